What follows belongs to an exercise in optimizing a design on an open flow for small area, a short achievable clock period and few clock cycles per item; a production flow would make more cautious choices. RTL that was checked went through simulation tests only; none was proved equivalent to the original. Runs are listed by start time; runs that overlapped did not see each other's results, and the first one shown may already differ from the original design. Not every run is shown, and edits may drop behaviour that the tests do not exercise. For runs 2 to 4 and 7 to 10, only the layout was checked, not whether the RTL still works. Power is estimated from default activity; no workload was simulated.

### run.sh
#!/bin/bash
# synth_recipe.tcl (not shown) runs the flow's synth.tcl, then flattens the netlist and writes it again
# the make line also repeats each setting of config.mk as NAME=value (left out here)
make -C /OpenROAD-flow-scripts/flow DESIGN_CONFIG=/design/flow/config.mk WORK_HOME=/design/flow/orfs CLKGATE_MAP_FILE= SYNTH_SCRIPT=/design/flow/synth_recipe.tcl finish
### config.mk
export PLATFORM = sky130hd
export DESIGN_NAME = functional_unit
export DESIGN_NICKNAME = functional_unit
export VERILOG_FILES = /design/flow/design.v
export SDC_FILE = /design/flow/constraint.sdc
export NUM_CORES = 4
export LEC_CHECK = 0
export CAP_MARGIN = 20
export CORE_MARGIN = 2
export CORE_UTILIZATION = 40
export SLEW_MARGIN = 20
### constraint.sdc
create_clock -name core_clock -period 16.0 [get_ports {clk}]
set_input_delay 3.2000 -clock core_clock [delete_from_list [all_inputs] [get_ports {clk}]]
set_output_delay 3.2000 -clock core_clock [all_outputs]
set_load 0.01 [all_outputs]
### design.v
module functional_unit(
    input[9:0] y_input,
    input clk,
    input start,
    input rst_n,
    output reg [1:0] state,
    output reg [7:0] x_guess,
    output reg done
    );
    reg [1:0] next_state;  
    reg [7:0] lower, upper, mid;
    reg [7:0] next_lower, next_upper;
    reg [7:0] x_guess_next;
    reg [9:0] diff, update_diff, last_comp;
    reg [9:0] func;
    parameter [1:0] IDLE=0;
    parameter [1:0] CALC=1;
    parameter [1:0] FINISH=2;
    always@(posedge clk) begin
        if (~rst_n) begin
            lower<=8'd0;
            upper<=8'd255;
            state<=IDLE;
            x_guess<=8'd0;
        end else begin
            upper<=next_upper;
            lower<=next_lower;
            state<=next_state;
            x_guess<=x_guess_next;
        end
    end
    always @(*) begin
        done=1'b0;
        next_state=state;
        next_upper=upper;
        next_lower=lower;
        x_guess_next=x_guess;
        mid=8'd0;
        func=10'd0;
        diff=10'd0;
        update_diff=10'd0;
        last_comp=10'd0;
        case (state) 
            IDLE: begin
                if (start) begin
                    next_state=CALC;
                end
            end
            CALC: begin
                if (lower<upper) begin
                    next_state=CALC;
                    mid=(lower+upper)/2;
                    func=(24*mid+3000)/10;
                    update_diff=(func-y_input)>=0?(func-y_input):(y_input-func);
                    diff=((24*x_guess+3000)/10-y_input)>=0?((24*x_guess+3000)/10-y_input):(y_input-(24*x_guess+3000)/10);
                    if (update_diff<diff) begin
                        x_guess_next=mid;
                    end else begin 
                        x_guess_next=x_guess;
                    end
                    if (func<y_input) begin
                        next_lower=mid+1;
                    end else begin
                        next_upper=mid-1;
                    end
                end
                else if (lower==upper) begin
                    next_state=FINISH;
                    x_guess_next=lower;
                end
                else begin
                    next_state=FINISH;
                    func=(24*x_guess+3000)/10;
                    if (func>y_input) begin
                        last_comp=(24*(x_guess-1)+3000)/10;
                        update_diff=y_input-last_comp;
                        diff=func-y_input;
                        if (update_diff<diff) begin
                            x_guess_next=x_guess-1;
                        end else begin
                            x_guess_next=x_guess;
                        end
                    end
                    else if (func<y_input) begin
                        last_comp=(24*(x_guess+1)+3000)/10;
                        update_diff=last_comp-y_input;
                        diff=y_input-func;
                        if (update_diff<diff) begin
                            x_guess_next=x_guess+1;
                        end else begin
                            x_guess_next=x_guess;
                        end
                    end
                    else begin
                        x_guess_next=x_guess;
                    end
                end
            end
            FINISH: begin
                done=1'b1;
                next_state=IDLE;
                x_guess_next=8'd0;
                next_lower=8'd0;
                next_upper=8'd255;
            end
        endcase
    end
endmodule
==> impl_results.md, run 1 <==
* Mapped cell area at 15700 um2
* Core Box Area at 38600 um2
* Fmax at 0.0662 GHz
* Unique masters post-synth at 125
* Slew Viols, Final at 0
* Global routing usage on met2 at 36.9%
* TritonRoute pass-1 iters at 6
* Initial antenna violation count at 0
* H-tree lvl count at 1
* Setup violators final at 0
* Main synth FF type: dfxtp_1
* Grt ovf at 0
* Post-synthesis area per instance at 6.98 um2
* M3 GR Usage at 2.03%
* IO Pins at 24
* Most frequent cells in the layout: nand2_1, nor2_1, a21oi_1, ha_1, o21ai_0
* Die span in y at 202 um
* Detailed Route WL at 49900 um
* Fin crit period at 15.11 ns
* Post-synth EDFFs at 0
* CTS max path bufs at 2
* GR Util All Layers at 23.4%
* CP Class: flop to flop
* Worst Tran Pin Value at 1.11 ns
* Run status: complete, no violations
* Synth Instances at 2246
* Number of vias per cell at 6.28
* I/O Buffers at 23
* Crit. End Element: flop
* Largest net degree at the start of global routing at 29
* GPL Wtd Cong at 0.918
* Max-cap violations at 0
* Root Buffer: clkbuf_16
* Critical path's largest stage delay at 0.52 ns
* Post-DP HPWL at 39900 um
* Chip width at 202 um
* Slowest-stage cell, CP: or4b_1
* Grt peak-use layer: met2
* Final Hold Violating Endpoints at 0
* Hold_buf cts at 0
* DP Cell Count at 2727
* Synthesized net count at 2430
* Rel. slew slack at 25.2%
* FFs w/ async S/R, synth at 0%
* Share of layout cells above drive strength 1 at 9.27%
* Area Growth Syn to Fin at 7.27%
* Final period util at 94.4%
* Hold/Removal Path Class: flop to flop
* Vias in the first global route at 15400
* Worst path arrival time at 15.29 ns
* Clk_skew at 0.00560 ns
* Vias at 17200
* Worst-path maximum fanout at 14
* WL/cell at 18.2 um
* Antenna diodes at 0
* Antenna Nets Post-Route at 0
* Seq cells post-synth at 26
* Global Route met1 Usage at 33.9%
* Fin nets at 2409
* Clock-pin slew of the registers on the worst-case setup and hold paths at 0.07 ns
* Clock Latency Late Sink at 0.26 ns
* FP Rows at 72
* Iter 0 DRT Violations at 1397
* Flop2flop setup slack at 0.89 ns
* Fin cells at 2741
* Num CTS Buffers at 3
* Commonest non-fill, non-tap cell in the layout: nand2_1
* DRC violations left at 0
* Starting Density at 40.6%
* CP Launch Type: flop
* CTS tree: built
* Part of the Yosys area used for sequential elements at 3.32%
* Die ar. at 40800 um2
* Crit-path most repeated cell: ha_1
* Synth warn at 1
* First-pass GRT wire length at 81200 um
* Worst Path Required at 16.18 ns
* Clk sinks at 26
path summary, 6_finish.rpt:
path,start,to,cells past startpoint
min,upper[6],upper[6],2
min reg2reg,upper[6],upper[6],2
max reg2reg,x_guess[1],x_guess[5],63
max,x_guess[1],x_guess[5],63
cells in the mapped netlist (24+ instances only):
master	n	share of area (%)
or3_1	27	1.1
and2_1	27	1.1
o211ai_1	39	1.9
a211oi_1	37	1.8
nor3_1	77	2.5
nand2b_1	38	1.5
mux2i_1	24	1.5
nand2_1	179	4.3
and3_1	27	1.1
nor4_1	24	0.96
clkbuf_1	67	1.6
a21oi_1	163	5.2
inv_1	101	2.4
o21ai_0	142	4.5
a31oi_1	40	1.6
nor2_1	173	4.1
ha_1	162	13
xnor2_1	143	8.0
nand3_1	76	2.4
xor2_1	61	3.4
dfxtp_1	26	3.3
nor2b_1	42	1.7
a21o_1	52	2.5
state kept, by name, summed over array words and instances, names as in the netlist:
| signal | flops |
|---|---|
| lower | 8 |
| state | 2 |
| upper | 8 |
| x_guess | 8 |
worst max-delay path: cells and delay by family (launching register included):
kind	cells	cell delay, ns
muxes	1	0.33
AOI/OAI and AO/OA	29	6.45
buffers and inverters	5	1.09
and+or+nand+nor	20	4.44
adders and majority gates	7	2.16
DFF	1	0.38
xor gates and xnor gates	1	0.16
routing by layer:
layer	part of all wire, %	routed length [um]
met5	0	0
met4	2.4	1220
met3	5.2	2600
met2	44	22100
met1	48	24000
timing repair:
action	4_1_cts	5_1_grt
setup endpoints to repair	0	24
buffers inserted	0	9
resized for setup	0	58
endpoints found under the hold margin	0	0
logic make-up (layout without fill, tap and decap cells):
| family | count (synthesis) | after routing | share of synthesized area [%] |
|---|---|---|---|
| XOR/XNOR | 210 | 210 | 12.1 |
| buffers and inverters | 201 | 178 | 5.31 |
| adder cells (fa/ha/maj) | 178 | 178 | 14.5 |
| AND/OR/NAND/NOR | 791 | 791 | 25.8 |
| multiplexers | 41 | 41 | 2.82 |
| AO/OA/AOI/OAI | 799 | 799 | 36.1 |
| flip-flops | 26 | 26 | 3.32 |
per-stage QoR:
step                utilization, %  TNS, ns  area (um2)  worst slack [ns]  hold WS [ns]
finish                        43.5        0       16800             0.894         0.535
global route                  43.5  -0.0326       16800           -0.0157         0.572
CTS                           42.6        0       16500             0.156         0.543
detailed placement            42.4        0       16400             0.201         0.530
global placement              42.4        0       16400             0.298         0.514
floorplan                        -        0       15700              2.11         0.486
area by class of cell:
class	count	area [um2]
well taps	518	648
clock buffers	3	75.1
multi-input cells	2019	14600
repair buffers	68	568
inverters	107	412
flip-flops and latches	26	524
fillers	3943	21800
Testbench counts, summed over its fixed seeds: cycles 32,357, items 3,200.
Power of run 1 is left out: the tool's default activity adds up to more than one toggle a clock period on the data nets, which glitch-free logic cannot reach.
==> run 2: changes to the inputs <==
==> design.v (replaced) <==
module functional_unit(
    input [9:0] y_input,
    input clk,
    input start,
    input rst_n,
    output [1:0] state,
    output reg [7:0] x_guess,
    output done
    );
    reg busy;
    wire [12:0] v = 13'd5 * y_input - 13'd1489;
    wire [6:0] k = v / 13'd24;
    wire lo = y_input < 10'd303;
    wire hi = y_input >= 10'd910;
    wire [7:0] x_next = lo ? 8'd0 : hi ? 8'd255 : {k, 1'b0};
    always @(posedge clk) begin
        busy <= rst_n & start;
        x_guess <= x_next;
    end
    assign done = busy;
    assign state = {busy, 1'b0};
endmodule
==> run 2 against run 1 <==
Still clean. Sequential share of layout area grew 4.8 points. Flip-flop and latch count decreased by 17. Fmax grew 91%. Global-route usage fell by 4.4 points. Worst hold slack improved by 3.0 ns. Via count down 88%. Clock-buffer cell count increased by 1. Setup slack better by 7.2 ns. Utilization increased by 4.3 points. Die area shrank 86%. Critical path depth shrank 48. Critical endpoint is now x_guess[1]. Largest cell class unchanged.
==> impl_results.md, run 2 <==
* Num CTS Buffers at 3
* Grt ovf at 0
* Synth top area share at 14.5%
* H-tree lvl count at 1
* FP Rows at 25
* Synthesized net count at 304
* Post-CTS setup buffers at 0
* Sw Pwr at 166 uW
* Root Buffer: clkbuf_8
* CTS tree: built
* GR Util All Layers at 18.9%
* RSZ-0062 raised after global routing: no
* Max reg flops at 8
* Hold_buf cts at 0
* Unique masters post-synth at 66
* WL/cell at 14.3 um
* Design area at 2270 um2
* Synth warn at 1
* Post-synth EDFFs at 0
* Final period util at 49.5%
* Slowest-stage cell, CP: nor4_1
* Chip width at 74.5 um
* Crit. End Element: flop
* Worst hold start: start
* CP Class: input port to flop
* Largest net degree at the start of global routing at 18
* Most frequent cells in the layout: a21oi_1, nor2_1, ha_1, clkdlybuf4s50_1, nand2_1
* Initial antenna violation count at 0
* Seq cells post-synth at 9
* Number of vias per cell at 5.99
* Slew Viols, Final at 0
* Die ar. at 5550 um2
* Die span in y at 74.5 um
* Critical path destination: x_guess[1]
* Synth top area cells: ha_1, dfxtp_1, a21oi_1
* Commonest cells in the netlist: a21oi_1, nor2_1, ha_1
* Final hold slack at 3.55 ns
* Hold/Removal Path Class: input port to flop
* Main synth FF type: dfxtp_1
* First-pass GRT wire length at 8550 um
* TritonRoute pass-1 iters at 4
* Critical path's largest stage delay at 0.62 ns
* CP Launch Type: input port
* Clock-pin slew of the registers on the worst-case setup and hold paths at 0.04 ns
* Internal power at 165 uW
* Seq pwr share at 10.3%
* Sw frac at 50.1%
* Core Box Area at 4750 um2
* Clock power share at 7.7%
* Worst VDD drop at 0.0501 mV
* Worst Path Required at 16.15 ns
* Post-route setup slack at 8.08 ns
* Worst setup path startpoint: y_input[2]
* CTS max path bufs at 2
* GPL Wtd Cong at 0.899
* Post-synthesis area per instance at 7.53 um2
* Fin nets at 320
* FFs w/ async S/R, synth at 0%
* Starting Density at 41.8%
* DP Cell Count at 342
* Fin cells at 346
* Final Hold Violating Endpoints at 0
* Static Leakage at 0.000937 uW
* Vias at 2074
* Worst path arrival time at 8.07 ns
* Rel. slew slack at 33.6%
* Setup TNS at 0 ns
* Fin crit period at 7.92 ns
* Max-cap violations at 0
* Worst hold stages at 2
* Run status: complete, no violations
* Area Growth Syn to Fin at 14.3%
* Synth Instances at 264
* Post-DP Area at 2230 um2
* Iter 0 DRT Violations at 175
* Worst-path maximum fanout at 14
* Post-cts resize count at 0
* Largest registers: x_guess: 8 flops, busy: 1 flops
* Clk sinks at 9
* Antenna Nets Post-Route at 0
* Comb power frac at 82.0%
* IO Pins at 24
* Fmax at 0.126 GHz
* Area leader, netlist: ha_1
* Setup violators final at 0
* Detailed Route WL at 4940 um
* DP Worst Slack at 7.87 ns
* Part of the Yosys area used for sequential elements at 9.06%
* Power per cell area at 146 nW/um2
* Share of layout cells above drive strength 1 at 7.53%
* Most flops, register: x_guess
* Post-DP HPWL at 3920 um
* Vias in the first global route at 1859
* I/O Buffers at 22
* CP cell instances: clkdlybuf4s50_1 -> ha_1 -> fa_1 -> ha_1 -> a21oi_2 -> o22ai_1 -> and3_4 -> nor4_1 -> nor2_1 -> a211oi_1 -> o32ai_2 -> nor2_1 -> nor3_1 -> or4b_1 -> a41oi_1
* Worst Tran Pin Value at 0.993 ns
* DRC violations left at 0
* Antenna diodes at 0
* Mapped cell area at 1990 um2
run 2: cell types whose count changed after synthesis, sizes merged, moves of 67 or more:
cell	delta
a21oi	-140
ha	-139
o21ai	-145
nand2	-162
nor2	-152
inv	-93
xnor2	-138
nand3	-67
run 2: area by class of cell:
| type | instances | area (um2) |
|---|---|---|
| fill | 493 | 2480 |
| multi-input combinational | 231 | 1690 |
| timing repair buffer | 23 | 228 |
| sequential | 9 | 180 |
| tap | 67 | 83.8 |
| clock buffer | 4 | 45.0 |
| inverter | 12 | 45.0 |
run 2: cells by family after synthesis:
family | Yosys count | share of synthesized area (%)
other cells | 1 | 0.189
simple gates | 87 | 21.5
buf+inv | 24 | 5.85
flops | 9 | 9.06
compound gates | 99 | 36.3
fa+ha+maj | 28 | 19.0
mux | 3 | 1.64
xor+xnor | 13 | 6.42
run 2: metrics by stage:
step | utilization (%) | total power [uW]
after floorplan | - | 242
after global placement | 46.9 | 303
after detailed placement | 46.9 | 301
after CTS | 47.8 | 329
after global routing | 47.8 | 363
final | 47.8 | 331
run 2: worst max-delay path, delay by kind of cell:
kind | cells | cell delay, ns
AOI/OAI and AO/OA | 5 | 1.07
and+or+nand+nor | 6 | 2.22
buffers and inverters | 1 | 0.48
adders and majority gates | 3 | 1.07
run 2: layer usage:
layer | vias to the layer above | part of all wire [%] | global-route usage [%]
li1 | 1033 | - | -
met1 | 961 | 47 | 27.6
met2 | 78 | 48 | 31.1
met3 | 2 | 4.9 | 1.63
met4 | 0 | 0.081 | 2.78
met5 | - | 0 | 0
run 2: worst min path at each step:
stage | to | slack, ns
after floorplan | busy | 3.32
after detailed placement | busy | 3.78
after global placement | busy | 3.77
after CTS | busy | 3.55
final | busy | 3.55
after global routing | busy | 3.56
run 2: power groups by stage:
stage               registers [uW]  clock network, uW  logic (uW)
finish                        34.0               25.5         272
global route                  35.0               27.8         300
CTS                           34.1               26.2         269
detailed placement            34.7                  0         267
global placement              34.4                  0         269
floorplan                     39.7                  0         202
==> run 3: changes to the inputs <==
==> design.v (replaced) <==
module functional_unit(
    input [9:0] y_input,
    input clk,
    input start,
    input rst_n,
    output [1:0] state,
    output [7:0] x_guess,
    output done
    );
    genvar i;
    wire [9:0] y = y_input;
    wire [7:0] r1, r0;
    wire [6:0] a;
    assign r1[7] = 1'b0;
    assign r0[7] = 1'b0;
    generate for (i = 6; i >= 0; i = i - 1) begin : dv
        wire nb = y[i+3];
        assign a[i]  = r1[i+1] | (r0[i+1] & nb);
        assign r1[i] = (~r1[i+1] & r0[i+1] & ~nb) | (r1[i+1] & nb);
        assign r0[i] = (~r1[i+1] & ~r0[i+1] & nb) | (r1[i+1] & ~nb);
    end endgenerate
    wire [4:0] b = {r1[0], r0[0], y[2:0]};
    reg [2:0] t1;
    always @(*) begin
        case (b)
            5'd0: t1 = 3'd1;
            5'd1, 5'd2, 5'd3, 5'd4: t1 = 3'd2;
            5'd5, 5'd6, 5'd7, 5'd8, 5'd9: t1 = 3'd3;
            5'd10, 5'd11, 5'd12, 5'd13, 5'd14: t1 = 3'd4;
            5'd15, 5'd16, 5'd17, 5'd18, 5'd19: t1 = 3'd5;
            default: t1 = 3'd6;
        endcase
    end
    reg busy;
    reg [5:0] a_q;      
    reg [2:0] t1_q;
    reg hi_q;
    always @(posedge clk) begin
        busy <= rst_n & start;
        a_q <= a[5:0];
        t1_q <= t1;
        hi_q <= y >= 10'd910;
    end
    wire [8:0] p = {1'b0, a_q, 2'b00};
    wire [8:0] w = {3'b000, a_q};
    wire [8:0] u = {6'd0, t1_q};
    wire [9:0] c1, c2;
    wire [8:0] m, s;
    assign c1[0] = 1'b0;
    assign c2[0] = 1'b0;
    generate for (i = 0; i < 9; i = i + 1) begin : add
        assign m[i] = w[i] ^ u[i] ^ c1[i];
        assign c1[i+1] = (w[i] & u[i]) | (w[i] & c1[i]) | (u[i] & c1[i]);
        assign s[i] = p[i] ^ m[i] ^ c2[i];
        assign c2[i+1] = (p[i] & m[i]) | (p[i] & c2[i]) | (m[i] & c2[i]);
    end endgenerate
    wire ok = s[7] | s[6];
    assign x_guess = hi_q ? 8'd255 : ok ? {s[7], s[5:0], 1'b0} : 8'd0;
    assign done = busy;
    assign state = {busy, 1'b0};
endmodule
==> flow/run.sh (new file) <==
#!/bin/bash
# Own flow: the standard synthesis, its combinational logic re-mapped with a stronger
# ABC script (registers untouched), then the standard layout steps with small port buffers.
set -euo pipefail
W=$(pwd)
R=$W/orfs/results/${FLOW_PLATFORM}/functional_unit/base
YOSYS=${YOSYS_EXE:-$(command -v yosys || echo /OpenROAD-flow-scripts/tools/install/yosys/bin/yosys)}
LIB=$FLOW_HOME/platforms/${FLOW_PLATFORM}/lib/sky130_fd_sc_hd__tt_025C_1v80.lib
PORTBUF=${PORTBUF:-sky130_fd_sc_hd__buf_1}

bash standard.sh synth > standard_synth.log 2>&1
cp "$LIB" platform.lib
python3 flow/minilib.py platform.lib comb.lib > minilib.log 2>&1
cp "$R/1_2_yosys.v" std_synth.v
"$YOSYS" -s flow/post.ys > post_synth.log 2>&1
cp post_synth.v "$R/1_2_yosys.v"
rm -f "$R/1_synth.odb" "$R/1_synth.sdc"
bash standard.sh "BUFFER_PORTS_ARGS=-buffer_cell $PORTBUF" finish > standard_finish.log 2>&1
==> flow/heavy.abc (new file) <==
strash
balance; rewrite; refactor; balance; rewrite; rewrite -z; balance; refactor -z; rewrite -z; balance
balance -l; resub -K 6 -l; rewrite -l; resub -K 6 -N 2 -l; refactor -l; resub -K 8 -l; balance -l; resub -K 8 -N 2 -l; rewrite -l; resub -K 10 -l; rewrite -z -l; resub -K 10 -N 2 -l; balance -l; resub -K 12 -l; refactor -z -l; resub -K 12 -N 2 -l; rewrite -z -l; balance -l
dch -f
amap
topo
==> flow/minilib.py (new file) <==
# Writes a Liberty file holding only the platform's combinational logic cells
# (no flip-flops, latches, clock gates, tie/fill/tap/decap cells, don't-use cells),
# so that Yosys can read them as logic and ABC can map to them.
import re, sys
src = open(sys.argv[1]).read()
i = src.find('cell (')
out = [src[:i]]
pos = i
skip_prefix = ('df', 'sdf', 'dl', 'sed', 'edf', 'ebuf', 'einv', 'conb', 'tap', 'fill',
               'decap', 'diode', 'dfr')
while True:
    j = src.find('cell (', pos)
    if j < 0:
        break
    k = src.find('{', j)
    d = 1
    m = k + 1
    while d:
        c = src[m]
        if c == '{':
            d += 1
        elif c == '}':
            d -= 1
        m += 1
    blk = src[j:m]
    name = re.match(r'cell \("?(\w+)"?\)', blk).group(1)
    base = name.split('__')[1]
    if ('statetable' not in blk and ' ff (' not in blk and ' ff(' not in blk
            and 'latch' not in blk and 'lpflow' not in name and 'probe' not in name
            and 'clkdly' not in name and not base.startswith(skip_prefix)):
        out.append(blk + "\n")
    pos = m
out.append("}\n")
open(sys.argv[2], 'w').write("".join(out))
==> flow/post.ys (new file) <==
# Re-map the combinational logic of the standard synthesis netlist with a stronger
# ABC script. Flip-flops and tie cells stay as they are (same instances, same names).
read_liberty -ignore_redef comb.lib
read_liberty -lib -ignore_redef platform.lib
read_verilog std_synth.v
hierarchy -top functional_unit
flatten
opt -purge
techmap
opt -purge
abc -script flow/heavy.abc -liberty comb.lib
opt_clean -purge
tee -o post_synth.stat stat -liberty platform.lib
write_verilog -noattr -noexpr post_synth.v
==> standard.sh (new file) <==
#!/bin/bash
# synth_recipe.tcl (not shown) runs the flow's synth.tcl, then flattens the netlist and writes it again
# the make line also repeats each setting of config.mk as NAME=value (left out here)
make -C /OpenROAD-flow-scripts/flow DESIGN_CONFIG=/design/flow/config.mk WORK_HOME=/design/flow/orfs CLKGATE_MAP_FILE= SYNTH_SCRIPT=/design/flow/synth_recipe.tcl "${@:-finish}"
--- a/config.mk
+++ b/config.mk
@@ -6,6 +6,6 @@
 export NUM_CORES = 4
 export LEC_CHECK = 0
 export CAP_MARGIN = 20
-export CORE_MARGIN = 2
-export CORE_UTILIZATION = 40
+export CORE_AREA = 3 3 65 65
+export DIE_AREA = 0 0 68 68
 export SLEW_MARGIN = 20
removed: run.sh
==> run 3 against run 2 <==
Via count shrank 56%. Critical endpoint is now x_guess[2]. Cell count shrank 40%. Flip-flop and latch count grew 2. Wire length shrank 65%.
==> impl_results.md, run 3 <==
* Worst Path Required at 12.80 ns
* Setup violators final at 0
* First-pass GRT wire length at 2840 um
* Most flops, register: a_q
* Grt ovf at 0
* Worst VDD drop at 0.0240 mV
* CP Launch Type: flop
* Antenna diodes at 0
* GR Util All Layers at 7.89%
* Starting Density at 23.4%
* GPL Wtd Cong at 0.765
* Die ar. at 4620 um2
* Post-cts resize count at 0
* Mapped cell area at 823 um2
* Fin nets at 176
* Fmax at 0.158 GHz
* Clk sinks at 11
* Synthesized net count at 149
* Detailed Route WL at 1730 um
* CTS max path bufs at 2
* Post-CTS setup buffers at 0
* Share of layout cells above drive strength 1 at 2.47%
* Initial antenna violation count at 0
* Hold_buf cts at 0
* CP Class: flop to output port
* Utilization after layout at 28.7%
* I/O Buffers at 22
* CP top delay family: compound AO/OA/AOI/OAI gates
* Largest registers: a_q: 6 flops, t1_q: 3 flops
* Final Hold Violating Endpoints at 0
* Max reg flops at 6
* Iter 0 DRT Violations at 23
* WL/cell at 8.30 um
* Fin cells at 208
* Hold/Removal Path Class: input port to flop
* Number of buffers and inverters on the critical path at 4
* IO Pins at 24
* RSZ-0062 raised after global routing: no
* Root Buffer: clkbuf_8
* Crit-path most repeated cell: nand2_1
* # fillers at 408
* Post-synthesis area per instance at 6.05 um2
* Setup TNS at 0 ns
* Static Leakage at 0.000358 uW
* Number of vias per cell at 4.36
* Synth Instances at 136
* Run status: complete, no violations
* CP cell instances: nor2_1 -> a21oi_1 -> a22oi_1 -> nand2_1 -> o21ai_0 -> clkinv_1 -> nand2_1 -> clkinv_1 -> o22ai_1 -> clkinv_1 -> a22oi_1 -> nand2_1 -> o21ai_0 -> nand2_1 -> nand2_1 -> nand2_1 -> nand2_1 -> o21ai_0 -> nor2_1 -> o21ai_0 -> buf_1
* Power per cell area at 104 nW/um2
* Final hold slack at 3.16 ns
* H-tree lvl count at 1
* Area Growth Syn to Fin at 22.6%
* Worst path arrival time at 3.13 ns
* Slowest-stage cell, CP: dfxtp_1
* DRC violations left at 0
* Clock-pin slew of the registers on the worst-case setup and hold paths at 0.05 ns
* Critical path's largest stage delay at 0.33 ns
* Post-DP HPWL at 1510 um
* CTS tree: built
* Num CTS Buffers at 3
* Core Box Area at 3520 um2
* Fin crit period at 6.33 ns
* DP Cell Count at 204
* Vias at 906
* Chip width at 68 um
* Vias in the first global route at 758
* Synth warn at 1
* Worst-path maximum fanout at 6
* Slew Viols, Final at 0
* Commonest non-fill, non-tap cell in the layout: clkinv_1
* Antenna Nets Post-Route at 0
* Die span in y at 68 um
* Most frequent cells in the layout: clkinv_1, o21ai_0, buf_1, nor2_1, nand2_1
* FP Rows at 21
* Largest net degree at the start of global routing at 9
* Final period util at 39.6%
* TritonRoute pass-1 iters at 4
* Crit. End Element: output port
* Max-cap violations at 0
[run 3: layer usage]
| metal | up-vias | GRT usage, % | share of wire (%) |
|---|---|---|---|
| met5 | - | 0 | 0 |
| met4 | 0 | 4.47 | 1.9 |
| met3 | 4 | 0.493 | 2.8 |
| met2 | 17 | 13.6 | 47 |
| met1 | 362 | 9.63 | 48 |
| li1 | 523 | - | - |
[run 3: final cells by class]
class / instances / area (um2) / share of cell area [%]
timing repair buffer: 22 / 82.6 / 8.18
sequential: 11 / 220 / 21.8
multi-input combinational: 98 / 502 / 49.7
inverter: 27 / 101 / 10.0
tap: 46 / 57.6 / 5.70
clock inverter: 1 / 5.00 / 0.496
clock buffer: 3 / 41.3 / 4.09
[run 3: final timing paths]
path  slack [ns]  startpoint         end  depth (start not counted)
max         9.67      a_q[1]  x_guess[2]                         21
min         3.16       start        busy                          2
[run 3: stage by stage]
stage / worst slack, ns / area [um2] / total power, uW
finish: 9.67 / 1010 / 105
CTS: 9.62 / 1010 / 107
floorplan: 10.24 / 823 / 67.7
global route: 9.21 / 1010 / 117
detailed placement: 9.90 / 963 / 79.7
global placement: 9.94 / 963 / 79.2
[run 3: power breakdown]
part,leakage (uW),switching [uW],total [uW],internal [uW]
clock network,0.0000255,9.45,26.5,17.0
registers,0.0000923,2.59,33.6,31.0
logic,0.000240,28.8,45.2,16.4
==> run 4: changes to the inputs <==
--- a/flow/run.sh
+++ b/flow/run.sh
@@ -6,7 +6,7 @@
 R=$W/orfs/results/${FLOW_PLATFORM}/functional_unit/base
 YOSYS=${YOSYS_EXE:-$(command -v yosys || echo /OpenROAD-flow-scripts/tools/install/yosys/bin/yosys)}
 LIB=$FLOW_HOME/platforms/${FLOW_PLATFORM}/lib/sky130_fd_sc_hd__tt_025C_1v80.lib
-PORTBUF=${PORTBUF:-sky130_fd_sc_hd__buf_1}
+PORTBUF=${PORTBUF:-sky130_fd_sc_hd__buf_2}
 
 bash standard.sh synth > standard_synth.log 2>&1
 cp "$LIB" platform.lib
==> run 4 against run 3 <==
Still clean. Fmax is 0.22% lower. Flip-flop and latch count stayed put. Sequential power hardly changed. Non-clock buffer count stayed put. Utilization is 0.75 points higher. Sequential share of layout area is 0.55 points lower. Largest cell class unchanged. Largest power group unchanged.
==> impl_results.md, run 4 <==
* Detailed Route WL at 1750 um
* WL/cell at 8.41 um
* Slew Viols, Final at 0
* Share of layout cells above drive strength 1 at 15.4%
* Number of buffers and inverters on the critical path at 4
* Mapped cell area at 823 um2
* # fillers at 414
* Most flops, register: a_q
* CP Class: flop to output port
* Worst setup path startpoint: a_q[1]
* DR top layer: met4
* Die span in y at 68 um
* CP top delay family: compound AO/OA/AOI/OAI gates
* Hold/Removal Path Class: input port to flop
* Run status: complete, no violations
* Commonest non-fill, non-tap cell in the layout: clkinv_1
* Static Leakage at 0.000421 uW
* Antenna Nets Post-Route at 0
* Iter 0 DRT Violations at 26
* Fmax at 0.158 GHz
* DRC violations left at 0
* Slowest-stage cell, CP: dfxtp_1
* Most frequent cells in the layout: clkinv_1, o21ai_0, buf_2, nor2_1, nand2_1
* Synthesized net count at 149
* Starting Density at 23.4%
* Crit. End Element: output port
* Design area at 1040 um2
* Fin cells at 208
* Worst hold stages at 2
* Clock-pin slew of the registers on the worst-case setup and hold paths at 0.04 ns
* Met2 wire len at 830 um
* Post-Route M1 WL at 853 um
* Final period util at 39.7%
* I/O Buffers at 22
* Met3 Wirelength at 48 um
* Vias in the first global route at 717
* Grt ovf at 0
* IO Pins at 24
* GR Util All Layers at 7.38%
* Core Box Area at 3520 um2
* DP Cell Count at 204
* H-tree lvl count at 1
* Chip width at 68 um
* Post-DP Area at 991 um2
* Largest net degree at the start of global routing at 9
* Root Buffer: clkbuf_8
* Antenna diodes at 0
* GPL Wtd Cong at 0.770
* WP depth at 21
* Fin nets at 176
* CTS tree: built
* Critical path's largest stage delay at 0.33 ns
* Num CTS Buffers at 3
* Setup violators final at 0
* Clk sinks at 11
* Worst-path maximum fanout at 6
* CP Launch Type: flop
* Worst VDD drop at 0.0230 mV
* Crit-path most repeated cell: nand2_1
* Worst path arrival time at 3.15 ns
* Synth Instances at 136
* CP cell instances: nor2_1 -> a21oi_1 -> a22oi_1 -> nand2_1 -> o21ai_0 -> clkinv_1 -> nand2_1 -> clkinv_1 -> o22ai_1 -> clkinv_1 -> a22oi_1 -> nand2_1 -> o21ai_0 -> nand2_1 -> nand2_1 -> nand2_1 -> nand2_1 -> o21ai_0 -> nor2_1 -> o21ai_0 -> buf_2
* Final Hold Violating Endpoints at 0
* Post-cts resize count at 0
* Setup TNS at 0 ns
* Synth warn at 1
* FP Rows at 21
* Largest registers: a_q: 6 flops, t1_q: 3 flops
* RSZ-0062 raised after global routing: no
* Max-cap violations at 0
* TritonRoute pass-1 iters at 2
* Post-CTS setup buffers at 0
* Post-synthesis area per instance at 6.05 um2
* Post-DP HPWL at 1500 um
* Worst Path Required at 12.80 ns
* Fin crit period at 6.35 ns
* Initial antenna violation count at 0
* Worst hold start: start
* Power per cell area at 103 nW/um2
* Area Growth Syn to Fin at 25.8%
* Hold_buf cts at 0
* Number of vias per cell at 4.38
* CTS max path bufs at 2
* First-pass GRT wire length at 2710 um
* Max reg flops at 6
* Vias at 911
* Die ar. at 4620 um2
[run 4: changes by cell type in the layout (fill, tap and decap cells not counted)]
cell / before / now
buf_1: 22 / 0
buf_2: 0 / 22
clkbuf_1: 0 / 1
clkinv_2: 1 / 0
[run 4: worst paths after layout]
| path | end | slack, ns |
|---|---|---|
| max | x_guess[2] | 9.65 |
| min | busy | 3.17 |
[run 4: power breakdown]
part / switching (uW) / internal (uW) / leakage (uW) / total (uW)
sequential: 2.68 / 31.0 / 0.0000923 / 33.7
clock: 8.72 / 17.3 / 0.0000228 / 26.1
combinational: 28.6 / 18.7 / 0.000306 / 47.3
total: 40.0 / 67.1 / 0.000421 / 107
[run 4: stage by stage]
step	power (uW)	setup WS (ns)	utilization, %	hold slack, ns
CTS	109	9.63	29.4	3.16
detailed placement	81.8	9.89	28.1	3.41
global placement	81.3	9.96	28.1	3.40
finish	107	9.65	29.4	3.17
floorplan	67.7	10.24	-	3.31
global route	118	9.26	29.4	3.17
[run 4: final cells by class]
cell class	instances	area (um2)	area share (%)
timing repair buffer	22	110	10.6
clock buffer	4	45.0	4.35
inverter	27	101	9.78
tap	46	57.6	5.56
sequential	11	220	21.3
multi-input combinational	98	502	48.4
[run 4: routing by layer]
| layer | GRT usage, % | vias to the layer above |
|---|---|---|
| met5 | 0 | - |
| met4 | 4.47 | 0 |
| met3 | 0 | 2 |
| met2 | 13.1 | 13 |
| met1 | 8.84 | 371 |
| li1 | - | 525 |
==> run 5: changes to the inputs <==
--- a/design.v
+++ b/design.v
@@ -31,15 +31,17 @@
             default: t1 = 3'd6;
         endcase
     end
+    wire lo = y < 10'd298;
+    wire hi = y >= 10'd910;
     reg busy;
     reg [5:0] a_q;      
     reg [2:0] t1_q;
     reg hi_q;
     always @(posedge clk) begin
         busy <= rst_n & start;
-        a_q <= a[5:0];
-        t1_q <= t1;
-        hi_q <= y >= 10'd910;
+        a_q <= hi ? 6'd37 : lo ? 6'd0 : a[5:0];
+        t1_q <= hi ? 3'd6 : lo ? 3'd0 : t1;
+        hi_q <= hi;
     end
     wire [8:0] p = {1'b0, a_q, 2'b00};
     wire [8:0] w = {3'b000, a_q};
@@ -54,8 +56,7 @@
         assign s[i] = p[i] ^ m[i] ^ c2[i];
         assign c2[i+1] = (p[i] & m[i]) | (p[i] & c2[i]) | (m[i] & c2[i]);
     end endgenerate
-    wire ok = s[7] | s[6];
-    assign x_guess = hi_q ? 8'd255 : ok ? {s[7], s[5:0], 1'b0} : 8'd0;
+    assign x_guess = {s[7], s[5:0], hi_q};
     assign done = busy;
     assign state = {busy, 1'b0};
 endmodule
--- a/flow/run.sh
+++ b/flow/run.sh
@@ -6,7 +6,7 @@
 R=$W/orfs/results/${FLOW_PLATFORM}/functional_unit/base
 YOSYS=${YOSYS_EXE:-$(command -v yosys || echo /OpenROAD-flow-scripts/tools/install/yosys/bin/yosys)}
 LIB=$FLOW_HOME/platforms/${FLOW_PLATFORM}/lib/sky130_fd_sc_hd__tt_025C_1v80.lib
-PORTBUF=${PORTBUF:-sky130_fd_sc_hd__buf_2}
+PORTBUF=${PORTBUF:-sky130_fd_sc_hd__buf_1}
 
 bash standard.sh synth > standard_synth.log 2>&1
 cp "$LIB" platform.lib
--- a/config.mk
+++ b/config.mk
@@ -5,6 +5,7 @@
 export SDC_FILE = /design/flow/constraint.sdc
 export NUM_CORES = 4
 export LEC_CHECK = 0
+export ABC_AREA = 1
 export CAP_MARGIN = 20
 export CORE_AREA = 3 3 65 65
 export DIE_AREA = 0 0 68 68
==> run 5 against run 4 <==
Sequential power barely moved. Clock-buffer cell count did not move. First-iteration DRC count rose by 69%. Worst hold slack got worse by 0.0065 ns. Setup slack improved by 0.44 ns. Sequential share of layout area rose by 3.3 points. Wire length fell by 15%. Cell area fell by 13%. Critical path type unchanged.
==> impl_results.md, run 5 <==
* Fmax at 0.169 GHz
* Fin crit period at 5.90 ns
* Synthesized net count at 128
* Worst hold start: rst_n
* Chip width at 68 um
* Design area at 898 um2
* WP depth at 17
* Vias at 786
* Antenna Nets Post-Route at 0
* Crit. End Element: output port
* CP cell instances: nor2_1 -> a21oi_1 -> nand2_1 -> o21ai_0 -> nand2_1 -> o21ai_0 -> nor2_1 -> a21oi_1 -> nor2_1 -> a21oi_1 -> nand2_1 -> o21ai_0 -> a21oi_1 -> o21ai_0 -> clkinv_1 -> o32ai_1 -> buf_1
* Synth warn at 1
* Vias in the first global route at 694
* Largest net degree at the start of global routing at 7
* Internal power at 62.7 uW
* Static Leakage at 0.000341 uW
* Max reg flops at 6
* Global routing usage on met2 at 11.4%
* Hold/Removal Path Class: input port to flop
* Worst VDD drop at 0.0210 mV
* Comb power frac at 38.9%
* Starting Density at 20.3%
* Critical path's largest stage delay at 0.40 ns
* GPL Wtd Cong at 0.725
* Max-cap violations at 0
* Share of layout cells above drive strength 1 at 2.13%
* Die ar. at 4620 um2
* Power per cell area at 109 nW/um2
* Detailed Route WL at 1490 um
* Number of buffers and inverters on the critical path at 2
* Grt ovf at 0
* FP Rows at 21
* Post-CTS setup buffers at 0
* Initial antenna violation count at 0
* Post-DP Area at 853 um2
* Global Route met1 Usage at 8.25%
* Post-cts resize count at 0
* Mapped cell area at 713 um2
* Number of vias per cell at 4.20
* CTS max path bufs at 2
* RSZ-0062 raised after global routing: no
* Seq pwr share at 34.3%
* Num CTS Buffers at 3
* Core Box Area at 3520 um2
* First-pass GRT wire length at 2550 um
* CP Launch Type: flop
* Worst path arrival time at 2.70 ns
* Iter 0 DRT Violations at 44
* DRC violations left at 0
* Final hold slack at 3.16 ns
* Run status: complete, no violations
* TritonRoute pass-1 iters at 4
* Grt peak-use layer: met2
* Final period util at 36.9%
* Area Growth Syn to Fin at 26.0%
* Root Buffer: clkbuf_8
* CP Class: flop to output port
* H-tree lvl count at 1
* Post-synthesis area per instance at 6.20 um2
* I/O Buffers at 22
* Most frequent cells in the layout: buf_1, nor2_1, o21ai_0, nand2_1, clkinv_1
* Worst Path Required at 12.80 ns
* Sw frac at 36.0%
* Slew Viols, Final at 0
* # fillers at 420
* Slowest-stage cell, CP: dfxtp_1
* Final Hold Violating Endpoints at 0
* Clk sinks at 11
* GR Util All Layers at 7.14%
* Antenna diodes at 0
* Worst hold stages at 2
* Hold EP: busy
* Fin nets at 155
* Largest registers: a_q: 6 flops, t1_q: 3 flops
* Most flops, register: a_q
* WL/cell at 7.96 um
* CP top delay family: compound AO/OA/AOI/OAI gates
* M3 GR Usage at 0.657%
* Die span in y at 68 um
* Setup violators final at 0
* Sw Pwr at 35.3 uW
* Synth Instances at 115
* Clock-pin slew of the registers on the worst-case setup and hold paths at 0.04 ns
* Commonest non-fill, non-tap cell in the layout: buf_1
* IO Pins at 24
* Hold_buf cts at 0
* CTS tree: built
* Clock power share at 26.8%
* Worst-path maximum fanout at 6
* Post-DP HPWL at 1260 um
* Setup TNS at 0 ns
==> run 5: cell types whose count changed in the layout (fill, tap and decap cells not counted), moves of 2 or more <==
cell,change
clkinv_1,-14
nand2_1,+2
buf_2,-22
a21oi_1,+2
a22oi_1,-4
buf_1,+22
o22ai_1,-2
o21a_1,+2
o21ai_0,-5
nor3_1,-2
==> run 5: worst max path at each step <==
stage                from    endpoint  slack (ns)
2_1_floorplan  y_input[8]     t1_q[0]       10.63
3_3_place_gp   y_input[8]     t1_q[0]       10.29
3_5_place_dp   y_input[8]     t1_q[0]       10.20
4_1_cts            a_q[1]  x_guess[7]       10.05
5_1_grt            a_q[1]  x_guess[7]        9.63
6_report           a_q[1]  x_guess[7]       10.10
==> run 5: metal layers <==
layer,vias up,wire length [um]
met5,-,0
met4,0,28
met3,3,92
met2,14,680
met1,319,687
li1,450,-
==> run 5: through the flow <==
step	worst slack, ns	instances	utilization (%)	power [uW]
2_1_floorplan	10.63	115	-	62.1
3_3_place_gp	10.29	183	24.2	72.0
3_5_place_dp	10.20	183	24.2	72.5
4_1_cts	10.05	187	25.5	99.5
5_1_grt	9.63	187	25.5	108
6_report	10.10	187	25.5	98.0
==> run 5: power groups by stage <==
stage | clock (uW) | combinational [uW] | sequential [uW]
final | 26.2 | 38.1 | 33.6
after global routing | 28.9 | 45.0 | 34.2
after CTS | 27.3 | 38.6 | 33.6
after floorplan | 0 | 28.3 | 33.7
after global placement | 0 | 38.0 | 34.0
after detailed placement | 0 | 38.4 | 34.1
==> run 5: area by class of cell <==
class / instances / area (um2) / area share [%]
multi-input combinational: 91 / 444 / 49.4
sequential: 11 / 220 / 24.5
timing repair buffer: 22 / 82.6 / 9.19
tap: 46 / 57.6 / 6.41
inverter: 13 / 48.8 / 5.43
clock buffer: 4 / 45.0 / 5.01
Testbench counts for the RTL of run 5, summed over its fixed seeds: cycles 6,400, items 3,200.
==> run 6: changes to the inputs <==
--- a/config.mk
+++ b/config.mk
@@ -8,5 +8,7 @@
 export ABC_AREA = 1
 export CAP_MARGIN = 20
 export CORE_AREA = 3 3 65 65
+export CTS_BUF_LIST = sky130_fd_sc_hd__clkbuf_2
+export CTS_CLUSTER_SIZE = 30
 export DIE_AREA = 0 0 68 68
 export SLEW_MARGIN = 20
==> run 6 against run 5 <==
First-iteration DRC count fell by 32%. Total power fell by 12%. Critical path depth did not move. Utilization fell by 0.71 points. Clock power fell by 45%. Worst hold slack got worse by 0.011 ns. Via count fell by 1.8%. Sequential power barely moved. Synthesized area did not move. Synthesized cell count did not move. Combinational power barely moved. Die area did not move. Critical endpoint unchanged. Largest cell class unchanged.
==> impl_results.md, run 6 <==
* Synthesized net count at 128
* Commonest non-fill, non-tap cell in the layout: buf_1
* Mapped cell area at 713 um2
* Setup TNS at 0 ns
* Post-route setup slack at 10.07 ns
* Share of layout cells above drive strength 1 at 2.84%
* Vias in the first global route at 695
* Worst hold stages at 2
* CP top delay family: compound AO/OA/AOI/OAI gates
* First-pass GRT wire length at 2500 um
* Antenna Nets Post-Route at 0
* Worst VDD drop at 0.0183 mV
* Most flops, register: a_q
* Largest registers: a_q: 6 flops, t1_q: 3 flops
* Detailed Route WL at 1440 um
* Static Leakage at 0.000335 uW
* Clock-pin slew of the registers on the worst-case setup and hold paths at 0.09 ns
* Number of vias per cell at 4.13
* Root Buffer: clkbuf_2
* Power per cell area at 98.5 nW/um2
* Max reg flops at 6
* Num CTS Buffers at 3
* H-tree lvl count at 1
* Largest net degree at the start of global routing at 7
* GR Util All Layers at 6.77%
* CTS tree: built
* GPL Wtd Cong at 0.725
* Seq. cell area at 220 um2
* CP cell instances: nor2_1 -> a21oi_1 -> nand2_1 -> o21ai_0 -> nand2_1 -> o21ai_0 -> nor2_1 -> a21oi_1 -> nor2_1 -> a21oi_1 -> nand2_1 -> o21ai_0 -> a21oi_1 -> o21ai_0 -> clkinv_1 -> o32ai_1 -> buf_1
* Footprint of the multi-input gates at 444 um2
* Core Box Area at 3520 um2
* Setup violators final at 0
* Clk sinks at 11
* Fmax at 0.169 GHz
* Vias at 772
* CP Class: flop to output port
* Fin cells at 187
* Post-synthesis area per instance at 6.20 um2
* Initial antenna violation count at 0
* Crit. End Element: output port
* Iter 0 DRT Violations at 30
* Slowest-stage cell, CP: dfxtp_1
* Antenna diodes at 0
* DP Cell Count at 183
* Number of buffers and inverters on the critical path at 2
* Max-cap violations at 0
* Hold_buf cts at 0
* Synth Instances at 115
* Post-CTS setup buffers at 0
* IO Pins at 24
* Die span in y at 68 um
* Post-DP HPWL at 1260 um
* DP Worst Slack at 10.20 ns
* Synth warn at 1
* TritonRoute pass-1 iters at 4
* # fillers at 420
* DRC violations left at 0
* Run status: complete, no violations
* Worst path arrival time at 2.73 ns
* WP depth at 17
* Chip width at 68 um
* CTS max path bufs at 2
* Fin crit period at 5.93 ns
* Worst-path maximum fanout at 6
* Final period util at 37.0%
* Area Growth Syn to Fin at 22.5%
* FP Rows at 21
* WL/cell at 7.69 um
* Post-cts resize count at 0
* Starting Density at 20.3%
* Grt ovf at 0
* I/O Buffers at 22
* Final Hold Violating Endpoints at 0
* Worst Path Required at 12.80 ns
* RSZ-0062 raised after global routing: no
* Most frequent cells in the layout: buf_1, nor2_1, o21ai_0, nand2_1, clkinv_1
* Fin nets at 155
* Die ar. at 4620 um2
* Slew Viols, Final at 0
* Critical path's largest stage delay at 0.42 ns
* CP Launch Type: flop
* Hold/Removal Path Class: input port to flop
==> run 6: worst paths after layout <==
check / from / slack, ns / to
max: a_q[1] / 10.07 / x_guess[7]
min: rst_n / 3.15 / busy
==> run 6: layout make-up <==
type	count	area share (%)
tap	46	6.59
timing repair buffer	22	9.46
multi-input combinational	91	50.9
sequential	11	25.2
inverter	13	5.59
clock buffer	4	2.29
==> run 6: power by group <==
| group | total (uW) | internal [uW] | switching [uW] | leakage (uW) |
|---|---|---|---|---|
| Sequential | 33.5 | 30.8 | 2.62 | 0.0000921 |
| Combinational | 38.1 | 14.4 | 23.8 | 0.000226 |
| Clock | 14.4 | 6.64 | 7.80 | 0.0000166 |
==> run 6: routing by layer <==
metal | vias up | routed length (um) | part of all wire, % | track usage, %
met3 | 0 | 89 | 6.2 | 0.657
met1 | 308 | 676 | 47 | 8.25
met2 | 13 | 672 | 47 | 11.2
li1 | 451 | - | - | -
met4 | 0 | 0 | 0 | 4.47
met5 | - | 0 | 0 | 0
==> run 6: stage by stage <==
stage | power [uW] | utilization [%] | area [um2] | hold WS [ns]
after floorplan | 62.1 | - | 713 | 3.31
after global placement | 72.0 | 24.2 | 853 | 3.39
after detailed placement | 72.5 | 24.2 | 853 | 3.40
after CTS | 87.4 | 24.8 | 873 | 3.13
after global routing | 95.8 | 24.8 | 873 | 3.12
final | 86.0 | 24.8 | 873 | 3.15
==> run 7: changes to the inputs <==
==> design.v (replaced) <==
module functional_unit(
    input [9:0] y_input,
    input clk,
    input start,
    input rst_n,
    output [1:0] state,
    output [7:0] x_guess,
    output done
    );
    genvar i;
    wire [9:0] y = y_input;
    wire [6:0] r1, r0;
    wire [5:0] q;
    assign r1[6] = 1'b0;
    assign r0[6] = 1'b0;
    generate for (i = 5; i >= 0; i = i - 1) begin : dv
        wire nb = y[i+4];
        assign q[i]  = r1[i+1] | (r0[i+1] & nb);
        assign r1[i] = (~r1[i+1] & r0[i+1] & ~nb) | (r1[i+1] & nb);
        assign r0[i] = (~r1[i+1] & ~r0[i+1] & nb) | (r1[i+1] & ~nb);
    end endgenerate
    localparam [255:0] TC = 256'hbbbbaaaaa999998888877776666655555444443333322221;
    wire [3:0] c = TC[{r1[0], r0[0], y[3:0]}*4 +: 4];
    wire lo = y < 10'd298;
    wire hi = y >= 10'd910;
    wire [4:0] ah_n = hi ? 5'd19 : lo ? 5'd0 : q[4:0];
    wire [3:0] c_n = hi ? 4'd1 : lo ? 4'd0 : c;
    reg busy;
    reg [4:0] ah_q;
    reg [3:0] c_q;
    reg hi_q;
    always @(posedge clk) begin
        busy <= rst_n & start;
        ah_q <= ah_n;
        c_q <= c_n;
        hi_q <= hi;
    end
    wire [7:0] s = 10 * ah_q + c_q;
    assign x_guess = {s[7], s[5:0], hi_q};
    assign done = busy;
    assign state = {busy, 1'b0};
endmodule
==> flow/area.abc (new file) <==
strash
balance; rewrite; refactor; balance; rewrite; rewrite -z; balance; refactor -z; rewrite -z; balance
&get -n
&deepsyn -T 30 -S 1

&put
dch -f; amap
topo
--- a/flow/post.ys
+++ b/flow/post.ys
@@ -8,7 +8,7 @@
 opt -purge
 techmap
 opt -purge
-abc -script flow/heavy.abc -liberty comb.lib
+abc -script flow/area.abc -liberty comb.lib
 opt_clean -purge
 tee -o post_synth.stat stat -liberty platform.lib
 write_verilog -noattr -noexpr post_synth.v
removed: flow/heavy.abc
==> run 7 against run 6 <==
Clock power about the same. Global-route usage up 0.45 points. Critical endpoint unchanged. Flip-flop and latch count unchanged. Die area unchanged. Sequential share of layout area down 0.072 points. Highest routed layer unchanged. Largest cell class unchanged. Clock-buffer cell count unchanged. First-iteration DRC count down 27%. Synthesized area up 0.35%. Combinational power down 19%. Worst hold slack about the same. Setup slack better by 0.27 ns.
==> impl_results.md, run 7 <==
* Post-CTS setup buffers at 0
* Crit. End Element: output port
* Global routing usage on met2 at 12.4%
* Chip width at 68 um
* RSZ-0062 raised after global routing: no
* Hold_buf cts at 0
* WL/cell at 8.64 um
* Worst Path Required at 12.80 ns
* DP Cell Count at 180
* Fmax at 0.177 GHz
* Largest registers: ah_q: 5 flops, c_q: 4 flops
* Fin nets at 152
* Post-synthesis area per instance at 6.39 um2
* Static Leakage at 0.000331 uW
* Most flops, register: ah_q
* Global Route met1 Usage at 8.86%
* CP Launch Type: flop
* Power per cell area at 89.6 nW/um2
* Post-cts resize count at 0
* Vias at 789
* Hold/Removal Path Class: input port to flop
* Num CTS Buffers at 3
* First-pass GRT wire length at 2680 um
* Largest net degree at the start of global routing at 8
* Area Growth Syn to Fin at 22.4%
* Antenna Nets Post-Route at 0
* Utilization after layout at 24.9%
* Worst hold stages at 2
* Setup TNS at 0 ns
* M3 GR Usage at 0.164%
* Commonest non-fill, non-tap cell in the layout: nor2_1
* GR Util All Layers at 7.21%
* Detailed Route WL at 1590 um
* Core Box Area at 3520 um2
* Clk sinks at 11
* Run status: complete, no violations
* IO Pins at 24
* Synth warn at 1
* Final period util at 35.4%
* Fin cells at 184
* Final Hold Violating Endpoints at 0
* Starting Density at 20.3%
* Post-DP Area at 856 um2
* DRC violations left at 0
* Worst path arrival time at 2.46 ns
* Grt peak-use layer: met2
* Die ar. at 4620 um2
* CTS max path bufs at 2
* Number of vias per cell at 4.29
* H-tree lvl count at 1
* Root Buffer: clkbuf_2
* Synthesized net count at 125
* Iter 0 DRT Violations at 22
* Initial antenna violation count at 0
* Die span in y at 68 um
* GPL Wtd Cong at 0.837
* FP Rows at 21
* Max reg flops at 5
* Worst-path maximum fanout at 7
* Max-cap violations at 0
* TritonRoute pass-1 iters at 4
* Post-DP HPWL at 1380 um
* I/O Buffers at 22
* Worst VDD drop at 0.0135 mV
* Setup violators final at 0
* Slew Viols, Final at 0
* Clock-pin slew of the registers on the worst-case setup and hold paths at 0.10 ns
* Mapped cell area at 716 um2
* Grt ovf at 0
* Fin crit period at 5.66 ns
* Most frequent cells in the layout: nor2_1, buf_1, nand2_1, clkinv_1
* Synth Instances at 112
* Share of layout cells above drive strength 1 at 2.90%
* Design area at 876 um2
* Vias in the first global route at 705
* Antenna diodes at 0
* CP Class: flop to output port
* CTS tree: built
run 7: cell types whose count changed in the layout (fill, tap and decap cells not counted), moves of 2 or more:
cell	change
o21ai_0	-8
a21oi_1	-5
o21a_1	-3
nor2_1	+2
run 7: final cells by class:
| class | instances | area [um2] |
|---|---|---|
| fill | 425 | 2650 |
| multi-input combinational | 88 | 447 |
| sequential | 11 | 220 |
| timing repair buffer | 22 | 82.6 |
| tap | 46 | 57.6 |
| inverter | 13 | 48.8 |
| clock buffer | 4 | 20.0 |
run 7: worst max-delay path: stages (launching register included):
cell and delay [ns]:
dfxtp_1 0.37, and2_0 0.17, nor2_1 0.13, nand2_1 0.08, o211ai_1 0.12, o21ai_0 0.16
nor2_1 0.16, nor2_1 0.08, nor2_1 0.11, nand2_1 0.07, a22oi_1 0.20, nor2b_1 0.10
a221oi_1 0.29, buf_1 0.19
run 7: metal layers:
layer / vias up / share of wire [%]
li1: 444 / -
met1: 331 / 45
met2: 14 / 50
met3: 0 / 5.0
met4: 0 / 0
met5: - / 0
run 7: path summary, 6_finish.rpt:
path / startpoint / end / slack, ns
worst min-delay path: rst_n / busy / 3.15
worst max-delay path: ah_q[1] / x_guess[7] / 10.34
run 7: metrics by stage:
stage | hold WS (ns) | setup slack, ns | power (uW)
6_report | 3.15 | 10.34 | 78.5
2_1_floorplan | 3.32 | 10.82 | 55.7
3_3_place_gp | 3.39 | 10.55 | 65.0
5_1_grt | 3.13 | 10.03 | 86.9
4_1_cts | 3.13 | 10.31 | 79.8
3_5_place_dp | 3.40 | 10.56 | 65.0
run 7: where the power goes:
group | switching [uW] | internal (uW)
clock network | 7.73 | 6.64
logic | 19.3 | 11.7
registers | 2.35 | 30.7
total | 29.4 | 49.1
==> run 8: changes to the inputs <==
==> design.v (replaced) <==
module functional_unit(
    input [9:0] y_input,
    input clk,
    input start,
    input rst_n,
    output [1:0] state,
    output [7:0] x_guess,
    output done
    );
    genvar i;
    wire [9:0] y = y_input;
    wire [5:0] r1, r0;
    wire [4:0] q;
    assign r1[5] = 1'b0;
    assign r0[5] = 1'b0;
    generate for (i = 4; i >= 0; i = i - 1) begin : dv
        wire nb = y[i+5];
        assign q[i]  = r1[i+1] | (r0[i+1] & nb);
        assign r1[i] = (~r1[i+1] & r0[i+1] & ~nb) | (r1[i+1] & nb);
        assign r0[i] = (~r1[i+1] & ~r0[i+1] & nb) | (r1[i+1] & ~nb);
    end endgenerate
    localparam [639:0] TC = 640'had6b5a5294a4e739ce5294a518c630842107bdef7b9ce739ad6b5ac6318b5ad6b5294a525294a5084210739ce6318c6294a5290842106318c6210841;
    wire [4:0] c = TC[{r1[0], r0[0], y[4:0]}*5 +: 5];
    wire lo = y < 10'd298;
    wire hi = y >= 10'd910;
    wire [3:0] ah_n = hi ? 4'd9 : lo ? 4'd0 : q[3:0];
    wire [4:0] c_n = hi ? 5'd11 : lo ? 5'd0 : c;
    reg busy;
    reg [3:0] ah_q;
    reg [4:0] c_q;
    reg hi_q;
    always @(posedge clk) begin
        busy <= rst_n & start;
        ah_q <= ah_n;
        c_q <= c_n;
        hi_q <= hi;
    end
    wire [7:0] s = 20 * ah_q + c_q;
    assign x_guess = {s[7], s[5:0], hi_q};
    assign done = busy;
    assign state = {busy, 1'b0};
endmodule
==> flow/post.ys (replaced) <==
# Re-map the combinational logic of the standard synthesis netlist with a stronger
# ABC script, separately for the logic before the registers (from the inputs) and the
# logic after them (to the outputs). Flip-flops and tie cells stay as they are
# (same instances, same names).
read_liberty -ignore_redef comb.lib
read_liberty -lib -ignore_redef platform.lib
read_verilog std_synth.v
hierarchy -top functional_unit
flatten
opt -purge
techmap
opt -purge
select -set s2 o:x_guess %ci*:-sky130_fd_sc_hd__dfxtp_1
abc -script flow/area.abc -liberty comb.lib @s2 %n
select -set s2 o:x_guess %ci*:-sky130_fd_sc_hd__dfxtp_1
abc -script flow/area.abc -liberty comb.lib @s2
opt_clean -purge
tee -o post_synth.stat stat -liberty platform.lib
write_verilog -noattr -noexpr post_synth.v
==> run 8 against run 7 <==
Still clean on timing, DRC and antenna. Die area did not move. Clock power barely moved. Sequential share of layout area fell by 1.1 points. Synthesized area rose by 5.6%. Cell count rose by 7.6%. Synthesized cell count rose by 13%. Clock-buffer cell count did not move. Non-clock buffer count did not move. Critical path type is now input port to flop.
==> impl_results.md, run 8 <==
* DP Worst Slack at 10.26 ns
* Detailed Route WL at 1720 um
* Slowest-stage cell, CP: o21ai_0
* Die ar. at 4620 um2
* CP Launch Type: input port
* Starting Density at 21.5%
* Worst Path Required at 16.14 ns
* Internal power at 47.7 uW
* Mapped cell area at 756 um2
* Share of layout cells above drive strength 1 at 2.63%
* Largest net degree at the start of global routing at 11
* CP cell instances: buf_1 -> clkinv_1 -> o21ai_0 -> nor2_1 -> a21oi_1 -> clkinv_1 -> o21ai_0 -> o21ai_0 -> clkinv_1 -> o21ai_0 -> nor2b_1 -> a21oi_1 -> o21ai_0 -> nor2_1 -> a21oi_1 -> nor2_1 -> nor2_1 -> nor3_1 -> nor2_1 -> nor2_1
* Post-cts resize count at 0
* IO Pins at 24
* Post-route setup slack at 10.52 ns
* Seq pwr share at 43.2%
* Antenna diodes at 0
* Hold_buf cts at 0
* Synth Instances at 126
* Post-DP HPWL at 1480 um
* Fin nets at 166
* Final period util at 34.3%
* GR Util All Layers at 8.40%
* Post-synthesis area per instance at 6.00 um2
* RSZ-0062 raised after global routing: no
* Synth warn at 1
* Worst path arrival time at 5.63 ns
* Antenna Nets Post-Route at 0
* Sw frac at 36.8%
* Fin crit period at 5.48 ns
* Clk sinks at 11
* CTS tree: built
* Number of buffers and inverters on the critical path at 4
* Sw Pwr at 27.7 uW
* Commonest non-fill, non-tap cell in the layout: nor2_1
* GPL Wtd Cong at 0.851
* Post-CTS setup buffers at 0
* Largest registers: c_q: 5 flops, ah_q: 4 flops
* I/O Buffers at 22
* WL/cell at 8.69 um
* Crit. End Element: flop
* Grt ovf at 0
* H-tree lvl count at 1
* Comb power frac at 37.4%
* Run status: complete, no violations
* Fin cells at 198
* Setup violators final at 0
* Synthesized net count at 139
* Clock-pin slew of the registers on the worst-case setup and hold paths at 0.10 ns
* CP Class: input port to flop
* First-pass GRT wire length at 3020 um
* Chip width at 68 um
* Root Buffer: clkbuf_2
* TritonRoute pass-1 iters at 4
* CP top delay family: compound AO/OA/AOI/OAI gates
* Worst hold stages at 2
* Fmax at 0.182 GHz
* Core Box Area at 3520 um2
* Power per cell area at 82.3 nW/um2
* Most flops, register: c_q
* Worst VDD drop at 0.0165 mV
* Iter 0 DRT Violations at 38
* Crit-path most repeated cell: nor2_1
* DRC violations left at 0
* Slew Viols, Final at 0
* Static Leakage at 0.000342 uW
* Hold EP: busy
* Number of vias per cell at 4.28
* Final Hold Violating Endpoints at 0
* FP Rows at 21
* Hold/Removal Path Class: input port to flop
* Clock power share at 19.4%
* Critical path's largest stage delay at 0.29 ns
* Most frequent cells in the layout: nor2_1, buf_1, clkinv_1, nand2_1, o21ai_0
* Max reg flops at 5
* CTS max path bufs at 2
* Worst hold start: rst_n
* Max-cap violations at 0
* DP Cell Count at 194
* Worst-path maximum fanout at 4
* Area Growth Syn to Fin at 21.2%
* Die span in y at 68 um
* Initial antenna violation count at 0
* Setup TNS at 0 ns
* Vias in the first global route at 761
* Num CTS Buffers at 3
* Vias at 848
run 8: how the worst max path moves through the flow:
| stage | start | end | slack [ns] | depth (start not counted) |
|---|---|---|---|---|
| final | y_input[7] | c_q[2] | 10.52 | 20 |
| after global routing | y_input[9] | c_q[2] | 10.13 | 20 |
| after CTS | y_input[7] | c_q[2] | 10.53 | 20 |
| after detailed placement | y_input[7] | c_q[2] | 10.26 | 20 |
| after global placement | y_input[7] | c_q[2] | 10.32 | 20 |
| after floorplan | y_input[9] | c_q[2] | 10.70 | 19 |
run 8: layer usage:
layer  global-route usage (%)  share of wire, %  up-vias  wire length (um)
met5                        0                 0        -                 0
met4                     4.47               1.5        0                25
met3                    0.985               5.6        2                96
met2                     14.2                43       20               747
met1                     10.3                49      350               851
li1                         -                 -      476                 -
run 8: through the flow:
stage / area, um2 / hold slack (ns) / utilization [%] / total power, uW
final: 916 / 3.15 / 26.0 / 75.4
after global routing: 916 / 3.12 / 26.0 / 83.7
after CTS: 916 / 3.13 / 26.0 / 76.3
after detailed placement: 896 / 3.40 / 25.4 / 61.5
after global placement: 896 / 3.41 / 25.4 / 61.4
after floorplan: 756 / 3.32 / - / 53.1
run 8: area by class of cell:
class / instances / area, um2
fill: 419 / 2610
multi-input combinational: 96 / 464
sequential: 11 / 220
timing repair buffer: 22 / 82.6
inverter: 19 / 71.3
tap: 46 / 57.6
clock buffer: 4 / 20.0
run 8: power by group through the flow:
stage	clock (uW)	sequential, uW	combinational (uW)
5_1_grt	17.5	33.1	33.0
4_1_cts	15.2	32.6	28.4
3_3_place_gp	0	33.2	28.2
3_5_place_dp	0	33.2	28.3
2_1_floorplan	0	33.6	19.5
6_report	14.6	32.5	28.2
==> run 9: changes to the inputs <==
==> design.v (replaced) <==
module functional_unit(
    input [9:0] y_input,
    input clk,
    input start,
    input rst_n,
    output [1:0] state,
    output [7:0] x_guess,
    output done
    );
    genvar i;
    wire [9:0] y = y_input;
    wire [6:0] r1, r0;
    wire [5:0] q;
    assign r1[6] = 1'b0;
    assign r0[6] = 1'b0;
    generate for (i = 5; i >= 0; i = i - 1) begin : dv
        wire nb = y[i+4];
        assign q[i]  = r1[i+1] | (r0[i+1] & nb);
        assign r1[i] = (~r1[i+1] & r0[i+1] & ~nb) | (r1[i+1] & nb);
        assign r0[i] = (~r1[i+1] & ~r0[i+1] & nb) | (r1[i+1] & ~nb);
    end endgenerate
    localparam [255:0] TC = 256'h0000000000000000bbbbaaaaa999998888877776666655555444443333322221;
    wire [3:0] c = TC[{r1[0], r0[0], y[3:0]}*4 +: 4];
    wire lo = y < 10'd298;
    wire hi = y >= 10'd910;
    reg busy;
    reg [4:0] ah_q;      
    reg [3:0] c_q;
    always @(posedge clk) begin
        busy <= rst_n & start;
        ah_q <= hi ? 5'd19 : lo ? 5'd0 : q[4:0];
        c_q <= hi ? 4'd1 : lo ? 4'd0 : c;
    end
    wire [7:0] s = 8'd10 * ah_q + c_q;
    wire top = ah_q[4] & ah_q[1] & ah_q[0];    
    assign x_guess = {s[7], s[5:0], top};
    assign done = busy;
    assign state = {busy, 1'b0};
endmodule
==> flow/post.ys (replaced) <==
# Re-map the combinational logic of the standard synthesis netlist with a stronger
# ABC script. Flip-flops and tie cells stay as they are (same instances, same names).
read_liberty -ignore_redef comb.lib
read_liberty -lib -ignore_redef platform.lib
read_verilog std_synth.v
hierarchy -top functional_unit
flatten
opt -purge
techmap
opt -purge
abc -script flow/area.abc -liberty comb.lib
opt_clean -purge
tee -o post_synth.stat stat -liberty platform.lib
write_verilog -noattr -noexpr post_synth.v
==> run 9 against run 8 <==
Flip-flop and latch count fell by 1. Sequential share of layout area fell by 0.056 points. Cell count fell by 9.6%. Cell area fell by 8.9%. Utilization fell by 2.3 points. Total power fell by 4.8%. Via count fell by 8.5%. First-iteration DRC count fell by 29%. Largest cell class unchanged.
==> impl_results.md, run 9 <==
* Worst Tran Pin Value at 0.532 ns
* Initial antenna violation count at 0
* Worst path arrival time at 6.25 ns
* Starting Density at 19.3%
* Final Hold Violating Endpoints at 0
* Most flops, register: ah_q
* Internal power at 44.2 uW
* CTS max path bufs at 2
* Static Leakage at 0.000303 uW
* Die span in y at 68 um
* Max-cap violations at 0
* Detailed Route WL at 1540 um
* Vias in the first global route at 682
* H-tree lvl count at 1
* # fillers at 438
* Setup TNS at 0 ns
* Sw Pwr at 27.6 uW
* Max reg flops at 5
* Seq pwr share at 41.8%
* Post-cts resize count at 0
* Final Power at 71.8 uW
* GR Util All Layers at 7.75%
* CP Class: input port to flop
* Power per cell area at 86.0 nW/um2
* Mapped cell area at 679 um2
* Crit. End Element: flop
* Synth warn at 1
* Grt ovf at 0
* Worst hold stages at 2
* Crit-path most repeated cell: nor2_1
* Post-DP HPWL at 1330 um
* Clock power share at 16.7%
* Fin nets at 148
* Slew Viols, Final at 0
* Clock-pin slew of the registers on the worst-case setup and hold paths at 0.08 ns
* Final period util at 38.0%
* Antenna Nets Post-Route at 0
* Synthesized net count at 121
* Share of layout cells above drive strength 1 at 2.26%
* Fmax at 0.165 GHz
* Post-DP Area at 820 um2
* Worst setup path startpoint: y_input[7]
* Largest net degree at the start of global routing at 7
* Run status: complete, no violations
* Synth Instances at 108
* Post-synthesis area per instance at 6.29 um2
* Clk sinks at 10
* TritonRoute pass-1 iters at 4
* CP cell instances: buf_1 -> clkinv_1 -> nor2_1 -> o22ai_1 -> a21oi_1 -> nor2_1 -> a21oi_1 -> nor2_1 -> o21ai_0 -> clkinv_1 -> o221ai_1 -> a21oi_1 -> a311oi_1 -> nor2_1 -> o22ai_1 -> nor2_1 -> o21ai_0 -> o211a_1
* Core Box Area at 3520 um2
* GPL Wtd Cong at 0.799
* Chip width at 68 um
* FP Rows at 21
* Most frequent cells in the layout: nor2_1, buf_1, clkinv_1, nand2_1
* Worst VDD drop at 0.0159 mV
* Area Growth Syn to Fin at 22.8%
* First-pass GRT wire length at 2840 um
* Slowest-stage cell, CP: o21ai_0
* Commonest non-fill, non-tap cell in the layout: nor2_1
* Root Buffer: clkbuf_2
* Critical path destination: c_q[2]
* Footprint of the multi-input gates at 419 um2
* DRC violations left at 0
* Die ar. at 4620 um2
* Seq. cell area at 200 um2
* Number of vias per cell at 4.34
* IO Pins at 24
* Setup violators final at 0
* Post-CTS setup buffers at 0
* Critical path's largest stage delay at 0.43 ns
* Sw frac at 38.5%
* DP Worst Slack at 9.72 ns
* RSZ-0062 raised after global routing: no
* CTS tree: built
* Vias at 776
* Antenna diodes at 0
* I/O Buffers at 22
* Rel. slew slack at 64.2%
* Worst Path Required at 16.18 ns
* CP Launch Type: input port
* Design area at 835 um2
* Hold_buf cts at 0
* Hold/Removal Path Class: input port to flop
* Comb power frac at 41.5%
* Num CTS Buffers at 3
* WL/cell at 8.59 um
* Largest registers: ah_q: 5 flops, c_q: 4 flops, busy: 1 flops
* Iter 0 DRT Violations at 27
* Post-route setup slack at 9.92 ns
* Fin crit period at 6.08 ns
* Worst-path maximum fanout at 5
[run 9: per-stage QoR]
step	util, %	hold WS [ns]	instances
CTS	23.7	3.13	179
finish	23.7	3.15	179
detailed placement	23.3	3.39	176
global route	23.7	3.13	179
global placement	23.3	3.39	176
floorplan	-	3.32	108
[run 9: worst min-delay path by stage]
stage,end,startpoint
3_5_place_dp,busy,rst_n
5_1_grt,busy,rst_n
3_3_place_gp,busy,rst_n
6_report,busy,rst_n
4_1_cts,busy,rst_n
2_1_floorplan,busy,rst_n
[run 9: worst max-delay path: cells and delay by family]
family,cells,cell delay [ns]
AND/OR/NAND/NOR,5,0.54
buffers and inverters,3,0.47
AO/OA/AOI/OAI,10,2.06
[run 9: cell type report]
class,instances,share of cell area (%)
clock buffer,3,1.80
timing repair buffer,22,9.90
tap,46,6.90
multi-input combinational,82,50.2
inverter,16,7.20
sequential,10,24.0
[run 9: power groups by stage]
stage,Combinational (uW),Clock [uW],Sequential [uW]
6_report,29.8,12.0,30.0
2_1_floorplan,21.3,0,30.6
4_1_cts,30.1,13.1,30.0
3_5_place_dp,30.0,0,30.6
3_3_place_gp,29.7,0,30.6
5_1_grt,35.4,14.7,30.5
[run 9: metal layers]
| layer | global-route usage, % | up-vias | share of wire (%) | routed length, um |
|---|---|---|---|---|
| met5 | 0 | - | 0 | 0 |
| met4 | 4.47 | 0 | 1.1 | 17 |
| met3 | 0.493 | 2 | 5.7 | 88 |
| met2 | 12.0 | 18 | 42 | 644 |
| met1 | 10.5 | 328 | 51 | 786 |
| li1 | - | 428 | - | - |
==> run 10: changes to the inputs <==
--- a/flow/run.sh
+++ b/flow/run.sh
@@ -15,4 +15,6 @@
 "$YOSYS" -s flow/post.ys > post_synth.log 2>&1
 cp post_synth.v "$R/1_2_yosys.v"
 rm -f "$R/1_synth.odb" "$R/1_synth.sdc"
-bash standard.sh "BUFFER_PORTS_ARGS=-buffer_cell $PORTBUF" finish > standard_finish.log 2>&1
+bash standard.sh "BUFFER_PORTS_ARGS=-buffer_cell $PORTBUF" \
+  "CTS_ARGS=-sink_clustering_enable -sink_clustering_size 30 -buf_list sky130_fd_sc_hd__clkbuf_2 -root_buf sky130_fd_sc_hd__clkbuf_2 -dont_use_dummy_load -repair_clock_nets" \
+  finish > standard_finish.log 2>&1
==> run 10 against run 9 <==
First-iteration DRC count stayed put. Worst hold slack stayed put. Combinational power barely moved. Largest power group unchanged. Via count unchanged. Non-clock buffer count is the same. Sequential power about the same. Wire length unchanged. Sequential share of layout area did not move. Highest routed layer unchanged. Flip-flop and latch count did not move.
==> impl_results.md, run 10 <==
* Clk sinks at 10
* Hold_buf cts at 0
* GR Util All Layers at 7.75%
* CP Class: input port to flop
* Crit-path most repeated cell: nor2_1
* Slowest-stage cell, CP: o21ai_0
* Final Hold Violating Endpoints at 0
* Worst Path Required at 16.18 ns
* Synth warn at 1
* Initial antenna violation count at 0
* Internal power at 44.2 uW
* Post-DP HPWL at 1330 um
* Final Power at 71.8 uW
* Mapped cell area at 679 um2
* Clock power share at 16.7%
* Max reg flops at 5
* Static Leakage at 0.000303 uW
* Hold/Removal Path Class: input port to flop
* Die span in y at 68 um
* Fin nets at 148
* Antenna diodes at 0
* Chip width at 68 um
* CTS max path bufs at 2
* Share of layout cells above drive strength 1 at 2.26%
* Comb power frac at 41.5%
* DP Worst Slack at 9.72 ns
* RSZ-0062 raised after global routing: no
* GPL Wtd Cong at 0.799
* Worst VDD drop at 0.0159 mV
* Post-CTS setup buffers at 0
* CP Launch Type: input port
* Die ar. at 4620 um2
* Final hold slack at 3.15 ns
* DR top layer: met4
* Root Buffer: clkbuf_2
* TritonRoute pass-1 iters at 4
* Core Box Area at 3520 um2
* DRC violations left at 0
* Synth Instances at 108
* Met3 Wirelength at 88 um
* Met2 wire len at 644 um
* Worst-path maximum fanout at 5
* Setup violators final at 0
* Run status: complete, no violations
* Synthesized net count at 121
* I/O Buffers at 22
* Post-cts resize count at 0
* H-tree lvl count at 1
* Starting Density at 19.3%
* Post-route setup slack at 9.92 ns
* Most flops, register: ah_q
* Clock-pin slew of the registers on the worst-case setup and hold paths at 0.08 ns
* Sw frac at 38.5%
* Number of vias per cell at 4.34
* Fmax at 0.165 GHz
* CP cell instances: buf_1 -> clkinv_1 -> nor2_1 -> o22ai_1 -> a21oi_1 -> nor2_1 -> a21oi_1 -> nor2_1 -> o21ai_0 -> clkinv_1 -> o221ai_1 -> a21oi_1 -> a311oi_1 -> nor2_1 -> o22ai_1 -> nor2_1 -> o21ai_0 -> o211a_1
* DP Cell Count at 176
* FP Rows at 21
* Commonest non-fill, non-tap cell in the layout: nor2_1
* Sw Pwr at 27.6 uW
* Iter 0 DRT Violations at 27
* Critical path's largest stage delay at 0.43 ns
* Rel. slew slack at 64.2%
* WL/cell at 8.59 um
* Antenna Nets Post-Route at 0
* First-pass GRT wire length at 2840 um
* Final period util at 38.0%
* Fin cells at 179
* Vias at 776
* Detailed Route WL at 1540 um
* Largest registers: ah_q: 5 flops, c_q: 4 flops, busy: 1 flops
* Worst Tran Pin Value at 0.532 ns
* Area Growth Syn to Fin at 22.8%
* Largest net degree at the start of global routing at 7
* Seq pwr share at 41.8%
* Num CTS Buffers at 3
* Worst path arrival time at 6.25 ns
* CP top delay family: compound AO/OA/AOI/OAI gates
* Slew Viols, Final at 0
* CTS tree: built
* Vias in the first global route at 682
* Crit. End Element: flop
* Max-cap violations at 0
* Number of buffers and inverters on the critical path at 3
* Post-Route M1 WL at 786 um
* Power per cell area at 86.0 nW/um2
* Setup TNS at 0 ns
* Grt ovf at 0
* Post-synthesis area per instance at 6.29 um2
* Fin crit period at 6.08 ns
* Most frequent cells in the layout: nor2_1, buf_1, clkinv_1, nand2_1
* IO Pins at 24
## run 10: power groups by stage
stage / logic, uW / registers (uW) / clock network, uW
after floorplan: 21.3 / 30.6 / 0
after global placement: 29.7 / 30.6 / 0
after detailed placement: 30.0 / 30.6 / 0
after CTS: 30.1 / 30.0 / 13.1
after global routing: 35.4 / 30.5 / 14.7
final: 29.8 / 30.0 / 12.0
## run 10: final cells by class
class | instances | area, um2
multi-input combinational | 82 | 419
timing repair buffer | 22 | 82.6
clock buffer | 3 | 15.0
sequential | 10 | 200
tap | 46 | 57.6
fill | 438 | 2690
inverter | 16 | 60.1
## run 10: per-layer routing
layer,GRT usage [%],up-vias
met1,10.5,328
met3,0.493,2
met2,12.0,18
li1,-,428
met5,0,-
met4,4.47,0
## run 10: metrics by stage
stage               cell area, um2  util [%]
CTS                            835      23.7
finish                         835      23.7
detailed placement             820      23.3
floorplan                      679         -
global route                   835      23.7
global placement               820      23.3
## run 10: path summary, 6_finish.rpt
check  startpoint  endpoint  slack (ns)  cells past startpoint
max    y_input[7]    c_q[2]        9.92                     18
min         rst_n      busy        3.15                      2

re-timing with driven ports:
Ports are ideal in the flow. The routed layouts listed here were re-timed in OpenROAD. Step 1, drivers: a clkbuf_16 drives clk and a buf_2 each remaining input, both assumed. Step 2 moves the port delays by t, midway between the first and last clock arrival at a register: inputs arrive t later, outputs are due t later. That takes back most of the time a late clock gives input paths. Three values: ideal, step 1, step 2; two values: the first two.
| run | t, ns | setup WS [ns] | worst slew at a driven data input, ns |
|---|---|---|---|
| run 1 | 0.292 | 0.894 / 0.894 / 0.894 | 0.06 |
| run 2 | 0.247 | 8.079 / 8.079 / 7.832 | 0.03 |
| run 3 | 0.252 | 9.668 / 9.648 / 9.899 | 0.03 |
| run 4 | 0.247 | 9.653 / 9.635 / 9.882 | 0.03 |
| run 5 | 0.252 | 10.096 / 10.075 / 10.177 | 0.03 |
| run 6 | 0.254 | 10.073 / 10.058 / 10.192 | 0.03 |
| run 7 | 0.254 | 10.340 / 10.323 / 10.546 | 0.03 |
| run 8 | 0.255 | 10.519 / 10.505 / 10.250 | 0.03 |
| run 9 | 0.246 | 9.924 / 9.918 / 9.672 | 0.04 |
| run 10 | 0.246 | 9.924 / 9.918 / 9.672 | 0.04 |
After both steps setup and hold are still met in every run listed. For run 8, which loses most, drivers alone change the setup slack by -0.014 ns; drivers and shift together by -0.269 ns.
